From an optimization exercise on the open Yosys and OpenROAD flow, aimed at small area; shortcuts taken in it are not production practice. RTL that was checked went through simulation tests only; none was proved equivalent to the original. Order is by start time. A run may have started before the one above it ended, and the first run may already hold edits. The series may have gaps, and a smaller design here may also do less where the tests do not look. Function not checked in run 3: the RTL went through the layout flow alone. The clock port is modelled as an ideal driver; clocking choices that lean on that would not hold on a real chip.

### design/flow/design.v
module uart_rx( 
   input                clk,
   input                rst_n,
   input  [2:0]         baud_set,
   input                din,  
   output  reg [7:0]    rx_dout,    
   output  reg          rx_vld     
);		
localparam  BPS_115200 = 434,
            BPS_57600  = 868,
            BPS_38400  = 1302,
            BPS_19200  = 2604,
            BPS_9600   = 5208;
reg   [12:0]      cnt_bps;
wire              add_cnt_bps;
wire              end_cnt_bps;
reg   [9:0]       cnt_bit;
wire              add_cnt_bit;
wire              end_cnt_bit;
reg  [12:0]       rx_bps;   
reg  [9:0]       rx_data_r;    
reg               din_r0;  
reg               din_r1;  
reg               din_r2;
wire              nedge;
reg              rx_flag;
always @(*)begin
   case(baud_set)
      0:rx_bps = BPS_115200;
      1:rx_bps = BPS_57600;
      2:rx_bps = BPS_38400;
      3:rx_bps = BPS_19200;
      4:rx_bps = BPS_9600;
      default : rx_bps = BPS_115200;
   endcase
end
always @(posedge clk or negedge rst_n)begin 
   if(!rst_n)begin
      cnt_bps <= 0;
   end 
   else if(add_cnt_bps)begin 
      if(end_cnt_bps)begin 
         cnt_bps <= 0;
      end
      else begin 
         cnt_bps <= cnt_bps + 1;
      end 
   end
end 
assign add_cnt_bps = rx_flag  ;
assign end_cnt_bps = add_cnt_bps && cnt_bps == rx_bps -1 ;
always @(posedge clk or negedge rst_n)begin
   if (!rst_n)begin
      din_r0 <= 1'b1;
      din_r1 <= 1'b1;
      din_r2 <= 1'b1;
   end
   else begin
      din_r0 <= din;
      din_r1 <= din_r0;    
      din_r2 <= din_r1;
   end
end
assign nedge = ~din_r1 & din_r2;
always @(posedge clk or negedge rst_n)begin 
      if(!rst_n)begin
          rx_flag <= 1'b0;
      end 
      else if(nedge && rx_flag == 1'b0 )begin 
         rx_flag <= 1'b1; 
      end 
      else if(end_cnt_bit && rx_flag == 1'b1)begin
         rx_flag <= 1'b0;
      end 
end
always @(posedge clk or negedge rst_n)begin 
   if(!rst_n)begin
       cnt_bit <= 0;
   end 
   else if(add_cnt_bit)begin 
      if(end_cnt_bit)begin 
         cnt_bit <= 0;
      end
      else begin 
         cnt_bit <= cnt_bit + 1;
      end 
   end
end 
assign add_cnt_bit = end_cnt_bps;
assign end_cnt_bit = add_cnt_bit && (cnt_bit == 10-1 || rx_data_r[0]);
always @(posedge clk or negedge rst_n)begin
    if(!rst_n) begin
      rx_data_r <= 0;
    end
    else if (rx_flag &&  cnt_bps == (rx_bps>>1 ))begin
       rx_data_r[cnt_bit] <= din_r1 ;
    end
end
always @(posedge clk or negedge rst_n) begin
   if(!rst_n) begin
      rx_dout <= 0;
   end
   else if (end_cnt_bit)begin
      rx_dout <= rx_data_r[8:1] ;
   end
end
   always @(posedge clk or negedge rst_n) begin
      if(!rst_n)begin
         rx_vld <= 1'b0;
      end
      else if (end_cnt_bit)begin
         rx_vld <= 1'b1;
      end
      else  begin
         rx_vld <= 1'b0;
      end
   end
endmodule
module fifo #(
    parameter DATA_WIDTH = 8,
    parameter ADDR_WIDTH = 8
) (
    input wire aclr,
    input wire clock,
    input wire [DATA_WIDTH-1:0] data,
    input wire rdreq,
    input wire wrreq,
    output wire empty,
    output wire full,
    output wire [DATA_WIDTH-1:0] q,
    output wire [ADDR_WIDTH-1:0] usedw
);
  localparam DEPTH = 1 << ADDR_WIDTH;
  reg [DATA_WIDTH-1:0] fifo_mem [0:DEPTH-1];
  reg [ADDR_WIDTH-1:0] rd_ptr;
  reg [ADDR_WIDTH-1:0] wr_ptr;
  reg [ADDR_WIDTH:0] usedw_reg;
  reg [DATA_WIDTH-1:0] q_reg;
  wire read_en = rdreq && (usedw_reg != 0);
  wire write_en = wrreq && (usedw_reg != DEPTH);
  assign empty = (usedw_reg == 0);
  assign full = (usedw_reg == DEPTH);
  assign usedw = usedw_reg[ADDR_WIDTH-1:0];
  assign q = q_reg;
  always @(posedge clock or posedge aclr) begin
    if (aclr) begin
      rd_ptr <= {ADDR_WIDTH{1'b0}};
      wr_ptr <= {ADDR_WIDTH{1'b0}};
      usedw_reg <= {(ADDR_WIDTH+1){1'b0}};
      q_reg <= {DATA_WIDTH{1'b0}};
    end else begin
      if (write_en) begin
        fifo_mem[wr_ptr] <= data;
        wr_ptr <= wr_ptr + 1'b1;
      end
      if (read_en) begin
        q_reg <= fifo_mem[rd_ptr];
        rd_ptr <= rd_ptr + 1'b1;
      end
      case ({write_en, read_en})
        2'b10: usedw_reg <= usedw_reg + 1'b1;
        2'b01: usedw_reg <= usedw_reg - 1'b1;
        default: usedw_reg <= usedw_reg;
      endcase
    end
  end
endmodule
module control
    (input clk,
     input rst_n,
     input [7 : 0] rx_din,
     input rx_vld,
     input busy,
     output reg [7 : 0] tx_din,
     output reg tx_vld   
    );
  parameter SEND_BYTE = 8;   
  reg rdreq_sig;   
  wire [7 : 0] data_sig;
  wire wrreq_sig;
  wire empty_sig;
  wire full_sig;
  wire [7 : 0] q_sig;
  wire [7 : 0] usedw_sig;
  reg rdreq_sig_flag;   
  always @(posedge clk or negedge rst_n) begin
    if (!rst_n) begin
      rdreq_sig_flag <= 1'b0;
    end else if (usedw_sig >= SEND_BYTE) begin
      rdreq_sig_flag <= 1'b1;
    end else if (empty_sig) begin
      rdreq_sig_flag <= 1'b0;
    end
  end
  always @(*) begin
    if (rdreq_sig_flag && empty_sig == 1'b0 && busy == 1'b0) begin
      rdreq_sig <= 1'b1;
    end else begin
      rdreq_sig <= 1'b0;
    end
  end
  always @(*) begin
    tx_din = q_sig;
  end
  always @(posedge clk or negedge rst_n) begin
    if (!rst_n) begin
      tx_vld <= 1'b0;
    end else if (rdreq_sig) begin
      tx_vld <= 1'b1;
    end else begin
      tx_vld <= 1'b0;
    end
  end
  assign wrreq_sig = rx_vld &&
                     full_sig == 1'b0;   
  assign data_sig = rx_din;
  fifo fifo_inst(.aclr(~rst_n),
                 .clock(clk),
                 .data(data_sig),
                 .rdreq(rdreq_sig),
                 .wrreq(wrreq_sig),
                 .empty(empty_sig),
                 .full(full_sig),
                 .q(q_sig),
                 .usedw(usedw_sig));
endmodule
module uart_tx(
    input         clk,
    input         rst_n,
    input  [2:0]  baud_set,
    input  [7:0]  tx_din,     
    input         tx_vld,     
    output  reg   tx_dout ,
    output   reg   busy    
);
    localparam  BPS_115200 = 434,
                BPS_57600  = 868,
                BPS_38400  = 1302,
                BPS_19200  = 2604,
                BPS_9600   = 5208;
    reg   [12:0]  cnt_bps;     
    wire          add_cnt_bps;
    wire          end_cnt_bps;
    reg   [3:0]   cnt_bit;     
    wire          add_cnt_bit;
    wire          end_cnt_bit;
    reg          tx_flag;
    reg    [12:0] tx_bps;
    reg    [9:0]  tx_data_r;   
    always @ (*)begin
        case(baud_set)
            0 : tx_bps = BPS_115200;
            1 : tx_bps = BPS_57600;
            2 : tx_bps = BPS_38400;
            3 : tx_bps = BPS_19200;
            4 : tx_bps = BPS_9600;
            default : tx_bps = BPS_115200;
        endcase
    end 
    always @ (posedge clk or negedge rst_n)begin
        if(!rst_n)begin
            cnt_bps <= 0;
        end
        else if (add_cnt_bps)begin
            if(end_cnt_bps)
                cnt_bps <= 0;
            else 
                cnt_bps <= cnt_bps + 1;    
        end
    end
    assign add_cnt_bps = tx_flag ;
    assign end_cnt_bps = add_cnt_bps && cnt_bps == tx_bps - 1;
    always @(posedge clk or negedge rst_n)begin 
            if(!rst_n)begin
                cnt_bit <= 0;
            end 
            else if(add_cnt_bit)begin 
                if(end_cnt_bit)
                    cnt_bit <= 0;
                else   
                    cnt_bit <= cnt_bit + 1;  
            end 
    end
    assign add_cnt_bit = end_cnt_bps;
    assign end_cnt_bit = add_cnt_bit && cnt_bit == 10-1;
    always @(posedge clk or negedge rst_n)begin
        if(!rst_n)begin
            tx_flag <= 1'b0;
        end
        else if(tx_vld)        
            tx_flag <= 1'b1;
        else if(end_cnt_bit)    
            tx_flag <= 1'b0;
    end
    always @(posedge clk or negedge rst_n)begin 
            if(!rst_n)begin
               tx_data_r <= 0;
            end 
            else if(tx_vld)begin 
                tx_data_r <= {1'b1,tx_din,1'b0};
            end 
    end
    always @(posedge clk or negedge rst_n)begin 
            if(!rst_n)begin
                tx_dout <= 1'b1;   
            end 
            else if(tx_flag && cnt_bps == 2-1 )begin   
                tx_dout <= tx_data_r[cnt_bit];
            end 
            else begin 
                tx_dout <= tx_dout;
            end 
    end
    always @(*)begin 
        if(tx_vld || tx_flag)begin 
            busy = 1'b1;
        end 
        else begin 
            busy = 0;
        end 
    end
endmodule
module de1_soc_uart_top (
    input  wire        CLOCK_50,
    input  wire        reset_n,
    input  wire        serial_rx,
    output wire        serial_tx,
    input  wire [2:0]  baud_select,
    output wire        tx_busy_led
);
  wire [7:0] rx_byte;
  wire       rx_byte_valid;
  wire [7:0] tx_byte;
  wire       tx_byte_valid;
  wire       tx_busy;
  uart_rx uart_rx_inst (
      .clk(CLOCK_50),
      .rst_n(reset_n),
      .baud_set(baud_select),
      .din(serial_rx),
      .rx_dout(rx_byte),
      .rx_vld(rx_byte_valid)
  );
  control control_inst (
      .clk(CLOCK_50),
      .rst_n(reset_n),
      .rx_din(rx_byte),
      .rx_vld(rx_byte_valid),
      .busy(tx_busy),
      .tx_din(tx_byte),
      .tx_vld(tx_byte_valid)
  );
  uart_tx uart_tx_inst (
      .clk(CLOCK_50),
      .rst_n(reset_n),
      .baud_set(baud_select),
      .tx_din(tx_byte),
      .tx_vld(tx_byte_valid),
      .tx_dout(serial_tx),
      .busy(tx_busy)
  );
  assign tx_busy_led = tx_busy;
endmodule
### design/flow/run.sh
#!/bin/bash
# synth_recipe.tcl (not shown) runs the flow's synth.tcl, then flattens the netlist and writes it again
# the make line also repeats each setting of config.mk as NAME=value (left out here)
make -C /OpenROAD-flow-scripts/flow DESIGN_CONFIG=/design/flow/config.mk WORK_HOME=/design/flow/orfs CLKGATE_MAP_FILE= SYNTH_SCRIPT=/design/flow/synth_recipe.tcl finish
### design/flow/config.mk
export PLATFORM = sky130hd
export DESIGN_NAME = de1_soc_uart_top
export DESIGN_NICKNAME = de1_soc_uart_top
export VERILOG_FILES = /design/flow/design.v
export SDC_FILE = /design/flow/constraint.sdc
export NUM_CORES = 4
export LEC_CHECK = 0
export CAP_MARGIN = 20
export CELL_PAD_IN_SITES_DETAIL_PLACEMENT = 1
export CELL_PAD_IN_SITES_GLOBAL_PLACEMENT = 2
export CORE_MARGIN = 2
export CORE_UTILIZATION = 30
export PLACE_DENSITY = 0.55
export SLEW_MARGIN = 20
### design/flow/constraint.sdc
create_clock -name core_clock -period 20.0 [get_ports {CLOCK_50}]
set_input_delay 4.0000 -clock core_clock [delete_from_list [all_inputs] [get_ports {CLOCK_50}]]
set_output_delay 4.0000 -clock core_clock [all_outputs]
set_load 0.01 [all_outputs]
==> flow_results.org, run 1 <==
** Layout
- The register with the most flip-flops in the layout has 2048 of them.
- In the final design database the tool counted 5852 nets.
- Most frequent cells in the layout :: 2048 x sky130_fd_sc_hd__edfxtp_1, 486 x sky130_fd_sc_hd__a22oi_1, 455 x sky130_fd_sc_hd__buf_4
- Most common library cell in the layout ignoring fill and taps :: sky130_fd_sc_hd__edfxtp_1
- Top reg by flops :: control_inst.fifo_inst.fifo_mem
- Registers with the most flip-flops :: control_inst.fifo_inst.fifo_mem x2048, uart_rx_inst.cnt_bps x13, uart_tx_inst.cnt_bps x13
- Compared with the post-synthesis result, the final layout area differs by 18.1%.
- In the final layout, the share of cells above drive strength 1 is 18.2%.

** Drt
- Antenna-violating nets left :: 0
- Detailed-route via count :: 67500
- 1st-iter DRT viols :: 14900
- Dividing the detail-routed wire length by the instance count gives 60.2 um.
- DRC violations left :: 0
- Initial DRT Pass Iterations :: 6
- Using the TritonRoute via totals, the vias-per-cell ratio works out to 6.89.
- Summed over all layers, the routed wires come to 590000 um.

** GRT
- The total overflow left after global routing is 0.
- GRT Util Overall :: 40.2%
- The via count of the first global-routing pass is 60100.
- The initial antenna violation count is 96.
- First-pass GRT wire length :: 728000 um
- Entering global routing, the biggest net connects 167 pins.

** Timing
- Slew margin rel. :: 8.79%
- Post-layout minimum cycle time :: 7.20 ns
- After layout, the worst path uses 36.0% of the clock period.
- Unrepaired setup endpoints after global routing :: no
- The number of max-slew violations in the final report came to 0.
- At the pin with the least slew margin, the transition time is 1.36 ns.
- The final hold violation count is 0.
- Setup violators final :: 0
- In the final timing run, aggregate negative setup slack is 0 ns.
- Static timing analysis puts the maximum clock frequency at 0.139 GHz.
- Worst clock skew :: 0.103 ns

** Clock network
- Clock tree from TritonCTS :: done
- Buffers inserted during clock tree synthesis total 240.
- Source-to-sink clock delay at the later pin of the worst-skew pair :: 0.99 ns
- Root buffer selected by CTS :: sky130_fd_sc_hd__clkbuf_16
- The tree built by TritonCTS fans out to 2156 sinks.
- Maximum number of buffers from clock root to sink :: 4
- The H-tree generated during clock tree synthesis spans 4 levels.
- Hold buffer count at CTS :: 0
- Setup fix buffers added after clock tree synthesis :: 0
- Clock-pin slew of the registers on the worst-case setup and hold paths :: 0.06 ns
- Post-cts resize count :: 0

** Floorplan
- Pin placement for this block handled 8 I/O pins.
- The floorplan step defined a die boundary enclosing 287000 sq um.
- Initial Util :: 30.1%
- The core region is 282000 sq um.
- The floorplan step set the die height to 536 um.
- The initialized floorplan defines 195 standard-cell rows.
- Measured along the x axis, the die boundary spans 536 um.

** Worst setup path
- Worst Setup Path Type :: flip-flop to flip-flop
- Worst Path Max Fanout :: 42
- Max stage delay cell, worst path :: sky130_fd_sc_hd__a2111oi_0
- Data required time at the worst endpoint :: 20.84 ns
- The worst setup path is captured at a flip-flop.
- Sequence of cells on the critical path :: buf_4, or4bb_2, buf_4, nor2_1, a2111oi_0, buf_4, nand4_1, nor4bb_1, nand3b_1, or2_1, nand4_1, o221a_2
- Sum of buffers and inverters on the critical path :: 3
- Data arrives at the worst endpoint at 8.04 ns.
- In this design, the stage delay of the slowest critical-path cell is 1.08 ns.
- In this design, the largest share of critical-path delay is due to simple AND/OR/NAND/NOR gates.
- Library cell appearing most often on the critical path :: sky130_fd_sc_hd__buf_4
- STA classifies the critical path startpoint as a flip-flop.

** Logic synthesis
- YS warnings :: 5
- Counting flops and latches in the post-synthesis netlist gives 2156.
- Async SR Flop Fraction :: 5.01%
- In this run, synthesis inferred 2048 flip-flops with an integrated enable.
- The number of different library cells used by synthesis comes to 101.
- After synthesis the cells add up to 84900 sq um.
- The cell count after synthesis came out at 5489.
- Post-Synthesis Net Count :: 5520
- Each instance of the synthesized netlist takes up on average 15.5 sq um.
- Portion of the post-synthesis area used by sequential elements :: 75.6%
- Among all flip-flop cells after synthesis, the most frequent one is sky130_fd_sc_hd__edfxtp_1.

** Flow run
- Across the run, the number of max-cap violations was 0.

** Placement
- The count of buffers added on input and output ports is 7.
- Routability-driven placement finished with a final weighted congestion of 1.11.
- The wire-length estimate of the detail-placed layout is 403000 um.

** Outcome
- Outcome :: complete, no violations

** Min path
- Worst hold path type :: flip-flop to flip-flop
[metal layers]
metal	GRT usage, %	wire, um	part of all wire [%]
met1	49.4	210000	36
met2	55.0	235000	40
met3	17.6	87500	15
met4	30.7	57200	9.7
met5	0	490	0.083
[worst register-to-register path, delay by kind of cell (launching register included)]
| family | cells | cell delay [ns] |
|---|---|---|
| compound gates | 2 | 1.37 |
| flops | 1 | 0.78 |
| buf+inv | 3 | 1.54 |
| simple gates | 7 | 3.43 |
[cells by family (layout without fill, tap and decap cells)]
logic type      Yosys count  count (layout)  synth area share, %
mux                      79              79                 1.01
xor+xnor                 59              59                0.608
buf+inv                 442             974                 2.38
simple gates           1353            1353                 8.00
compound gates         1374            1374                 12.0
other cells               0              39                    0
flops                  2156            2156                 75.6
fa+ha+maj                26              26                0.389
[through the flow]
step           utilization [%]  worst slack [ns]  hold slack (ns)  instances  cell area (sq um)
2_1_floorplan                -             13.74            0.345       5489              84900
3_3_place_gp              32.7             11.65            0.349       9296              92200
3_5_place_dp              32.8             11.77            0.348       9307              92400
4_1_cts                   35.5             12.68            0.360       9749             100000
5_1_grt                   35.5             12.51            0.363       9771             100000
6_report                  35.6             12.80            0.357       9803             100000
[cells in the mapped netlist (24+ instances only)]
cell | count | area [sq um]
sky130_fd_sc_hd__mux2i_1 | 33 | 330
sky130_fd_sc_hd__mux2_2 | 45 | 507
sky130_fd_sc_hd__a222oi_1 | 44 | 440
sky130_fd_sc_hd__nand3_1 | 244 | 1220
sky130_fd_sc_hd__a21oi_1 | 120 | 601
sky130_fd_sc_hd__inv_1 | 33 | 124
sky130_fd_sc_hd__clkbuf_1 | 189 | 709
sky130_fd_sc_hd__edfxtp_1 | 2048 | 61500
sky130_fd_sc_hd__a22o_1 | 72 | 631
sky130_fd_sc_hd__a31oi_1 | 25 | 156
sky130_fd_sc_hd__nand4_1 | 111 | 694
sky130_fd_sc_hd__o21ai_0 | 93 | 465
sky130_fd_sc_hd__o22ai_1 | 161 | 1010
sky130_fd_sc_hd__dfrtp_1 | 104 | 2600
sky130_fd_sc_hd__nor3_1 | 75 | 375
sky130_fd_sc_hd__a221oi_1 | 59 | 517
sky130_fd_sc_hd__a22oi_1 | 487 | 3660
sky130_fd_sc_hd__buf_2 | 125 | 626
sky130_fd_sc_hd__ha_1 | 24 | 300
sky130_fd_sc_hd__buf_1 | 62 | 233
sky130_fd_sc_hd__xor2_1 | 27 | 236
sky130_fd_sc_hd__nand2_1 | 158 | 593
sky130_fd_sc_hd__nor4_1 | 83 | 519
sky130_fd_sc_hd__a32oi_1 | 177 | 1550
sky130_fd_sc_hd__xnor2_1 | 32 | 280
sky130_fd_sc_hd__nor2_1 | 490 | 1840
[final cells by class]
class                   count  area, sq um
inverters                  34          128
well taps                3743         4680
fillers                 28700       182000
flip-flops and latches   2156        64300
clock inverters           151         1310
diodes                     39         97.6
multi-input cells        2891        19500
repair buffers            498         4100
clock buffers             291         6290
[path summary, 6_finish.rpt]
kind                                               endpoint  cells after the start                        startpoint  slack, ns
hold reg to reg                         uart_rx_inst.din_r1                      0               uart_rx_inst.din_r0       0.36
max in group asynchronous  control_inst.fifo_inst.rd_ptr[2]                      2                           reset_n      15.66
setup reg to reg            control_inst.fifo_inst.q_reg[3]                     12  control_inst.fifo_inst.rd_ptr[7]      12.80
setup / recovery            control_inst.fifo_inst.q_reg[3]                     12  control_inst.fifo_inst.rd_ptr[7]      12.80
hold / removal                          uart_rx_inst.din_r1                      0               uart_rx_inst.din_r0       0.36
min in group asynchronous           uart_rx_inst.cnt_bit[3]                      1                           reset_n       3.11
Power of run 1 is not shown: the default activity estimate is doubtful for this run.
==> run 2, diff against run 1 <==
==> design/flow/design.v (replaced) <==
module uart_rx (
    input            clk,
    input            rst_n,
    input      [2:0] baud_set,
    input            din,
    output     [7:0] rx_dout,
    output reg       rx_vld
);
  reg [12:0] rx_bps;
  reg [12:0] rx_half;
  always @(*) begin
    case (baud_set)
      3'd1: begin rx_bps = 13'd867;  rx_half = 13'd434;  end
      3'd2: begin rx_bps = 13'd1301; rx_half = 13'd651;  end
      3'd3: begin rx_bps = 13'd2603; rx_half = 13'd1302; end
      3'd4: begin rx_bps = 13'd5207; rx_half = 13'd2604; end
      default: begin rx_bps = 13'd433; rx_half = 13'd217; end
    endcase
  end
  reg [12:0] cnt_bps;
  reg [3:0]  cnt_bit;
  reg [8:0]  rx_data_r;
  reg        din_r0, din_r1, din_r2;
  reg        rx_flag;
  wire end_cnt_bps = rx_flag && cnt_bps == rx_bps;
  wire end_cnt_bit = end_cnt_bps && (cnt_bit == 4'd9 || rx_data_r[0]);
  wire nedge = ~din_r1 & din_r2;
  always @(posedge clk or negedge rst_n) begin
    if (!rst_n) begin
      cnt_bps <= 13'd0;
    end else if (rx_flag) begin
      if (end_cnt_bps) cnt_bps <= 13'd0;
      else cnt_bps <= cnt_bps + 13'd1;
    end
  end
  always @(posedge clk or negedge rst_n) begin
    if (!rst_n) begin
      din_r0 <= 1'b1;
      din_r1 <= 1'b1;
      din_r2 <= 1'b1;
    end else begin
      din_r0 <= din;
      din_r1 <= din_r0;
      din_r2 <= din_r1;
    end
  end
  always @(posedge clk or negedge rst_n) begin
    if (!rst_n) rx_flag <= 1'b0;
    else if (nedge && !rx_flag) rx_flag <= 1'b1;
    else if (end_cnt_bit) rx_flag <= 1'b0;
  end
  always @(posedge clk or negedge rst_n) begin
    if (!rst_n) cnt_bit <= 4'd0;
    else if (end_cnt_bps) begin
      if (end_cnt_bit) cnt_bit <= 4'd0;
      else cnt_bit <= cnt_bit + 4'd1;
    end
  end
  always @(posedge clk or negedge rst_n) begin
    if (!rst_n) rx_data_r <= 9'd0;
    else if (rx_flag && cnt_bps == rx_half && cnt_bit != 4'd9)
      rx_data_r[cnt_bit] <= din_r1;
  end
  assign rx_dout = rx_data_r[8:1];
  always @(posedge clk or negedge rst_n) begin
    if (!rst_n) rx_vld <= 1'b0;
    else rx_vld <= end_cnt_bit;
  end
endmodule
module fifo (
    input  wire       aclr_n,
    input  wire       clock,
    input  wire [7:0] data,
    input  wire       rdreq,
    input  wire       wrreq,
    output wire       empty,
    output wire       full,
    output wire [7:0] q,
    output wire       q_load,
    output wire [7:0] usedw
);
  reg [2047:0] ring;
  reg [7:0]    ph;
  reg [7:0]    rd_ptr;
  reg [7:0]    wr_ptr;
  reg [8:0]    usedw_reg;
  reg          wr_pend;
  reg          rd_pend;
  wire read_en  = rdreq && !empty;
  wire write_en = wrreq && !full;
  assign empty = (usedw_reg == 9'd0);
  assign full  = usedw_reg[8];
  assign usedw = usedw_reg[7:0];
  wire commit = wr_pend && (ph == wr_ptr);
  assign q_load = rd_pend && (ph == rd_ptr);
  assign q = ring[2047:2040];
  always @(posedge clock) begin
    ring <= {ring[7:0], commit ? data : ring[2047:2040], ring[2039:8]};
  end
  always @(posedge clock or negedge aclr_n) begin
    if (!aclr_n) begin
      ph        <= 8'd0;
      rd_ptr    <= 8'd0;
      wr_ptr    <= 8'd0;
      usedw_reg <= 9'd0;
      wr_pend   <= 1'b0;
      rd_pend   <= 1'b0;
    end else begin
      ph <= ph + 8'd1;
      if (write_en) begin
        wr_ptr  <= wr_ptr + 8'd1;
        wr_pend <= 1'b1;
      end else if (commit) begin
        wr_pend <= 1'b0;
      end
      if (read_en) begin
        rd_ptr  <= rd_ptr + 8'd1;
        rd_pend <= 1'b1;
      end else if (q_load) begin
        rd_pend <= 1'b0;
      end
      case ({write_en, read_en})
        2'b10: usedw_reg <= usedw_reg + 9'd1;
        2'b01: usedw_reg <= usedw_reg - 9'd1;
        default: ;
      endcase
    end
  end
endmodule
module control (
    input        clk,
    input        rst_n,
    input  [7:0] rx_din,
    input        rx_vld,
    input        busy,
    output [7:0] tx_din,
    output       tx_load,
    output reg   tx_vld
);
  wire       empty, full;
  wire [7:0] usedw;
  reg        rd_flag;
  wire       rdreq = rd_flag && !empty && !busy;
  always @(posedge clk or negedge rst_n) begin
    if (!rst_n) rd_flag <= 1'b0;
    else if (usedw >= 8'd8) rd_flag <= 1'b1;
    else if (empty) rd_flag <= 1'b0;
  end
  always @(posedge clk or negedge rst_n) begin
    if (!rst_n) tx_vld <= 1'b0;
    else tx_vld <= rdreq;
  end
  fifo fifo_inst (
      .aclr_n(rst_n),
      .clock(clk),
      .data(rx_din),
      .rdreq(rdreq),
      .wrreq(rx_vld && !full),
      .empty(empty),
      .full(full),
      .q(tx_din),
      .q_load(tx_load),
      .usedw(usedw)
  );
endmodule
module uart_tx (
    input            clk,
    input            rst_n,
    input      [2:0] baud_set,
    input      [7:0] tx_din,
    input            tx_load,
    input            tx_vld,
    output reg       tx_dout,
    output           busy
);
  reg [12:0] tx_bps;
  always @(*) begin
    case (baud_set)
      3'd1: tx_bps = 13'd867;
      3'd2: tx_bps = 13'd1301;
      3'd3: tx_bps = 13'd2603;
      3'd4: tx_bps = 13'd5207;
      default: tx_bps = 13'd433;
    endcase
  end
  reg [12:0] cnt_bps;
  reg [3:0]  cnt_bit;
  reg        tx_flag;
  reg [7:0]  tx_data_r;
  wire end_cnt_bps = tx_flag && cnt_bps == tx_bps;
  wire end_cnt_bit = end_cnt_bps && cnt_bit == 4'd9;
  always @(posedge clk or negedge rst_n) begin
    if (!rst_n) cnt_bps <= 13'd0;
    else if (tx_flag) begin
      if (end_cnt_bps) cnt_bps <= 13'd0;
      else cnt_bps <= cnt_bps + 13'd1;
    end
  end
  always @(posedge clk or negedge rst_n) begin
    if (!rst_n) cnt_bit <= 4'd0;
    else if (end_cnt_bps) begin
      if (end_cnt_bit) cnt_bit <= 4'd0;
      else cnt_bit <= cnt_bit + 4'd1;
    end
  end
  always @(posedge clk or negedge rst_n) begin
    if (!rst_n) tx_flag <= 1'b0;
    else if (tx_vld) tx_flag <= 1'b1;
    else if (end_cnt_bit) tx_flag <= 1'b0;
  end
  always @(posedge clk) begin
    if (tx_load) tx_data_r <= tx_din;
  end
  reg bit_val;
  always @(*) begin
    case (cnt_bit)
      4'd0: bit_val = 1'b0;
      4'd1: bit_val = tx_data_r[0];
      4'd2: bit_val = tx_data_r[1];
      4'd3: bit_val = tx_data_r[2];
      4'd4: bit_val = tx_data_r[3];
      4'd5: bit_val = tx_data_r[4];
      4'd6: bit_val = tx_data_r[5];
      4'd7: bit_val = tx_data_r[6];
      4'd8: bit_val = tx_data_r[7];
      default: bit_val = 1'b1;
    endcase
  end
  always @(posedge clk or negedge rst_n) begin
    if (!rst_n) tx_dout <= 1'b1;
    else if (tx_flag && cnt_bps == 13'd1) tx_dout <= bit_val;
  end
  assign busy = tx_vld | tx_flag;
endmodule
module de1_soc_uart_top (
    input  wire        CLOCK_50,
    input  wire        reset_n,
    input  wire        serial_rx,
    output wire        serial_tx,
    input  wire [2:0]  baud_select,
    output wire        tx_busy_led
);
  wire [7:0] rx_byte;
  wire       rx_byte_valid;
  wire [7:0] tx_byte;
  wire       tx_byte_load;
  wire       tx_byte_valid;
  wire       tx_busy;
  wire       tx_start_bit;
  uart_rx uart_rx_inst (
      .clk(CLOCK_50),
      .rst_n(reset_n),
      .baud_set(baud_select),
      .din(serial_rx),
      .rx_dout(rx_byte),
      .rx_vld(rx_byte_valid)
  );
  control control_inst (
      .clk(CLOCK_50),
      .rst_n(reset_n),
      .rx_din(rx_byte),
      .rx_vld(rx_byte_valid),
      .busy(tx_busy),
      .tx_din(tx_byte),
      .tx_load(tx_byte_load),
      .tx_vld(tx_byte_valid)
  );
  uart_tx uart_tx_inst (
      .clk(CLOCK_50),
      .rst_n(reset_n),
      .baud_set(baud_select),
      .tx_din(tx_byte),
      .tx_load(tx_byte_load),
      .tx_vld(tx_byte_valid),
      .tx_dout(serial_tx),
      .busy(tx_busy)
  );
  assign tx_busy_led = tx_busy;
endmodule
==> flow_results.org, run 2 <==
** Clock network
- Hold buffer count at CTS :: 0 (unchanged)
- Setup fix buffers added after clock tree synthesis :: 0 (unchanged)
- Number of levels in the clock H-tree :: 4 (unchanged)
- TritonCTS buffer count :: 202 (-16%)
- The clock net sink count came to 2143 (-0.60%).
- Maximum number of buffers from clock root to sink :: 3 (-1)
- Root buffer selected by CTS :: sky130_fd_sc_hd__clkbuf_16
- The clock latency of the later-clocked register in the worst-skew pair came to 0.79 ns (-0.20 ns).
- Post-cts resize count :: 0 (unchanged)
- Clock-pin slew of the registers on the worst-case setup and hold paths :: 0.06 ns (about the same)
- Clock tree from TritonCTS :: done

** Layout
- In the final layout, the registers with the most flip-flops are control_inst.fifo_inst.ring x2048, uart_rx_inst.cnt_bps x13, uart_tx_inst.cnt_bps x13.
- The share of layout cells above drive strength 1 is 11.8% (-6.4 points).
- Largest register FFs :: 2048 (unchanged)
- Most frequent cells in the layout :: 2048 x sky130_fd_sc_hd__dfxtp_1, 207 x sky130_fd_sc_hd__clkbuf_16, 83 x sky130_fd_sc_hd__dfrtp_1
- The number of antenna diodes was 0 (-100%).
- Most common library cell in the layout ignoring fill and taps :: sky130_fd_sc_hd__dfxtp_1
- Number of nets at the end of the flow :: 2856 (-51%)
- Count of placed standard cells in the final layout, fillers left out :: 5037 (-49%)
- From synthesis to final layout, the design area changed by 20.1%.
- Top reg by flops :: control_inst.fifo_inst.ring

** Drt
- The mean routed wirelength per cell came to 12.3 um (-80%).
- DRC violations left :: 0 (unchanged)
- Avg Vias per Cell :: 3.59 (-48%)
- The iteration-0 DRC count of the detailed router was 518 (-97%).
- The remaining antenna violation count came to 0 (unchanged).
- Total routed wirelength :: 62000 um (-90%)
- The first-pass iteration count of the detailed router was 4 (-2).
- Detailed-route via count :: 18100 (-73%)

** Timing
- The number of setup violations in the final report is 0 (unchanged).
- Highest clock rate :: 0.146 GHz (+5.4%)
- Unrepaired setup endpoints after global routing :: no
- The shortest period the worst path allows came to 6.83 ns (-0.369 ns).
- The post-route setup TNS is 0 ns (unchanged).
- The number of max-slew violations in the final report is 0 (unchanged).
- Worst clock skew :: 0.0380 ns (-0.0652 ns)
- The final period utilization was 34.2% (-1.8 points).
- Transition at the pin with the smallest max-transition slack :: 1.01 ns (-0.343 ns)
- Slew margin rel. :: 32.2% (+23 points)
- Number of endpoints with negative hold slack in the final report :: 0 (unchanged)

** Logic synthesis
- Post-Synthesis Net Count :: 2677 (-52%)
- Library cell with the highest instance count after synthesis :: sky130_fd_sc_hd__dfxtp_1
- The area share of and/or/nand/nor cells after synthesis is 2.45% (-5.5 points).
- Adder-Cell Fraction of Synth Area :: 0.686% (+0.30 points)
- After synthesis, the largest family of logic cells by area is simple AND/OR/NAND/NOR gates.
- The share of synthesized area spent on multiplexers came to 0.474% (-0.54 points).
- Portion of the post-synthesis area used by sequential elements :: 92.9% (+17 points)
- By count the netlist is led by 2048 x sky130_fd_sc_hd__dfxtp_1, 83 x sky130_fd_sc_hd__dfrtp_1, 58 x sky130_fd_sc_hd__nor2_1.
- The number of storage elements in the synthesis netlist was 2143 (-0.60%).
- YS warnings :: 4 (-1)
- Xor-xnor portion of the synthesized cell area :: 1.42% (+0.82 points)
- The instance count of the mapped netlist is 2646 (-52%).
- Of all cell types, the one taking the most synthesized area is sky130_fd_sc_hd__dfxtp_1.
- Number of distinct library cells after synthesis :: 67 (-34%)
- Among all flip-flop cells after synthesis, the most frequent one is sky130_fd_sc_hd__dfxtp_1.
- Async SR Flop Fraction :: 4.06% (-0.95 points)
- Fraction of post-synthesis cell area in the top cell type by area :: 87.7% (+15 points)
- The average footprint of a synthesized cell is 17.7 sq um (+14%).
- The number of synthesized flops with an enable pin is 8 (-99.6%).
- Complex-gate fraction of the synthesized area :: 1.50% (-11 points)
- Top cells by area in the synthesized netlist :: sky130_fd_sc_hd__dfxtp_1 88%, sky130_fd_sc_hd__dfrtp_1 4.4%, sky130_fd_sc_hd__xor2_1 0.88%, sky130_fd_sc_hd__ha_1 0.64%, sky130_fd_sc_hd__xnor2_1 0.54%
- The summed instance area of the synthesized netlist was 46700 sq um (-45%).

** GRT
- The initial antenna violation count was 0 (-100%).
- Largest net degree at the start of global routing :: 52 (-69%)
- The overall track demand over capacity in global routing is 8.17% (-32 points).
- The wire length of the first global-routing pass is 106000 um (-86%).
- The met1 layer usage reported by global route was 10.8% (-39 points).
- The met2 layer usage reported by global route is 12.0% (-43 points).
- Met3 Resource Use GR :: 2.82% (-15 points)
- met2 is the most crowded layer.
- GR Overflow Total :: 0 (unchanged)
- The via count of the first global-routing pass is 19900 (-67%).

** Floorplan
- Core area :: 154000 sq um (-45%)
- The row count came to 144 (-26%).
- Initial Util :: 30.3% (+0.14 points)
- Ports :: 8 (unchanged)
- Die footprint :: 159000 sq um (-45%)
- The die span in y is 399 um (-26%).
- The die width was 399 um (-26%).

** Worst setup path
- The maximum single-stage delay on the critical path came to 1.03 ns (-0.05 ns).
- Arrival time at the worst endpoint :: 7.49 ns (-0.55 ns)
- Data required time at the worst endpoint :: 20.66 ns (-0.18 ns)
- The signal on the critical path passes through clkdlybuf4s50_1, nor2b_1, nor2_1, nor4b_1, o21ba_2, and3b_1, mux2_2.
- Worst setup SP type :: input pin
- The total buffers and inverters traversed by the critical path is 1 (-2).
- Worst Setup Path Type :: input pin to flip-flop
- Endpoint class of the critical path :: flip-flop
- The peak fanout along the critical path came to 24 (-43%).
- Among all stages on the critical path, the largest delay is contributed by sky130_fd_sc_hd__clkdlybuf4s50_1.
- Kind of cell with the highest combined delay on the critical path :: simple AND/OR/NAND/NOR gates

** Placement
- Placed Instances :: 4664 (-50%)
- Placed wire-length estimate after detailed placement :: 31000 um (-92%)
- Last weighted congestion value of the routability-driven placer :: 0.697 (-37%)
- The count of buffers inserted at the top-level ports was 7 (unchanged).

** Flow run
- Max capacitance violation total :: 0 (unchanged)

** Outcome
- The flow ran to the end and the layout has no timing, DRC or antenna violations.

** Min path
- Worst hold path type :: flip-flop to flip-flop
run 2: changes by cell type in the layout (fill, tap and decap cells not counted), moves of 100 or more:
| cell | change |
|---|---|
| sky130_fd_sc_hd__nand2_1 | -109 |
| sky130_fd_sc_hd__nor2_1 | -337 |
| sky130_fd_sc_hd__a22oi_1 | -483 |
| sky130_fd_sc_hd__edfxtp_1 | -2040 |
| sky130_fd_sc_hd__buf_4 | -452 |
| sky130_fd_sc_hd__dfxtp_1 | +2048 |
| sky130_fd_sc_hd__a21oi_1 | -100 |
| sky130_fd_sc_hd__o22ai_1 | -153 |
| sky130_fd_sc_hd__nand3_1 | -211 |
| sky130_fd_sc_hd__a32oi_1 | -177 |
run 2: kinds of logic (layout without fill, tap and decap cells):
kind of cell,count (synthesis),count (layout)
compound gates,105,105
xor+xnor,76,76
fa+ha+maj,25,25
flops,2143,2143
buf+inv,55,402
simple gates,222,222
mux,20,20
run 2: layer usage:
layer  vias up  routed length (um)
li1       8835                   -
met1      8800               30300
met2       268               26300
met3       189                3180
met4         0                2170
met5         -                   0
run 2: final cells by class:
| cell class | count | area [sq um] |
|---|---|---|
| Inverter | 21 | 78.8 |
| Tap cell | 2044 | 2560 |
| Clock inverter | 85 | 1170 |
| Fill cell | 15200 | 98300 |
| Timing Repair Buffer | 9 | 77.6 |
| Clock buffer | 287 | 5750 |
| Sequential cell | 2143 | 43400 |
| Multi-Input combinational cell | 448 | 3060 |
run 2: worst paths after layout:
check / start / to / slack (ns) / cells past startpoint
min in group asynchronous: reset_n / control_inst.rd_flag / 3.17 / 1
max in group asynchronous: reset_n / uart_rx_inst.cnt_bit[2] / 15.65 / 2
max: baud_select[0] / uart_rx_inst.cnt_bit[0] / 13.17 / 7
min: control_inst.fifo_inst.ring[149] / control_inst.fifo_inst.ring[141] / 0.30 / 0
min reg2reg: control_inst.fifo_inst.ring[149] / control_inst.fifo_inst.ring[141] / 0.30 / 0
max reg2reg: control_inst.fifo_inst.usedw_reg[7] / control_inst.fifo_inst.usedw_reg[8] / 16.04 / 11
run 2: metrics by stage:
step / util [%] / hold slack (ns) / instance area (sq um) / worst slack [ns]
global placement: 31.9 / 0.311 / 49200 / 12.25
floorplan: - / 0.310 / 46700 / 14.26
finish: 36.3 / 0.298 / 56100 / 13.17
detailed placement: 31.9 / 0.313 / 49200 / 12.20
global route: 36.3 / 0.307 / 56100 / 12.94
CTS: 36.3 / 0.289 / 56100 / 13.11
Power of run 2 is not shown: the default activity estimate is doubtful for this run.
==> run 3, diff against run 2 <==
--- a/design/flow/design.v
+++ b/design/flow/design.v
@@ -3,34 +3,43 @@
     input            rst_n,
     input      [2:0] baud_set,
     input            din,
-    output     [7:0] rx_dout,
+    output reg [7:0] rx_dout,
     output reg       rx_vld
 );
-  reg [12:0] rx_bps;
-  reg [12:0] rx_half;
+  reg [3:0] seg_end;
+  reg [3:0] seg_mid;
+  reg       odd;
   always @(*) begin
     case (baud_set)
-      3'd1: begin rx_bps = 13'd867;  rx_half = 13'd434;  end
-      3'd2: begin rx_bps = 13'd1301; rx_half = 13'd651;  end
-      3'd3: begin rx_bps = 13'd2603; rx_half = 13'd1302; end
-      3'd4: begin rx_bps = 13'd5207; rx_half = 13'd2604; end
-      default: begin rx_bps = 13'd433; rx_half = 13'd217; end
+      3'd1: begin seg_end = 4'd1;  seg_mid = 4'd1; odd = 1'b0; end
+      3'd2: begin seg_end = 4'd2;  seg_mid = 4'd1; odd = 1'b1; end
+      3'd3: begin seg_end = 4'd5;  seg_mid = 4'd3; odd = 1'b0; end
+      3'd4: begin seg_end = 4'd11; seg_mid = 4'd6; odd = 1'b0; end
+      default: begin seg_end = 4'd0; seg_mid = 4'd0; odd = 1'b1; end
     endcase
   end
-  reg [12:0] cnt_bps;
-  reg [3:0]  cnt_bit;
-  reg [8:0]  rx_data_r;
-  reg        din_r0, din_r1, din_r2;
-  reg        rx_flag;
-  wire end_cnt_bps = rx_flag && cnt_bps == rx_bps;
-  wire end_cnt_bit = end_cnt_bps && (cnt_bit == 4'd9 || rx_data_r[0]);
+  reg [8:0] sub;
+  reg [3:0] seg;
+  reg [3:0] cnt_bit;
+  reg       bit0;
+  reg       din_r0, din_r1, din_r2;
+  reg       rx_flag;
+  wire sub_end = sub == 9'd433;
+  wire end_cnt_bps = rx_flag && sub_end && seg == seg_end;
+  wire end_cnt_bit = end_cnt_bps && (cnt_bit == 4'd9 || bit0);
+  wire mid = rx_flag && seg == seg_mid && sub == (odd ? 9'd217 : 9'd0);
   wire nedge = ~din_r1 & din_r2;
   always @(posedge clk or negedge rst_n) begin
     if (!rst_n) begin
-      cnt_bps <= 13'd0;
+      sub <= 9'd0;
+      seg <= 4'd0;
     end else if (rx_flag) begin
-      if (end_cnt_bps) cnt_bps <= 13'd0;
-      else cnt_bps <= cnt_bps + 13'd1;
+      if (sub_end) begin
+        sub <= 9'd0;
+        seg <= end_cnt_bps ? 4'd0 : seg + 4'd1;
+      end else begin
+        sub <= sub + 9'd1;
+      end
     end
   end
   always @(posedge clk or negedge rst_n) begin
@@ -56,12 +65,14 @@
       else cnt_bit <= cnt_bit + 4'd1;
     end
   end
-  always @(posedge clk or negedge rst_n) begin
-    if (!rst_n) rx_data_r <= 9'd0;
-    else if (rx_flag && cnt_bps == rx_half && cnt_bit != 4'd9)
-      rx_data_r[cnt_bit] <= din_r1;
-  end
-  assign rx_dout = rx_data_r[8:1];
+  always @(posedge clk) begin
+    if (mid && cnt_bit == 4'd0) bit0 <= din_r1;
+  end
+  always @(posedge clk or negedge rst_n) begin
+    if (!rst_n) rx_dout <= 8'd0;
+    else if (mid && cnt_bit != 4'd0 && cnt_bit != 4'd9)
+      rx_dout <= {din_r1, rx_dout[7:1]};
+  end
   always @(posedge clk or negedge rst_n) begin
     if (!rst_n) rx_vld <= 1'b0;
     else rx_vld <= end_cnt_bit;
@@ -83,14 +94,14 @@
   reg [7:0]    ph;
   reg [7:0]    rd_ptr;
   reg [7:0]    wr_ptr;
-  reg [8:0]    usedw_reg;
+  reg          full_r;
   reg          wr_pend;
   reg          rd_pend;
+  assign usedw = wr_ptr - rd_ptr;
+  assign full  = full_r;
+  assign empty = (wr_ptr == rd_ptr) && !full_r;
   wire read_en  = rdreq && !empty;
-  wire write_en = wrreq && !full;
-  assign empty = (usedw_reg == 9'd0);
-  assign full  = usedw_reg[8];
-  assign usedw = usedw_reg[7:0];
+  wire write_en = wrreq && !full_r;
   wire commit = wr_pend && (ph == wr_ptr);
   assign q_load = rd_pend && (ph == rd_ptr);
   assign q = ring[2047:2040];
@@ -99,12 +110,12 @@
   end
   always @(posedge clock or negedge aclr_n) begin
     if (!aclr_n) begin
-      ph        <= 8'd0;
-      rd_ptr    <= 8'd0;
-      wr_ptr    <= 8'd0;
-      usedw_reg <= 9'd0;
-      wr_pend   <= 1'b0;
-      rd_pend   <= 1'b0;
+      ph      <= 8'd0;
+      rd_ptr  <= 8'd0;
+      wr_ptr  <= 8'd0;
+      full_r  <= 1'b0;
+      wr_pend <= 1'b0;
+      rd_pend <= 1'b0;
     end else begin
       ph <= ph + 8'd1;
       if (write_en) begin
@@ -119,11 +130,8 @@
       end else if (q_load) begin
         rd_pend <= 1'b0;
       end
-      case ({write_en, read_en})
-        2'b10: usedw_reg <= usedw_reg + 9'd1;
-        2'b01: usedw_reg <= usedw_reg - 9'd1;
-        default: ;
-      endcase
+      if (read_en) full_r <= 1'b0;
+      else if (write_en && usedw == 8'd255) full_r <= 1'b1;
     end
   end
 endmodule
@@ -173,27 +181,35 @@
     output reg       tx_dout,
     output           busy
 );
-  reg [12:0] tx_bps;
+  reg [3:0] seg_end;
   always @(*) begin
     case (baud_set)
-      3'd1: tx_bps = 13'd867;
-      3'd2: tx_bps = 13'd1301;
-      3'd3: tx_bps = 13'd2603;
-      3'd4: tx_bps = 13'd5207;
-      default: tx_bps = 13'd433;
+      3'd1: seg_end = 4'd1;
+      3'd2: seg_end = 4'd2;
+      3'd3: seg_end = 4'd5;
+      3'd4: seg_end = 4'd11;
+      default: seg_end = 4'd0;
     endcase
   end
-  reg [12:0] cnt_bps;
-  reg [3:0]  cnt_bit;
-  reg        tx_flag;
-  reg [7:0]  tx_data_r;
-  wire end_cnt_bps = tx_flag && cnt_bps == tx_bps;
+  reg [8:0] sub;
+  reg [3:0] seg;
+  reg [3:0] cnt_bit;
+  reg       tx_flag;
+  reg [7:0] tx_data_r;
+  wire sub_end = sub == 9'd433;
+  wire end_cnt_bps = tx_flag && sub_end && seg == seg_end;
   wire end_cnt_bit = end_cnt_bps && cnt_bit == 4'd9;
   always @(posedge clk or negedge rst_n) begin
-    if (!rst_n) cnt_bps <= 13'd0;
-    else if (tx_flag) begin
-      if (end_cnt_bps) cnt_bps <= 13'd0;
-      else cnt_bps <= cnt_bps + 13'd1;
+    if (!rst_n) begin
+      sub <= 9'd0;
+      seg <= 4'd0;
+    end else if (tx_flag) begin
+      if (sub_end) begin
+        sub <= 9'd0;
+        seg <= end_cnt_bps ? 4'd0 : seg + 4'd1;
+      end else begin
+        sub <= sub + 9'd1;
+      end
     end
   end
   always @(posedge clk or negedge rst_n) begin
@@ -228,7 +244,7 @@
   end
   always @(posedge clk or negedge rst_n) begin
     if (!rst_n) tx_dout <= 1'b1;
-    else if (tx_flag && cnt_bps == 13'd1) tx_dout <= bit_val;
+    else if (tx_flag && seg == 4'd0 && sub == 9'd1) tx_dout <= bit_val;
   end
   assign busy = tx_vld | tx_flag;
 endmodule
==> design/flow/flow/run.sh (new file) <==
#!/bin/bash
# Standard layout, with clock tree synthesis using small leaf clusters of
# clkbuf_8 and no dummy loads.
set -euo pipefail
export CTS_ARGS="-sink_clustering_enable -repair_clock_nets -dont_use_dummy_load -buf_list sky130_fd_sc_hd__clkbuf_8 -sink_clustering_size 16 -sink_clustering_max_diameter 40"
bash standard.sh > standard.log 2>&1
==> design/flow/standard.sh (new file) <==
#!/bin/bash
# synth_recipe.tcl (not shown) runs the flow's synth.tcl, then flattens the netlist and writes it again
# the make line also repeats each setting of config.mk as NAME=value (left out here)
make -C /OpenROAD-flow-scripts/flow DESIGN_CONFIG=/design/flow/config.mk WORK_HOME=/design/flow/orfs CLKGATE_MAP_FILE= SYNTH_SCRIPT=/design/flow/synth_recipe.tcl "${@:-finish}"
==> design/flow/config.mk (replaced) <==
export PLATFORM = sky130hd
export DESIGN_NAME = de1_soc_uart_top
export DESIGN_NICKNAME = de1_soc_uart_top
export VERILOG_FILES = /design/flow/design.v
export SDC_FILE = /design/flow/constraint.sdc
export NUM_CORES = 4
export LEC_CHECK = 0
export CAP_MARGIN = 20
export CELL_PAD_IN_SITES_DETAIL_PLACEMENT = 0
export CELL_PAD_IN_SITES_GLOBAL_PLACEMENT = 1
export CORE_MARGIN = 2
export CORE_UTILIZATION = 65
export PLACE_DENSITY = 0.75
export SLEW_MARGIN = 20
removed: design/flow/run.sh
==> flow_results.org, run 3 <==
** Drt
- Antenna-violating nets left :: 0 (unchanged)
- Total routed wirelength :: 46900 um (-24%)
- DRC violations left :: 0 (unchanged)
- 1st-iter DRT viols :: 572 (+10%)
- The mean routed wirelength per cell is 13.0 um (+5.4%).
- Initial DRT Pass Iterations :: 4 (unchanged)
- Detailed-route via count :: 15800 (-13%)
- The post-detailed-route via-to-cell ratio came to 4.37 (+22%).

** Clock network
- The clock latency of the later-clocked register in the worst-skew pair came to 0.77 ns (-0.02 ns).
- Post-cts resize count :: 0 (unchanged)
- The maximum count of clock buffers along a single path came to 3 (unchanged).
- Hold buffer count at CTS :: 0 (unchanged)
- The number of buffers created by CTS is 163 (-19%).
- # clock sinks :: 2135 (-0.37%)
- Clock tree from TritonCTS :: done
- Root buffer selected by CTS :: sky130_fd_sc_hd__clkbuf_8
- The CTS H-tree depth is 4 (unchanged).
- The clock transition at the register clock pins on the worst setup and hold paths after CTS is 0.09 ns (+0.03 ns).
- Setup fix buffers added after clock tree synthesis :: 0 (unchanged)

** Min path
- The worst hold path belongs to the class flip-flop to flip-flop.

** GRT
- GR Util met1 :: 20.7% (+9.9 points)
- GR Overflow Total :: 0 (unchanged)
- The via count of the first global-routing pass came to 16500 (-17%).
- Met3 Resource Use GR :: 4.05% (+1.2 points)
- The wire length of the first global-routing pass came to 81100 um (-23%).
- Initial antenna violation count :: 1 (+1)
- GRT Max-Usage Layer :: met1
- The overall track demand over capacity in global routing is 13.6% (+5.4 points).
- The met2 layer usage reported by global route is 17.9% (+6.0 points).
- Largest net degree at the start of global routing :: 79 (+52%)

** Floorplan
- The initial core utilization was 65.6% (+35 points).
- The row count was 97 (-33%).
- The placeable core region is 69900 sq um (-55%).
- Ports :: 8 (unchanged)
- The die span in y was 270 um (-32%).
- The die width was 270 um (-32%).
- Die footprint :: 72700 sq um (-54%)

** Worst setup path
- Data required time at the worst endpoint :: 20.58 ns (-0.08 ns)
- The worst setup path is launched from an input pin.
- Max stage delay cell, worst path :: sky130_fd_sc_hd__clkdlybuf4s50_1
- The maximum single-stage delay on the critical path came to 0.66 ns (-0.37 ns).
- Arrival time at the worst endpoint :: 6.82 ns (-0.67 ns)
- Sequence of cells on the critical path :: clkdlybuf4s50_1, nor3b_2, or2_2, a31oi_1, a2111oi_0, nor2b_1, mux2_2
- The peak fanout along the critical path was 11 (-54%).
- Endpoint class of the critical path :: flip-flop
- The critical path is of the input pin to flip-flop type.

** Logic synthesis
- Cell taking the most area after synthesis :: sky130_fd_sc_hd__dfxtp_1
- Synth Area per Inst :: 18.2 sq um (+3.0%)
- The number of distinct library cells after synthesis is 61 (-9.0%).
- The number of nets in the synthesized netlist was 2555 (-4.6%).
- For this run, the leading register cell type out of synthesis is sky130_fd_sc_hd__dfxtp_1.
- Post-synth top cells :: 2048 x sky130_fd_sc_hd__dfxtp_1, 74 x sky130_fd_sc_hd__dfrtp_1, 42 x sky130_fd_sc_hd__nor2_1
- Top cells by area in the synthesized netlist :: sky130_fd_sc_hd__dfxtp_1 89%, sky130_fd_sc_hd__dfrtp_1 4.0%, sky130_fd_sc_hd__ha_1 0.68%, sky130_fd_sc_hd__xnor2_1 0.59%, sky130_fd_sc_hd__edfxtp_1 0.59%
- The proportion of synthesized chip area in sequential cells is 94.2% (+1.3 points).
- sky130_fd_sc_hd__dfxtp_1 is the most common cell in the netlist.
- The number of synthesized flops with an enable pin came to 9 (+1).
- The area share of the leading cell type in the synthesized netlist is 89.4% (+1.6 points).
- Post-synthesis instance area :: 45900 sq um (-1.8%)
- The number of storage elements in the synthesis netlist was 2135 (-0.37%).
- Async SR Flop Fraction :: 3.65% (-0.41 points)
- The number of synthesis warnings was 4 (unchanged).
- Syn Inst Count :: 2523 (-4.6%)

** Layout
- Number of nets at the end of the flow :: 2712 (-5.0%)
- The count of placed standard cells in the final layout, fillers left out came to 3619 (-28%).
- The flip-flop count of the largest register after layout is 2048 (unchanged).
- Layout cell share with drive strength beyond 1 :: 7.51% (-4.3 points)
- Most common library cell in the layout ignoring fill and taps :: sky130_fd_sc_hd__dfxtp_1
- Top reg by flops :: control_inst.fifo_inst.ring
- The area growth from synthesis to layout is 7.46%.
- Most frequent cells in the layout :: 2048 x sky130_fd_sc_hd__dfxtp_1, 163 x sky130_fd_sc_hd__clkbuf_8, 74 x sky130_fd_sc_hd__dfrtp_1
- The largest registers in the layout are control_inst.fifo_inst.ring x2048, uart_rx_inst.sub x9, uart_tx_inst.sub x9.

** Flow run
- The count of max-cap constraint violations is 0 (unchanged).

** Timing
- Post-Route Hold Slack :: 0.260 ns (-0.0379 ns)
- The relative slew slack was 51.1% (+19 points).
- Setup repair after global routing left no endpoint under its margin.
- The final period utilization is 31.2% (-3.0 points).
- Final Worst Setup Slack :: 13.77 ns (+0.597 ns)
- The transition at the pin with the smallest max-transition slack came to 0.730 ns (-0.284 ns).
- Highest clock rate :: 0.160 GHz (+9.6%)
- The post-route setup TNS is 0 ns (unchanged).
- Setup violators final :: 0 (unchanged)
- The number of max-slew violations in the final report was 0 (unchanged).
- Post-layout minimum cycle time :: 6.23 ns (-0.597 ns)
- The clock skew came to 0.0870 ns (+0.0489 ns).
- The final hold violation count is 0 (unchanged).

** Outcome
- The run finished with no timing, DRC or antenna violations.

** Placement
- The count of buffers inserted at the top-level ports is 7 (unchanged).
- Placed wire-length estimate after detailed placement :: 23100 um (-26%)
- Pre-CTS setup slack :: 12.96 ns (+0.761 ns)
- Placed Instances :: 3455 (-26%)
- Last weighted congestion value of the routability-driven placer :: 0.779 (+12%)
==> run 3: cell count changes in the layout (fill, tap and decap cells not counted), sizes merged, moves of 10 or more <==
cell	delta
nand3	-12
clkbuf	-124
nor2	-17
o21ai	-10
xor2	-17
bufinv	-21
clkinv	-41
==> run 3: routing by layer <==
metal	wire length, um	up-vias
met3	2000	123
met4	1380	0
met2	17800	193
met1	25700	7341
met5	0	-
li1	-	8142
==> run 3: logic make-up after synthesis <==
group                      share of synthesized area [%]
adders and majority gates                          0.726
AOI/OAI and AO/OA                                   1.05
buffers and inverters                              0.398
and+or+nand+nor                                     1.91
xor gates and xnor gates                            1.16
DFF                                                 94.2
muxes                                              0.513
==> run 3: cell type report <==
type	instances	area, sq um
clock buffer	163	2240
tap	940	1180
inverter	26	97.6
multi-input combinational	345	2460
sequential	2135	43200
antenna	1	2.50
timing repair buffer	9	83.8
fill	4467	20600
==> run 3: through the flow <==
step | util [%] | area (sq um)
after global routing | 70.5 | 49300
after CTS | 70.5 | 49300
after floorplan | - | 45900
after detailed placement | 67.3 | 47000
final | 70.5 | 49300
after global placement | 67.3 | 47000
==> run 3: worst paths after layout <==
| check | cells past startpoint | from | slack [ns] | end |
|---|---|---|---|---|
| hold reg to reg | 0 | control_inst.fifo_inst.ring[1995] | 0.26 | control_inst.fifo_inst.ring[1987] |
| setup reg to reg | 6 | uart_rx_inst.sub[0] | 17.33 | uart_rx_inst.rx_dout[5] |
| setup / recovery | 7 | baud_select[2] | 13.77 | uart_rx_inst.rx_dout[5] |
| max in group asynchronous | 2 | reset_n | 16.04 | uart_rx_inst.sub[5] |
| min in group asynchronous | 2 | reset_n | 3.40 | control_inst.fifo_inst.ph[1] |
| hold / removal | 0 | control_inst.fifo_inst.ring[1995] | 0.26 | control_inst.fifo_inst.ring[1987] |
==> run 3: worst max-delay path: cells and delay by family <==
family | cells | cell delay (ns)
and+or+nand+nor | 3 | 1.15
buffers and inverters | 1 | 0.66
AOI/OAI and AO/OA | 2 | 0.61
muxes | 1 | 0.40
Power of run 3 is not shown: the default activity estimate is doubtful for this run.
==> run 4, diff against run 3 <==
--- a/design/flow/design.v
+++ b/design/flow/design.v
@@ -29,18 +29,13 @@
   wire end_cnt_bit = end_cnt_bps && (cnt_bit == 4'd9 || bit0);
   wire mid = rx_flag && seg == seg_mid && sub == (odd ? 9'd217 : 9'd0);
   wire nedge = ~din_r1 & din_r2;
-  always @(posedge clk or negedge rst_n) begin
-    if (!rst_n) begin
-      sub <= 9'd0;
-      seg <= 4'd0;
-    end else if (rx_flag) begin
-      if (sub_end) begin
-        sub <= 9'd0;
-        seg <= end_cnt_bps ? 4'd0 : seg + 4'd1;
-      end else begin
-        sub <= sub + 9'd1;
-      end
-    end
+  always @(posedge clk) begin
+    if (!rx_flag || sub_end) sub <= 9'd0;
+    else sub <= sub + 9'd1;
+  end
+  always @(posedge clk) begin
+    if (!rx_flag || end_cnt_bps) seg <= 4'd0;
+    else if (sub_end) seg <= seg + 4'd1;
   end
   always @(posedge clk or negedge rst_n) begin
     if (!rst_n) begin
@@ -58,12 +53,9 @@
     else if (nedge && !rx_flag) rx_flag <= 1'b1;
     else if (end_cnt_bit) rx_flag <= 1'b0;
   end
-  always @(posedge clk or negedge rst_n) begin
-    if (!rst_n) cnt_bit <= 4'd0;
-    else if (end_cnt_bps) begin
-      if (end_cnt_bit) cnt_bit <= 4'd0;
-      else cnt_bit <= cnt_bit + 4'd1;
-    end
+  always @(posedge clk) begin
+    if (!rx_flag || end_cnt_bit) cnt_bit <= 4'd0;
+    else if (end_cnt_bps) cnt_bit <= cnt_bit + 4'd1;
   end
   always @(posedge clk) begin
     if (mid && cnt_bit == 4'd0) bit0 <= din_r1;
@@ -91,44 +83,39 @@
     output wire [7:0] usedw
 );
   reg [2047:0] ring;
-  reg [7:0]    ph;
-  reg [7:0]    rd_ptr;
-  reg [7:0]    wr_ptr;
+  reg [7:0]    rd_rel;
+  reg [7:0]    wr_rel;
   reg          full_r;
   reg          wr_pend;
   reg          rd_pend;
-  assign usedw = wr_ptr - rd_ptr;
+  assign usedw = wr_rel - rd_rel;
   assign full  = full_r;
-  assign empty = (wr_ptr == rd_ptr) && !full_r;
+  assign empty = (usedw == 8'd0) && !full_r;
   wire read_en  = rdreq && !empty;
   wire write_en = wrreq && !full_r;
-  wire commit = wr_pend && (ph == wr_ptr);
-  assign q_load = rd_pend && (ph == rd_ptr);
+  wire commit = wr_pend && (wr_rel == 8'd0);
+  assign q_load = rd_pend && (rd_rel == 8'd0);
   assign q = ring[2047:2040];
   always @(posedge clock) begin
     ring <= {ring[7:0], commit ? data : ring[2047:2040], ring[2039:8]};
   end
   always @(posedge clock or negedge aclr_n) begin
     if (!aclr_n) begin
-      ph      <= 8'd0;
-      rd_ptr  <= 8'd0;
-      wr_ptr  <= 8'd0;
+      rd_rel  <= 8'd0;
+      wr_rel  <= 8'd0;
       full_r  <= 1'b0;
       wr_pend <= 1'b0;
       rd_pend <= 1'b0;
     end else begin
-      ph <= ph + 8'd1;
-      if (write_en) begin
-        wr_ptr  <= wr_ptr + 8'd1;
-        wr_pend <= 1'b1;
-      end else if (commit) begin
-        wr_pend <= 1'b0;
+      if (write_en) wr_pend <= 1'b1;
+      else begin
+        wr_rel <= wr_rel - 8'd1;
+        if (commit) wr_pend <= 1'b0;
       end
-      if (read_en) begin
-        rd_ptr  <= rd_ptr + 8'd1;
-        rd_pend <= 1'b1;
-      end else if (q_load) begin
-        rd_pend <= 1'b0;
+      if (read_en) rd_pend <= 1'b1;
+      else begin
+        rd_rel <= rd_rel - 8'd1;
+        if (q_load) rd_pend <= 1'b0;
       end
       if (read_en) full_r <= 1'b0;
       else if (write_en && usedw == 8'd255) full_r <= 1'b1;
@@ -199,25 +186,17 @@
   wire sub_end = sub == 9'd433;
   wire end_cnt_bps = tx_flag && sub_end && seg == seg_end;
   wire end_cnt_bit = end_cnt_bps && cnt_bit == 4'd9;
-  always @(posedge clk or negedge rst_n) begin
-    if (!rst_n) begin
-      sub <= 9'd0;
-      seg <= 4'd0;
-    end else if (tx_flag) begin
-      if (sub_end) begin
-        sub <= 9'd0;
-        seg <= end_cnt_bps ? 4'd0 : seg + 4'd1;
-      end else begin
-        sub <= sub + 9'd1;
-      end
-    end
-  end
-  always @(posedge clk or negedge rst_n) begin
-    if (!rst_n) cnt_bit <= 4'd0;
-    else if (end_cnt_bps) begin
-      if (end_cnt_bit) cnt_bit <= 4'd0;
-      else cnt_bit <= cnt_bit + 4'd1;
-    end
+  always @(posedge clk) begin
+    if (!tx_flag || sub_end) sub <= 9'd0;
+    else sub <= sub + 9'd1;
+  end
+  always @(posedge clk) begin
+    if (!tx_flag || end_cnt_bps) seg <= 4'd0;
+    else if (sub_end) seg <= seg + 4'd1;
+  end
+  always @(posedge clk) begin
+    if (!tx_flag || end_cnt_bit) cnt_bit <= 4'd0;
+    else if (end_cnt_bps) cnt_bit <= cnt_bit + 4'd1;
   end
   always @(posedge clk or negedge rst_n) begin
     if (!rst_n) tx_flag <= 1'b0;
==> design/flow/flow/run.sh (replaced) <==
#!/bin/bash
# The standard layout (standard.sh), with clock tree synthesis told to
# build leaf clusters of at most 18 sinks driven by clkbuf_8 and to insert
# no dummy loads: the ~2100 flip-flops otherwise get a clkbuf_16 per ~12
# sinks plus dummy loads. The full output goes to standard.log; ORFS's own
# per-step logs are under orfs/logs.
set -euo pipefail
export CTS_ARGS="-sink_clustering_enable -repair_clock_nets -dont_use_dummy_load -buf_list sky130_fd_sc_hd__clkbuf_8 -sink_clustering_size 18 -sink_clustering_max_diameter 50"
bash standard.sh > standard.log 2>&1
==> flow_results.org, run 4 <==
** Worst setup path
- Sum of buffers and inverters on the critical path :: 1 (unchanged)
- The signal on the critical path passes through clkdlybuf4s50_1, nor3b_1, a31oi_1, nor4_4, mux2_2.
- Endpoint class of the critical path :: flip-flop
- The endpoint identified for the worst register-to-register timing path is control_inst.fifo_inst.rd_rel[6].
- Worst Setup Path Type :: input pin to flip-flop
- Destination of the critical timing path :: uart_rx_inst.rx_dout[4]
- Max incr delay on CP :: 0.69 ns (+0.03 ns)
- The worst setup path is launched from an input pin.
- The critical path data arrival time came to 6.58 ns (-0.24 ns).
- The internal reg-to-reg setup slack is 16.75 ns (-0.58 ns).
- The peak fanout along the critical path was 10 (-1).
- The worst register-to-register path begins at control_inst.fifo_inst.wr_rel[0].
- The total number of cells along the worst setup path is 5 (-2).
- Kind of cell with the highest combined delay on the critical path :: simple AND/OR/NAND/NOR gates
- Worst reg2reg path depth :: 11 (+5)
- Origin of the worst setup path :: baud_select[2]
- The critical path data required time was 20.59 ns (about the same).
- The slowest stage of the critical path belongs to the cell sky130_fd_sc_hd__clkdlybuf4s50_1.

** Min path
- In this run the worst hold path is classified as flip-flop to flip-flop.

** Logic synthesis
- Of all cell types, the one taking the most synthesized area is sky130_fd_sc_hd__dfxtp_1.
- The share of flip-flops with an asynchronous set or reset came to 1.69% (-2.0 points).
- Number of enable flip-flop cells after synthesis :: 9 (unchanged)
- Post-synthesis instance area :: 45100 sq um (-1.6%)
- Most used flip-flop cell after synthesis :: sky130_fd_sc_hd__dfxtp_1
- The number of distinct library cells after synthesis is 55 (-9.8%).
- Portion of the post-synthesis area used by sequential elements :: 94.9% (+0.70 points)
- By area the synthesized netlist is led by sky130_fd_sc_hd__dfxtp_1 92%, sky130_fd_sc_hd__dfrtp_1 1.8%, sky130_fd_sc_hd__ha_1 0.67%, sky130_fd_sc_hd__edfxtp_1 0.60%, sky130_fd_sc_hd__xnor2_1 0.54%.
- Syn Inst Count :: 2459 (-2.5%)
- The area share of the leading cell type in the synthesized netlist is 92.3% (+3.0 points).
- The number of storage elements in the synthesis netlist was 2127 (-0.37%).
- Synth Area per Inst :: 18.4 sq um (+0.97%)
- Library cell with the highest instance count after synthesis :: sky130_fd_sc_hd__dfxtp_1
- Post-Synthesis Net Count :: 2490 (-2.5%)
- YS warnings :: 4 (unchanged)
- The commonest cells after synthesis are 2082 x sky130_fd_sc_hd__dfxtp_1, 55 x sky130_fd_sc_hd__nor2_1, 32 x sky130_fd_sc_hd__dfrtp_1.

** Layout
- Leaving out fill and tap cells, the most frequent cell in the layout is sky130_fd_sc_hd__dfxtp_1.
- The largest registers in the layout are control_inst.fifo_inst.ring x2048, uart_rx_inst.sub x9, uart_tx_inst.sub x9.
- The final non-filler cell area is 48300 sq um (-2.0%).
- Layout cell share with drive strength beyond 1 :: 6.58% (-0.93 points)
- Largest register FFs :: 2048 (unchanged)
- Number of nets at the end of the flow :: 2633 (-2.9%)
- The filler cell count in the final layout is 4397 (-1.6%).
- In the layout the commonest cells are 2082 x sky130_fd_sc_hd__dfxtp_1, 140 x sky130_fd_sc_hd__clkbuf_8, 55 x sky130_fd_sc_hd__nor2_1.
- Area Overhead vs Synth :: 6.97%
- The register with the most flip-flops in the final layout is control_inst.fifo_inst.ring.

** Timing
- The achievable clock frequency came to 0.167 GHz (+4.0%).
- Setup violators final :: 0 (unchanged)
- Slew margin rel. :: 54.2% (+3.1 points)
- Setup repair after global routing left no endpoint under its margin.
- The final hold violation count is 0 (unchanged).
- The shortest period the worst path allows came to 5.99 ns (-0.242 ns).
- Setup TNS :: 0 ns (unchanged)
- Worst clock skew :: 0.0807 ns (-0.00626 ns)
- Period Utilization, post-route :: 30.0% (-1.2 points)
- The number of max-slew violations in the final report was 0 (unchanged).
- The transition at the pin with the smallest max-transition slack was 0.685 ns (-0.0455 ns).

** Clock network
- The clock latency of the later-clocked register in the worst-skew pair was 0.78 ns (about the same).
- Hold buffer count at CTS :: 0 (unchanged)
- Clock tree synthesis selected as its root buffer the cell sky130_fd_sc_hd__clkbuf_8.
- Number of levels in the clock H-tree :: 4 (unchanged)
- Clock-pin slew of the registers on the worst-case setup and hold paths :: 0.10 ns (about the same)
- The number of gates resized after cts came to 0 (unchanged).
- The clock net sink count came to 2127 (-0.37%).
- TritonCTS buffer count :: 140 (-14%)
- The maximum count of clock buffers along a single path is 3 (unchanged).
- Setup fix buffers added after clock tree synthesis :: 0 (unchanged)
- Clock tree from TritonCTS :: done

** Floorplan
- Core area :: 68700 sq um (-1.7%)
- Floorplan die width :: 268 um (-0.79%)
- The die span in y came to 268 um (-0.79%).
- Ports :: 8 (unchanged)
- The row count is 96 (-1.0%).
- The area of the die is 71600 sq um (-1.6%).
- The initial core utilization came to 65.7% (+0.084 points).

** GRT
- The overflow left after global routing came to 0 (unchanged).
- The initial antenna violation count is 1 (unchanged).
- The pin count of the biggest net entering global routing is 37 (-53%).
- The wire length of the first global-routing pass came to 77500 um (-4.4%).
- The via count of the first global-routing pass came to 15700 (-4.7%).
- The overall track demand over capacity in global routing is 13.4% (-0.17 points).

** Drt
- Antenna-violating nets left :: 0 (unchanged)
- Total routed wirelength :: 45600 um (-2.9%)
- DRC violations left :: 0 (unchanged)
- The mean routed wirelength per cell was 12.9 um (-0.54%).
- The iteration-0 DRC count of the detailed router is 610 (+6.6%).
- The post-detailed-route via-to-cell ratio is 4.34 (-0.66%).
- Detailed-route via count :: 15300 (-3.1%)
- Initial DRT Pass Iterations :: 4 (unchanged)

** Placement
- # port buffers :: 7 (unchanged)
- The post-detailed-placement half-perimeter wirelength came to 22400 um (-2.9%).
- Last weighted congestion value of the routability-driven placer :: 0.726 (-6.7%)
- Cell area reported after detailed placement :: 46400 sq um (-1.5%)

** Flow run
- Max capacitance violation total :: 0 (unchanged)

** Outcome
- Outcome :: complete, no violations
-- run 4: cell families after synthesis --
logic type | after synthesis | synth area share, %
buf+inv | 36 | 0.316
flops | 2127 | 94.9
mux | 25 | 0.632
compound gates | 43 | 0.646
simple gates | 149 | 1.71
fa+ha+maj | 25 | 0.710
xor+xnor | 54 | 1.05
-- run 4: worst min path at each step --
stage,start,to,cells past startpoint
after floorplan,control_inst.fifo_inst.ring[8],control_inst.fifo_inst.ring[0],0
after global placement,control_inst.fifo_inst.ring[0],control_inst.fifo_inst.ring[2040],0
after detailed placement,control_inst.fifo_inst.ring[1178],control_inst.fifo_inst.ring[1170],0
after CTS,control_inst.fifo_inst.ring[1913],control_inst.fifo_inst.ring[1905],0
after global routing,control_inst.fifo_inst.ring[1913],control_inst.fifo_inst.ring[1905],0
final,control_inst.fifo_inst.ring[1913],control_inst.fifo_inst.ring[1905],0
-- run 4: final cells by class --
cell class / count / area, sq um / area share (%)
Clock buffer: 140 / 1930 / 3.99
Antenna cell: 1 / 2.50 / 0.00518
Multi-Input combinational cell: 296 / 2140 / 4.44
Timing Repair Buffer: 10 / 92.6 / 0.192
Inverter: 27 / 101 / 0.210
Tap cell: 931 / 1160 / 2.41
Sequential cell: 2127 / 42900 / 88.8
-- run 4: routing by layer --
layer	global-route usage (%)	wire length, um
met5	0	0
met4	5.83	1210
met3	3.71	1860
met2	17.9	17500
met1	20.4	25000
-- run 4: per-stage QoR --
stage | hold slack [ns] | instances | setup slack [ns] | util [%]
floorplan | 0.310 | 2459 | 14.04 | -
detailed placement | 0.312 | 3391 | 13.32 | 67.5
global route | 0.263 | 3532 | 13.94 | 70.3
CTS | 0.272 | 3531 | 13.96 | 70.3
finish | 0.270 | 3532 | 14.01 | 70.3
global placement | 0.310 | 3391 | 13.39 | 67.5
Power of run 4 is not shown: the default activity estimate is doubtful for this run.
==> run 5, diff against run 4 <==
--- a/design/flow/config.mk
+++ b/design/flow/config.mk
@@ -5,6 +5,7 @@
 export SDC_FILE = /design/flow/constraint.sdc
 export NUM_CORES = 4
 export LEC_CHECK = 0
+export ABC_AREA = 1
 export CAP_MARGIN = 20
 export CELL_PAD_IN_SITES_DETAIL_PLACEMENT = 0
 export CELL_PAD_IN_SITES_GLOBAL_PLACEMENT = 1
==> flow_results.org, run 5 <==
** Worst setup path
- The critical path data arrival time was 2.48 ns (-4.10 ns).
- Worst reg2reg startpoint :: control_inst.fifo_inst.wr_rel[0]
- Endpoint class of the critical path :: primary output
- Destination of the critical timing path :: tx_busy_led
- Worst reg2reg path depth :: 14 (+3)
- The critical path data required time is 16.00 ns (-4.59 ns).
- Reg2Reg Capture Point :: control_inst.fifo_inst.rd_pend
- Tracing the worst setup path back leads to its startpoint at uart_tx_inst.tx_flag.
- Worst setup SP type :: flip-flop
- The internal reg-to-reg setup slack came to 17.53 ns (+0.78 ns).
- The peak fanout along the critical path is 10 (unchanged).
- The critical path is of the flip-flop to primary output type.

** Layout
- The area of the multi-input gates came to 2380 sq um (+11%).
- The share of layout cells above drive strength 1 came to 6.80% (+0.22 points).
- The largest registers in the layout are control_inst.fifo_inst.ring x2048, uart_rx_inst.sub x9, uart_tx_inst.sub x9.
- The flip-flop count of the largest register after layout was 2048 (unchanged).
- The final net count came to 2814 (+6.9%).
- The layout-stage area growth over the synthesis result was 7.01% (about the same).
- Combined flip-flop and latch cell area :: 42900 sq um (unchanged)
- Number of inserted filler cells in the final layout :: 4379 (-0.41%)
- The library cell used most frequently in the layout, excluding fill and tap cells, is sky130_fd_sc_hd__dfxtp_1.
- Ranked by flip-flop count, first place goes to control_inst.fifo_inst.ring.
- In the layout the commonest cells are 2082 x sky130_fd_sc_hd__dfxtp_1, 154 x sky130_fd_sc_hd__nand2_1, 142 x sky130_fd_sc_hd__clkbuf_8.

** GRT
- Initial antenna violation count :: 3 (+2)
- The overall track demand over capacity in global routing came to 14.2% (+0.77 points).
- Largest net degree at the start of global routing :: 37 (unchanged)
- The wire length of the first global-routing pass is 81500 um (+5.2%).
- Number of global-route vias before repair :: 16400 (+4.4%)
- The overflow left after global routing came to 0 (unchanged).

** Logic synthesis
- Cell taking the most area after synthesis :: sky130_fd_sc_hd__dfxtp_1
- Fraction of post-synthesis cell area in the top cell type by area :: 91.4% (-0.90 points)
- Number of distinct library cells after synthesis :: 46 (-16%)
- The number of synthesized flops with an enable pin was 9 (unchanged).
- In the synthesized netlist, the cells that appear most often are 2082 x sky130_fd_sc_hd__dfxtp_1, 154 x sky130_fd_sc_hd__nand2_1, 74 x sky130_fd_sc_hd__inv_1.
- The share of flip-flops with an asynchronous set or reset is 1.69% (unchanged).
- Post-Synthesis Net Count :: 2665 (+7.0%)
- Syn Inst Count :: 2634 (+7.1%)
- Post-synthesis instance area :: 45600 sq um (+0.98%)
- Portion of the post-synthesis area used by sequential elements :: 94.0% (-0.92 points)
- YS warnings :: 4 (unchanged)
- The average footprint of a synthesized cell is 17.3 sq um (-5.7%).
- For this run, the leading register cell type out of synthesis is sky130_fd_sc_hd__dfxtp_1.
- Library cell with the highest instance count after synthesis :: sky130_fd_sc_hd__dfxtp_1
- The number of storage elements in the synthesis netlist was 2127 (unchanged).
- Top cells by area in the synthesized netlist :: sky130_fd_sc_hd__dfxtp_1 91%, sky130_fd_sc_hd__dfrtp_1 1.8%, sky130_fd_sc_hd__nand2_1 1.3%, sky130_fd_sc_hd__ha_1 0.66%, sky130_fd_sc_hd__inv_1 0.61%

** Floorplan
- Die footprint :: 72300 sq um (+0.97%)
- The placeable core region is 69800 sq um (+1.6%).
- The number of top-level pins is 8 (unchanged).
- Floorplan die width :: 269 um (+0.48%)
- Initial Util :: 65.3% (-0.38 points)
- Die height :: 269 um (+0.48%)
- Std cell rows :: 97 (+1.0%)

** Drt
- The overall routed net length was 48500 um (+6.5%).
- The iteration-0 DRC count of the detailed router is 638 (+4.6%).
- Mean routed wirelength per cell :: 13.0 um (+1.0%)
- Antenna-violating nets left :: 0 (unchanged)
- Initial DRT Pass Iterations :: 6 (+2)
- Avg Vias per Cell :: 4.33 (about the same)
- DRC violations left :: 0 (unchanged)
- Detailed-route via count :: 16100 (+5.3%)

** Timing
- Number of endpoints with negative hold slack in the final report :: 0 (unchanged)
- Setup violators final :: 0 (unchanged)
- Final Slew Violations :: 0 (unchanged)
- The final period utilization is 32.4% (+2.4 points).
- Highest clock rate :: 0.154 GHz (-7.6%)
- The transition at the pin with the smallest max-transition slack came to 0.836 ns (+0.151 ns).
- The relative slew slack was 44.0% (-10 points).
- Worst clock skew :: 0.0729 ns (-0.00777 ns)
- Post-layout minimum cycle time :: 6.48 ns (+0.490 ns)
- Setup TNS :: 0 ns (unchanged)
- Setup repair after global routing left no endpoint under its margin.

** Clock network
- The clock net sink count is 2127 (unchanged).
- The clock latency of the later-clocked register in the worst-skew pair was 0.74 ns (-0.04 ns).
- The cell sitting at the root of the clock tree is a sky130_fd_sc_hd__clkbuf_8.
- The CTS H-tree depth was 4 (unchanged).
- TritonCTS built the clock tree.
- The maximum count of clock buffers along a single path was 3 (unchanged).
- Setup fix buffers added after clock tree synthesis :: 0 (unchanged)
- Hold buffer count at CTS :: 0 (unchanged)
- The clock transition at the register clock pins on the worst setup and hold paths after CTS was 0.10 ns (about the same).
- TritonCTS buffer count :: 142 (+1.4%)
- The number of gates resized after cts was 0 (unchanged).

** Placement
- Placed wire-length estimate after detailed placement :: 25000 um (+12%)
- The count of buffers inserted at the top-level ports was 7 (unchanged).
- Last weighted congestion value of the routability-driven placer :: 0.747 (+2.8%)

** Flow run
- Max capacitance violation total :: 0 (unchanged)

** Min path
- The path class of the tightest hold or removal check is flip-flop to flip-flop.

** Outcome
- The run finished with no timing, DRC or antenna violations.
## run 5: area by class of cell
cell class	count	area share, %
tap	940	2.41
antenna	1	0.00513
timing repair buffer	9	0.174
sequential	2127	87.9
inverter	86	0.662
clock buffer	142	4.01
multi-input combinational	417	4.88
## run 5: logic make-up after synthesis
kind of cell | after synthesis | share of synthesized area, %
xor+xnor | 28 | 0.554
buf+inv | 90 | 0.760
simple gates | 320 | 3.42
flops | 2127 | 94.0
fa+ha+maj | 25 | 0.703
compound gates | 44 | 0.546
## run 5: how the worst min path moves through the flow
stage                                      start                                 to  slack [ns]  cells past startpoint
2_1_floorplan     control_inst.fifo_inst.ring[8]     control_inst.fifo_inst.ring[0]        0.31                      0
3_3_place_gp    control_inst.fifo_inst.ring[541]   control_inst.fifo_inst.ring[533]        0.31                      0
3_5_place_dp   control_inst.fifo_inst.ring[1138]  control_inst.fifo_inst.ring[1130]        0.31                      0
4_1_cts        control_inst.fifo_inst.ring[1684]  control_inst.fifo_inst.ring[1676]        0.29                      0
5_1_grt        control_inst.fifo_inst.ring[1684]  control_inst.fifo_inst.ring[1676]        0.30                      0
6_report       control_inst.fifo_inst.ring[1867]  control_inst.fifo_inst.ring[1859]        0.29                      0
## run 5: metal layers
layer  global-route usage (%)  up-vias  wire length, um
met3                     3.33      128             1730
li1                         -     8366                -
met2                     19.1      186            18700
met1                     21.6     7448            26600
met5                        0        -                0
met4                     6.62        0             1480
## run 5: worst max-delay path, cell delays in order (launching register included)
cell and delay (ns):
sky130_fd_sc_hd__dfrtp_1 0.47, sky130_fd_sc_hd__nor2_1 0.69, sky130_fd_sc_hd__inv_1 0.12, sky130_fd_sc_hd__clkdlybuf4s50_1 0.51
## run 5: stage by stage
step                      utilization (%)  setup slack (ns)  hold slack, ns  cells  cell area, sq um
after floorplan                         -             14.77           0.310   2634             45600
after global placement               67.1             14.10           0.310   3579             46800
after detailed placement             67.1             14.06           0.312   3579             46800
after CTS                            69.9             13.35           0.291   3721             48800
after global routing                 69.9             13.28           0.296   3722             48800
final                                69.9             13.52           0.293   3722             48800
Power of run 5 is not shown: the default activity estimate is doubtful for this run.
==> run 6, diff against run 5 <==
==> design/flow/flow/run.sh (replaced) <==
#!/bin/bash
# The standard layout (standard.sh), with clock tree synthesis told to
# build leaf clusters of at most 18 sinks driven by clkbuf_8 and to insert
# no dummy loads: the ~2100 flip-flops otherwise get a clkbuf_16 per ~12
# sinks plus dummy loads. The full output goes to standard.log; ORFS's own
# per-step logs are under orfs/logs.
set -euo pipefail
export CTS_ARGS="-sink_clustering_enable -repair_clock_nets -dont_use_dummy_load -buf_list sky130_fd_sc_hd__clkbuf_8 -sink_clustering_size 22 -sink_clustering_max_diameter 40"
bash standard.sh > standard.log 2>&1
--- a/design/flow/config.mk
+++ b/design/flow/config.mk
@@ -5,7 +5,6 @@
 export SDC_FILE = /design/flow/constraint.sdc
 export NUM_CORES = 4
 export LEC_CHECK = 0
-export ABC_AREA = 1
 export CAP_MARGIN = 20
 export CELL_PAD_IN_SITES_DETAIL_PLACEMENT = 0
 export CELL_PAD_IN_SITES_GLOBAL_PLACEMENT = 1
==> flow_results.org, run 6 <==
** Outcome
- The flow ran to the end and the layout has no timing, DRC or antenna violations.

** Worst setup path
- The critical path in this run is classified as flip-flop to primary output.
- Minimum setup slack among reg-to-reg paths :: 16.68 ns (-0.85 ns)
- Max incr delay on CP :: 0.48 ns (-0.21 ns)
- Worst Path Max Fanout :: 6 (-4)
- Reg2Reg Capture Point :: control_inst.fifo_inst.rd_rel[6]
- The cell depth of the worst flop-to-flop path came to 11 (-3).
- Origin of the worst setup path :: uart_tx_inst.tx_flag
- The critical path data required time was 16.00 ns (about the same).
- Worst setup SP type :: flip-flop
- Destination of the critical timing path :: tx_busy_led
- Max stage delay cell, worst path :: sky130_fd_sc_hd__clkdlybuf4s50_1
- Endpoint class of the critical path :: primary output
- Walking the worst path, the cells encountered are or2_2, clkdlybuf4s50_1.
- Arrival time at the worst endpoint :: 1.96 ns (-0.52 ns)
- In this run the critical register-to-register path is launched from control_inst.fifo_inst.wr_rel[0].

** Timing
- The number of max-slew violations in the final report came to 0 (unchanged).
- The shortest period the worst path allows was 5.96 ns (-0.521 ns).
- Unrepaired setup endpoints after global routing :: no
- Setup TNS :: 0 ns (unchanged)
- The transition at the pin with the smallest max-transition slack was 0.662 ns (-0.175 ns).
- Number of endpoints with negative hold slack in the final report :: 0 (unchanged)
- The clock skew is 0.0694 ns (-0.00356 ns).
- Setup violators final :: 0 (unchanged)
- Slew margin rel. :: 55.3% (+11 points)
- Final Worst Setup Slack :: 14.04 ns (+0.521 ns)
- The final period utilization is 29.8% (-2.6 points).
- The achievable clock frequency is 0.168 GHz (+8.7%).

** Clock network
- Clock tree from TritonCTS :: done
- Root buffer selected by CTS :: sky130_fd_sc_hd__clkbuf_8
- TritonCTS buffer count :: 146 (+2.8%)
- # clock sinks :: 2127 (unchanged)
- The clock transition at the register clock pins on the worst setup and hold paths after CTS is 0.11 ns (about the same).
- The maximum count of clock buffers along a single path was 3 (unchanged).
- The clock latency of the later-clocked register in the worst-skew pair was 0.75 ns (about the same).
- The CTS H-tree depth came to 4 (unchanged).
- The number of hold buffers added after cts is 0 (unchanged).
- The number of gates resized after cts came to 0 (unchanged).
- Setup fix buffers added after clock tree synthesis :: 0 (unchanged)

** Floorplan
- Die footprint :: 71600 sq um (-0.96%)
- The placeable core region was 68700 sq um (-1.5%).
- Std cell rows :: 96 (-1.0%)
- The die width came to 268 um (-0.48%).
- The initial core utilization is 65.7% (+0.38 points).
- Ports :: 8 (unchanged)
- Die height :: 268 um (-0.48%)

** GRT
- The initial antenna violation count was 2 (-1).
- First-pass GRT wire length :: 77200 um (-5.3%)
- The overall track demand over capacity in global routing was 13.4% (-0.78 points).
- Number of global-route vias before repair :: 15600 (-5.1%)
- GR Overflow Total :: 0 (unchanged)
- Largest net degree at the start of global routing :: 37 (unchanged)

** Layout
- Area Overhead vs Synth :: 7.16%
- In the layout the commonest cells are 2082 x sky130_fd_sc_hd__dfxtp_1, 146 x sky130_fd_sc_hd__clkbuf_8, 55 x sky130_fd_sc_hd__nor2_1.
- The library cell used most frequently in the layout, excluding fill and tap cells, is sky130_fd_sc_hd__dfxtp_1.
- The flip-flop count of the largest register after layout was 2048 (unchanged).
- The largest registers in the layout are control_inst.fifo_inst.ring x2048, uart_rx_inst.sub x9, uart_tx_inst.sub x9.
- Counting flops per register, the top entry is control_inst.fifo_inst.ring.
- The final net count was 2639 (-6.2%).
- Number of inserted filler cells in the final layout :: 4402 (+0.53%)
- The share of layout cells above drive strength 1 was 6.79% (about the same).

** Drt
- 1st-iter DRT viols :: 615 (-3.6%)
- The detailed-route DRC error count came to 0 (unchanged).
- The overall routed net length came to 45500 um (-6.3%).
- Mean routed wirelength per cell :: 12.8 um (-1.4%)
- The first-pass iteration count of the detailed router was 6 (unchanged).
- The detailed-route via count came to 15300 (-4.9%).
- Antenna-violating nets left :: 0 (unchanged)
- Avg Vias per Cell :: 4.34 (about the same)

** Placement
- Placed wire-length estimate after detailed placement :: 22400 um (-10%)
- Pre-CTS setup slack :: 13.32 ns (-0.745 ns)
- The count of buffers inserted at the top-level ports was 7 (unchanged).
- The routability congestion estimate came to 0.726 (-2.8%).

** Logic synthesis
- Fraction of post-synthesis cell area in the top cell type by area :: 92.3% (+0.90 points)
- The average footprint of a synthesized cell came to 18.4 sq um (+6.1%).
- For this run, the leading register cell type out of synthesis is sky130_fd_sc_hd__dfxtp_1.
- Number of distinct library cells after synthesis :: 55 (+20%)
- Portion of the post-synthesis area used by sequential elements :: 94.9% (+0.92 points)
- Library cell with the highest instance count after synthesis :: sky130_fd_sc_hd__dfxtp_1
- The number of synthesis warnings was 4 (unchanged).
- Cell taking the most area after synthesis :: sky130_fd_sc_hd__dfxtp_1
- Syn Inst Count :: 2459 (-6.6%)
- The summed instance area of the synthesized netlist is 45100 sq um (-0.97%).
- Yosys reg bits :: 2127 (unchanged)
- In the synthesized netlist, the cells that appear most often are 2082 x sky130_fd_sc_hd__dfxtp_1, 55 x sky130_fd_sc_hd__nor2_1, 32 x sky130_fd_sc_hd__dfrtp_1.
- Number of enable flip-flop cells after synthesis :: 9 (unchanged)
- The number of nets in the synthesized netlist was 2490 (-6.6%).
- The share of flip-flops with an asynchronous set or reset came to 1.69% (unchanged).
- Ranked by total cell area, the synthesized netlist is headed by sky130_fd_sc_hd__dfxtp_1 92%, sky130_fd_sc_hd__dfrtp_1 1.8%, sky130_fd_sc_hd__ha_1 0.67%, sky130_fd_sc_hd__edfxtp_1 0.60%, sky130_fd_sc_hd__xnor2_1 0.54%.

** Flow run
- The count of max-cap constraint violations came to 0 (unchanged).

** Min path
- The tightest min-delay check is of the flip-flop to flip-flop type.
- Cell count of the worst hold path :: 0 (unchanged)
-- run 6: cell count changes in the layout (fill, tap and decap cells not counted), moves of 10 or more --
cell                      delta
sky130_fd_sc_hd__nand2_1   -131
sky130_fd_sc_hd__inv_2      -11
sky130_fd_sc_hd__xnor2_1    +22
sky130_fd_sc_hd__mux2_2     +18
sky130_fd_sc_hd__nand4_1    -23
sky130_fd_sc_hd__inv_1      -47
sky130_fd_sc_hd__a21oi_1    -10
sky130_fd_sc_hd__nor3_1     -11
sky130_fd_sc_hd__nand3_1    -21
sky130_fd_sc_hd__nor2_1     +11
-- run 6: worst min-delay path by stage --
stage / endpoint / start / slack (ns)
after CTS: control_inst.fifo_inst.ring[1905] / control_inst.fifo_inst.ring[1913] / 0.26
after detailed placement: control_inst.fifo_inst.ring[1170] / control_inst.fifo_inst.ring[1178] / 0.31
after global placement: control_inst.fifo_inst.ring[2040] / control_inst.fifo_inst.ring[0] / 0.31
final: control_inst.fifo_inst.ring[1905] / control_inst.fifo_inst.ring[1913] / 0.26
after global routing: control_inst.fifo_inst.ring[1905] / control_inst.fifo_inst.ring[1913] / 0.25
after floorplan: control_inst.fifo_inst.ring[0] / control_inst.fifo_inst.ring[8] / 0.31
-- run 6: layout make-up --
| type | instances | area [sq um] | share of cell area, % |
|---|---|---|---|
| Timing Repair Buffer | 10 | 92.6 | 0.191 |
| Multi-Input combinational cell | 296 | 2140 | 4.43 |
| Sequential cell | 2127 | 42900 | 88.6 |
| Inverter | 27 | 101 | 0.210 |
| Tap cell | 931 | 1160 | 2.41 |
| Clock buffer | 146 | 2010 | 4.15 |
| Antenna cell | 2 | 5.00 | 0.0103 |
-- run 6: layer usage --
metal,GRT usage [%],share of wire [%],routed length (um),vias up
li1,-,-,-,7880
met1,20.4,55,24800,7151
met2,17.7,38,17400,195
met3,3.73,4.2,1920,119
met4,6.21,3.0,1360,0
met5,0,0,0,-
-- run 6: cells by family (layout without fill, tap and decap cells) --
logic type / Yosys count / in the layout / share of synthesized area [%]
DFF: 2127 / 2127 / 94.9
and+or+nand+nor: 149 / 149 / 1.71
xor gates and xnor gates: 54 / 54 / 1.05
AOI/OAI and AO/OA: 43 / 43 / 0.646
buffers and inverters: 36 / 183 / 0.316
adders and majority gates: 25 / 25 / 0.710
muxes: 25 / 25 / 0.632
other: 0 / 2 / 0
-- run 6: critical path: cells and delay by family, from the launching register on --
kind | cells | cell delay [ns]
buffers and inverters | 1 | 0.48
DFF | 1 | 0.43
and+or+nand+nor | 1 | 0.33
-- run 6: stage by stage --
step           util [%]  instance area, sq um  instances  hold WS [ns]
3_3_place_gp       67.5                 46400       3391         0.310
2_1_floorplan         -                 45100       2459         0.310
6_report           70.4                 48400       3539         0.259
3_5_place_dp       67.5                 46400       3391         0.312
4_1_cts            70.4                 48400       3537         0.259
5_1_grt            70.4                 48400       3539         0.254
Power of run 6 is not shown: the default activity estimate is doubtful for this run.
==> run 7, diff against run 6 <==
==> design/flow/flow/run.sh (replaced) <==
#!/bin/bash
# The standard layout (standard.sh), with clock tree synthesis told to
# build leaf clusters of at most 18 sinks driven by clkbuf_8 and to insert
# no dummy loads: the ~2100 flip-flops otherwise get a clkbuf_16 per ~12
# sinks plus dummy loads. The full output goes to standard.log; ORFS's own
# per-step logs are under orfs/logs.
set -euo pipefail
export CTS_ARGS="-sink_clustering_enable -repair_clock_nets -dont_use_dummy_load -buf_list sky130_fd_sc_hd__clkbuf_8 -sink_clustering_size 20 -sink_clustering_max_diameter 45"
bash standard.sh > standard.log 2>&1
==> flow_results.org, run 7 <==
** Min path
- Worst hold path type :: flip-flop to flip-flop

** Clock network
- Source-to-sink clock delay at the later pin of the worst-skew pair :: 0.77 ns (+0.02 ns)
- Clock-pin slew of the registers on the worst-case setup and hold paths :: 0.10 ns (about the same)
- The number of buffers created by CTS is 138 (-5.5%).
- The number of hold buffers added after cts is 0 (unchanged).
- The maximum count of clock buffers along a single path was 3 (unchanged).
- The CTS H-tree depth was 4 (unchanged).
- Root buffer selected by CTS :: sky130_fd_sc_hd__clkbuf_8
- The number of gates resized after cts was 0 (unchanged).
- Clock tree from TritonCTS :: done
- The total setup buffers inserted after CTS was 0 (unchanged).
- # clock sinks :: 2127 (unchanged)

** Logic synthesis
- Summed over all instances, the cell type with the most area after synthesis is sky130_fd_sc_hd__dfxtp_1.
- Number of distinct library cells after synthesis :: 55 (unchanged)
- The instance count of the mapped netlist was 2459 (unchanged).
- YS warnings :: 4 (unchanged)
- By instance count, the leading cell after synthesis is sky130_fd_sc_hd__dfxtp_1.
- Fraction of post-synthesis cell area in the top cell type by area :: 92.3% (unchanged)
- For this run, the leading register cell type out of synthesis is sky130_fd_sc_hd__dfxtp_1.
- Yosys reg bits :: 2127 (unchanged)
- The share of flip-flops with an asynchronous set or reset is 1.69% (unchanged).
- Number of enable flip-flop cells after synthesis :: 9 (unchanged)
- Post-Synthesis Net Count :: 2490 (unchanged)
- After synthesis, the most frequently instantiated cells are 2082 x sky130_fd_sc_hd__dfxtp_1, 55 x sky130_fd_sc_hd__nor2_1, 32 x sky130_fd_sc_hd__dfrtp_1.
- The proportion of synthesized chip area in sequential cells came to 94.9% (unchanged).
- By area the synthesized netlist is led by sky130_fd_sc_hd__dfxtp_1 92%, sky130_fd_sc_hd__dfrtp_1 1.8%, sky130_fd_sc_hd__ha_1 0.67%, sky130_fd_sc_hd__edfxtp_1 0.60%, sky130_fd_sc_hd__xnor2_1 0.54%.
- The summed instance area of the synthesized netlist was 45100 sq um (unchanged).
- The average footprint of a synthesized cell is 18.4 sq um (unchanged).

** Floorplan
- Die footprint :: 71600 sq um (unchanged)
- Die height :: 268 um (unchanged)
- The placeable core region was 68700 sq um (unchanged).
- Initial Util :: 65.7% (unchanged)
- The number of top-level pins was 8 (unchanged).
- The row count was 96 (unchanged).
- The die width came to 268 um (unchanged).

** Drt
- The remaining antenna violation count came to 0 (unchanged).
- Initial DRT Pass Iterations :: 4 (-2)
- The detailed-route DRC error count is 0 (unchanged).
- The iteration-0 DRC count of the detailed router came to 663 (+7.8%).
- The post-detailed-route via-to-cell ratio was 4.33 (about the same).
- The detailed-route via count was 15300 (-0.29%).
- The mean routed wirelength per cell is 12.9 um (+0.39%).
- Total routed wirelength :: 45500 um (+0.14%)

** Timing
- The clock skew was 0.0710 ns (+0.00159 ns).
- The post-route setup TNS is 0 ns (unchanged).
- The relative slew slack came to 53.8% (-1.5 points).
- Number of endpoints with negative hold slack in the final report :: 0 (unchanged)
- Transition at the pin with the smallest max-transition slack :: 0.692 ns (+0.0300 ns)
- The final period utilization was 30.0% (+0.16 points).
- Final Slew Violations :: 0 (unchanged)
- Unrepaired setup endpoints after global routing :: no
- The achievable clock frequency was 0.167 GHz (-0.53%).
- Setup violators final :: 0 (unchanged)
- Post-Route Hold Slack :: 0.253 ns (-0.00567 ns)
- Post-layout minimum cycle time :: 5.99 ns (+0.0319 ns)

** Placement
- # port buffers :: 7 (unchanged)
- The total cell area at the placement stage came to 46400 sq um (unchanged).
- Last weighted congestion value of the routability-driven placer :: 0.726 (unchanged)
- Placed Instances :: 3391 (unchanged)
- Placed wire-length estimate after detailed placement :: 22400 um (unchanged)

** GRT
- The initial antenna violation count was 1 (-1).
- Largest net degree at the start of global routing :: 37 (unchanged)
- The layer flagged by global routing as most heavily used is met1.
- The overflow left after global routing came to 0 (unchanged).
- The wire length of the first global-routing pass was 77500 um (+0.47%).
- The met3 layer usage reported by global route was 3.65% (-0.083 points).
- Number of global-route vias before repair :: 15600 (+0.21%)
- GR Util met1 :: 20.5% (+0.14 points)
- GRT Util Overall :: 13.4% (+0.070 points)
- Met2 Use GR :: 17.9% (+0.13 points)

** Worst setup path
- Worst reg2reg path depth :: 11 (unchanged)
- Worst reg2reg startpoint :: control_inst.fifo_inst.wr_rel[0]
- Worst setup SP type :: input pin
- The critical path data arrival time is 6.58 ns (+4.62 ns).
- In this run the worst setup path terminates at uart_rx_inst.rx_dout[4].
- Reg2Reg Capture Point :: control_inst.fifo_inst.rd_rel[6]
- Minimum setup slack among reg-to-reg paths :: 16.68 ns (about the same)
- The critical path starts at baud_select[2].
- STA classifies the critical path endpoint as a flip-flop.
- The critical path data required time came to 20.59 ns (+4.59 ns).
- By startpoint and endpoint, the worst setup path is classified as input pin to flip-flop.
- Worst Path Max Fanout :: 10 (+4)

** Outcome
- The flow ran to the end and the layout has no timing, DRC or antenna violations.

** Layout
- Layout cell share with drive strength beyond 1 :: 6.51% (-0.29 points)
- Number of inserted filler cells in the final layout :: 4421 (+0.43%)
- Ranked by flip-flop count, first place goes to control_inst.fifo_inst.ring.
- Most frequent cells in the layout :: 2082 x sky130_fd_sc_hd__dfxtp_1, 138 x sky130_fd_sc_hd__clkbuf_8, 55 x sky130_fd_sc_hd__nor2_1
- Design Area, Final :: 48300 sq um (-0.23%)
- Most common library cell in the layout ignoring fill and taps :: sky130_fd_sc_hd__dfxtp_1
- Largest register FFs :: 2048 (unchanged)
- Area Overhead vs Synth :: 6.91%
- Count of placed standard cells in the final layout, fillers left out :: 3530 (-0.25%)
- The largest registers in the layout are control_inst.fifo_inst.ring x2048, uart_rx_inst.sub x9, uart_tx_inst.sub x9.
- Number of nets at the end of the flow :: 2631 (-0.30%)

** Flow run
- Max capacitance violation total :: 0 (unchanged)
-- run 7: critical path: stages --
cell	delay, ns
sky130_fd_sc_hd__clkdlybuf4s50_1	0.69
sky130_fd_sc_hd__nor3b_1	0.63
sky130_fd_sc_hd__a31oi_1	0.29
sky130_fd_sc_hd__nor4_4	0.56
sky130_fd_sc_hd__mux2_2	0.41
-- run 7: through the flow --
stage	util, %	setup WS (ns)
final	70.2	14.01
after global routing	70.2	13.90
after global placement	67.5	13.39
after CTS	70.2	13.92
after floorplan	-	14.04
after detailed placement	67.5	13.32
-- run 7: cell type report --
| type | instances | area, sq um | share of cell area (%) |
|---|---|---|---|
| flip-flops and latches | 2127 | 42900 | 88.8 |
| multi-input cells | 296 | 2140 | 4.44 |
| clock buffers | 138 | 1900 | 3.94 |
| well taps | 931 | 1160 | 2.41 |
| inverters | 27 | 101 | 0.210 |
| repair buffers | 10 | 92.6 | 0.192 |
| diodes | 1 | 2.50 | 0.00519 |
-- run 7: worst min-delay path by stage --
stage / startpoint / end / cells past startpoint
global route: control_inst.fifo_inst.ring[1913] / control_inst.fifo_inst.ring[1905] / 0
floorplan: control_inst.fifo_inst.ring[8] / control_inst.fifo_inst.ring[0] / 0
global placement: control_inst.fifo_inst.ring[0] / control_inst.fifo_inst.ring[2040] / 0
finish: control_inst.fifo_inst.ring[1913] / control_inst.fifo_inst.ring[1905] / 0
CTS: control_inst.fifo_inst.ring[1913] / control_inst.fifo_inst.ring[1905] / 0
detailed placement: control_inst.fifo_inst.ring[1178] / control_inst.fifo_inst.ring[1170] / 0
-- run 7: cells by family after synthesis --
family	Yosys count	synth area share (%)
AND/OR/NAND/NOR	149	1.71
flip-flops	2127	94.9
AO/OA/AOI/OAI	43	0.646
adder cells (fa/ha/maj)	25	0.710
XOR/XNOR	54	1.05
multiplexers	25	0.632
buffers and inverters	36	0.316
-- run 7: per-layer routing --
| layer | vias up | share of wire, % |
|---|---|---|
| met5 | - | 0 |
| met4 | 0 | 2.9 |
| met3 | 117 | 4.1 |
| met2 | 184 | 39 |
| met1 | 7140 | 54 |
| li1 | 7860 | - |
Power of run 7 is not shown: the default activity estimate is doubtful for this run.
==> run 8, diff against run 7 <==
--- a/design/flow/design.v
+++ b/design/flow/design.v
@@ -12,9 +12,9 @@
   always @(*) begin
     case (baud_set)
       3'd1: begin seg_end = 4'd1;  seg_mid = 4'd1; odd = 1'b0; end
-      3'd2: begin seg_end = 4'd2;  seg_mid = 4'd1; odd = 1'b1; end
-      3'd3: begin seg_end = 4'd5;  seg_mid = 4'd3; odd = 1'b0; end
-      3'd4: begin seg_end = 4'd11; seg_mid = 4'd6; odd = 1'b0; end
+      3'd2: begin seg_end = 4'd3;  seg_mid = 4'd1; odd = 1'b1; end
+      3'd3: begin seg_end = 4'd13; seg_mid = 4'd7; odd = 1'b0; end
+      3'd4: begin seg_end = 4'd5;  seg_mid = 4'd11; odd = 1'b0; end
       default: begin seg_end = 4'd0; seg_mid = 4'd0; odd = 1'b1; end
     endcase
   end
@@ -24,18 +24,18 @@
   reg       bit0;
   reg       din_r0, din_r1, din_r2;
   reg       rx_flag;
-  wire sub_end = sub == 9'd433;
+  wire sub_end = sub == 9'd182;
   wire end_cnt_bps = rx_flag && sub_end && seg == seg_end;
   wire end_cnt_bit = end_cnt_bps && (cnt_bit == 4'd9 || bit0);
-  wire mid = rx_flag && seg == seg_mid && sub == (odd ? 9'd217 : 9'd0);
+  wire mid = rx_flag && seg == seg_mid && sub == (odd ? 9'd77 : 9'd0);
   wire nedge = ~din_r1 & din_r2;
   always @(posedge clk) begin
     if (!rx_flag || sub_end) sub <= 9'd0;
-    else sub <= sub + 9'd1;
+    else sub <= {sub[7:0], ~(sub[8] ^ sub[4])};
   end
   always @(posedge clk) begin
     if (!rx_flag || end_cnt_bps) seg <= 4'd0;
-    else if (sub_end) seg <= seg + 4'd1;
+    else if (sub_end) seg <= {seg[2:0], ~(seg[3] ^ seg[2])};
   end
   always @(posedge clk or negedge rst_n) begin
     if (!rst_n) begin
@@ -55,7 +55,7 @@
   end
   always @(posedge clk) begin
     if (!rx_flag || end_cnt_bit) cnt_bit <= 4'd0;
-    else if (end_cnt_bps) cnt_bit <= cnt_bit + 4'd1;
+    else if (end_cnt_bps) cnt_bit <= {cnt_bit[2:0], ~(cnt_bit[3] ^ cnt_bit[2])};
   end
   always @(posedge clk) begin
     if (mid && cnt_bit == 4'd0) bit0 <= din_r1;
@@ -172,9 +172,9 @@
   always @(*) begin
     case (baud_set)
       3'd1: seg_end = 4'd1;
-      3'd2: seg_end = 4'd2;
-      3'd3: seg_end = 4'd5;
-      3'd4: seg_end = 4'd11;
+      3'd2: seg_end = 4'd3;
+      3'd3: seg_end = 4'd13;
+      3'd4: seg_end = 4'd5;
       default: seg_end = 4'd0;
     endcase
   end
@@ -183,20 +183,20 @@
   reg [3:0] cnt_bit;
   reg       tx_flag;
   reg [7:0] tx_data_r;
-  wire sub_end = sub == 9'd433;
+  wire sub_end = sub == 9'd182;
   wire end_cnt_bps = tx_flag && sub_end && seg == seg_end;
   wire end_cnt_bit = end_cnt_bps && cnt_bit == 4'd9;
   always @(posedge clk) begin
     if (!tx_flag || sub_end) sub <= 9'd0;
-    else sub <= sub + 9'd1;
+    else sub <= {sub[7:0], ~(sub[8] ^ sub[4])};
   end
   always @(posedge clk) begin
     if (!tx_flag || end_cnt_bps) seg <= 4'd0;
-    else if (sub_end) seg <= seg + 4'd1;
+    else if (sub_end) seg <= {seg[2:0], ~(seg[3] ^ seg[2])};
   end
   always @(posedge clk) begin
     if (!tx_flag || end_cnt_bit) cnt_bit <= 4'd0;
-    else if (end_cnt_bps) cnt_bit <= cnt_bit + 4'd1;
+    else if (end_cnt_bps) cnt_bit <= {cnt_bit[2:0], ~(cnt_bit[3] ^ cnt_bit[2])};
   end
   always @(posedge clk or negedge rst_n) begin
     if (!rst_n) tx_flag <= 1'b0;
@@ -211,13 +211,13 @@
     case (cnt_bit)
       4'd0: bit_val = 1'b0;
       4'd1: bit_val = tx_data_r[0];
-      4'd2: bit_val = tx_data_r[1];
-      4'd3: bit_val = tx_data_r[2];
-      4'd4: bit_val = tx_data_r[3];
-      4'd5: bit_val = tx_data_r[4];
-      4'd6: bit_val = tx_data_r[5];
-      4'd7: bit_val = tx_data_r[6];
-      4'd8: bit_val = tx_data_r[7];
+      4'd3: bit_val = tx_data_r[1];
+      4'd7: bit_val = tx_data_r[2];
+      4'd14: bit_val = tx_data_r[3];
+      4'd13: bit_val = tx_data_r[4];
+      4'd11: bit_val = tx_data_r[5];
+      4'd6: bit_val = tx_data_r[6];
+      4'd12: bit_val = tx_data_r[7];
       default: bit_val = 1'b1;
     endcase
   end
==> design/flow/flow/run.sh (replaced) <==
#!/bin/bash
# The standard layout (standard.sh), with clock tree synthesis told to
# build leaf clusters of at most 18 sinks driven by clkbuf_8 and to insert
# no dummy loads: the ~2100 flip-flops otherwise get a clkbuf_16 per ~12
# sinks plus dummy loads. Port buffers are buf_1 rather than the
# clkdlybuf4s50_1 that buffer_ports picks by default. The full output goes
# to standard.log; ORFS's own per-step logs are under orfs/logs.
set -euo pipefail
export CTS_ARGS="-sink_clustering_enable -repair_clock_nets -dont_use_dummy_load -buf_list sky130_fd_sc_hd__clkbuf_8 -sink_clustering_size 18 -sink_clustering_max_diameter 50"
export BUFFER_PORTS_ARGS="-buffer_cell sky130_fd_sc_hd__buf_1"
bash standard.sh > standard.log 2>&1
==> flow_results.org, run 8 <==
** Placement
- The post-detailed-placement half-perimeter wirelength was 23200 um (+3.4%).
- The routability congestion estimate came to 0.697 (-4.1%).
- The count of buffers inserted at the top-level ports was 7 (unchanged).

** Logic synthesis
- For this run, the leading register cell type out of synthesis is sky130_fd_sc_hd__dfxtp_1.
- Post-Synthesis Net Count :: 2452 (-1.5%)
- The summed instance area of the synthesized netlist was 44900 sq um (-0.53%).
- In the post-synthesis netlist, the biggest area contributors are sky130_fd_sc_hd__dfxtp_1 93%, sky130_fd_sc_hd__dfrtp_1 1.8%, sky130_fd_sc_hd__edfxtp_1 0.60%, sky130_fd_sc_hd__ha_1 0.47%, sky130_fd_sc_hd__mux2_1 0.40%.
- The area share of the leading cell type in the synthesized netlist came to 92.8% (+0.49 points).
- Post-synth top cells :: 2082 x sky130_fd_sc_hd__dfxtp_1, 32 x sky130_fd_sc_hd__dfrtp_1, 30 x sky130_fd_sc_hd__nand2_1
- The number of distinct library cells after synthesis was 58 (+5.5%).
- The largest total area in the synthesized netlist belongs to sky130_fd_sc_hd__dfxtp_1.
- Yosys reg bits :: 2127 (unchanged)
- The average footprint of a synthesized cell came to 18.5 sq um (+0.74%).
- Syn Inst Count :: 2428 (-1.3%)
- The proportion of synthesized chip area in sequential cells was 95.4% (+0.51 points).
- YS warnings :: 4 (unchanged)
- Number of enable flip-flop cells after synthesis :: 9 (unchanged)
- The share of flip-flops with an asynchronous set or reset is 1.69% (unchanged).
- Yosys instantiated no cell more often than sky130_fd_sc_hd__dfxtp_1.

** Worst setup path
- The critical path goes through or2_2, buf_1.
- Worst setup SP type :: flip-flop
- The peak fanout along the critical path is 12 (+2).
- Arrival time at the worst endpoint :: 1.73 ns (-4.85 ns)
- Worst Setup Path Type :: flip-flop to primary output
- Endpoint class of the critical path :: primary output
- Max stage delay cell, worst path :: sky130_fd_sc_hd__dfrtp_1
- The critical path data required time came to 16.00 ns (-4.59 ns).
- The maximum single-stage delay on the critical path was 0.51 ns (-0.18 ns).

** Clock network
- The clock transition at the register clock pins on the worst setup and hold paths after CTS was 0.10 ns (about the same).
- Hold buffer count at CTS :: 0 (unchanged)
- TritonCTS built the clock tree.
- Post-cts resize count :: 0 (unchanged)
- The clock net sink count came to 2127 (unchanged).
- Number of levels in the clock H-tree :: 4 (unchanged)
- Source-to-sink clock delay at the later pin of the worst-skew pair :: 0.74 ns (-0.03 ns)
- The maximum count of clock buffers along a single path was 3 (unchanged).
- Setup fix buffers added after clock tree synthesis :: 0 (unchanged)
- TritonCTS buffer count :: 145 (+5.1%)
- Root buffer selected by CTS :: sky130_fd_sc_hd__clkbuf_8

** Floorplan
- The die width is 267 um (-0.26%).
- Initial Util :: 65.6% (-0.12 points)
- The die span in y is 267 um (-0.26%).
- Std cell rows :: 96 (unchanged)
- The area of the die is 71200 sq um (-0.52%).
- The placeable core region was 68500 sq um (-0.35%).
- Ports :: 8 (unchanged)

** Layout
- The largest registers in the layout are control_inst.fifo_inst.ring x2048, uart_rx_inst.sub x9, uart_tx_inst.sub x9.
- Most frequent cells in the layout :: 2082 x sky130_fd_sc_hd__dfxtp_1, 145 x sky130_fd_sc_hd__clkbuf_8, 32 x sky130_fd_sc_hd__dfrtp_1
- The layout-stage area growth over the synthesis result came to 6.88% (about the same).
- The share of layout cells above drive strength 1 came to 6.26% (-0.25 points).
- Top reg by flops :: control_inst.fifo_inst.ring
- The library cell used most frequently in the layout, excluding fill and tap cells, is sky130_fd_sc_hd__dfxtp_1.
- The flip-flop count of the largest register after layout is 2048 (unchanged).
- Number of nets at the end of the flow :: 2598 (-1.3%)

** GRT
- The overall track demand over capacity in global routing is 13.8% (+0.32 points).
- Largest net degree at the start of global routing :: 37 (unchanged)
- The via count of the first global-routing pass came to 15600 (+0.19%).
- The initial antenna violation count came to 1 (unchanged).
- The wire length of the first global-routing pass is 78700 um (+1.5%).
- GR Overflow Total :: 0 (unchanged)

** Timing
- Setup violators final :: 0 (unchanged)
- Transition at the pin with the smallest max-transition slack :: 0.881 ns (+0.189 ns)
- The final hold violation count came to 0 (unchanged).
- The number of max-slew violations in the final report was 0 (unchanged).
- The shortest period the worst path allows came to 5.73 ns (-0.261 ns).
- Period Utilization, post-route :: 28.7% (-1.3 points)
- Unrepaired setup endpoints after global routing :: no
- The clock skew was 0.0940 ns (+0.0230 ns).
- The relative slew slack is 41.3% (-12 points).
- The post-route setup TNS came to 0 ns (unchanged).
- Highest clock rate :: 0.174 GHz (+4.5%)

** Drt
- Initial DRT Pass Iterations :: 4 (unchanged)
- Avg Vias per Cell :: 4.36 (+0.47%)
- Total routed wirelength :: 46000 um (+1.1%)
- Mean routed wirelength per cell :: 13.3 um (+3.3%)
- The detailed-route DRC error count was 0 (unchanged).
- Antenna-violating nets left :: 0 (unchanged)
- The iteration-0 DRC count of the detailed router is 724 (+9.2%).
- Detailed-route via count :: 15000 (-1.7%)

** Min path
- Worst hold path type :: flip-flop to flip-flop

** Outcome
- The run finished with no timing, DRC or antenna violations.

** Flow run
- The count of max-cap constraint violations is 0 (unchanged).
==> run 8: cell types whose count changed after synthesis, sizes merged, moves of 7 or more <==
cell   change
a21oi      +7
nand2      +7
o21ai      +7
xnor2      -8
and2      +10
nor2b      +7
xor2      -18
nand3     -10
ha         -7
mux2i     +10
nor2      -28
==> run 8: final timing paths <==
path / from / endpoint / slack [ns] / depth (start not counted)
hold / removal: control_inst.fifo_inst.ring[35] / control_inst.fifo_inst.ring[27] / 0.25 / 0
max in group asynchronous: reset_n / uart_rx_inst.rx_dout[4] / 15.98 / 1
min in group asynchronous: reset_n / uart_rx_inst.rx_dout[1] / 3.37 / 1
hold reg to reg: control_inst.fifo_inst.ring[35] / control_inst.fifo_inst.ring[27] / 0.25 / 0
setup / recovery: uart_tx_inst.tx_flag / tx_busy_led / 14.27 / 2
setup reg to reg: control_inst.fifo_inst.wr_rel[0] / control_inst.fifo_inst.rd_rel[1] / 16.83 / 11
==> run 8: critical path, delay by kind of cell (launching register included) <==
| kind | cells | cell delay [ns] |
|---|---|---|
| flip-flops | 1 | 0.51 |
| buffers and inverters | 1 | 0.14 |
| AND/OR/NAND/NOR | 1 | 0.39 |
==> run 8: cell families (layout without fill, tap and decap cells) <==
kind of cell               Yosys count  after routing  share of synthesized area, %
muxes                               32             32                         0.758
xor gates and xnor gates            28             28                         0.546
buffers and inverters               35            179                         0.312
and+or+nand+nor                    128            128                          1.60
other                                0              1                             0
AOI/OAI and AO/OA                   60             60                         0.819
DFF                               2127           2127                          95.4
adders and majority gates           18             18                         0.518
==> run 8: layout make-up <==
| class | count | area, sq um |
|---|---|---|
| antenna | 1 | 2.50 |
| timing repair buffer | 7 | 27.5 |
| inverter | 27 | 101 |
| tap | 882 | 1100 |
| fill | 4204 | 20500 |
| multi-input combinational | 266 | 1910 |
| sequential | 2127 | 42900 |
| clock buffer | 145 | 2000 |
==> run 8: per-layer routing <==
metal  global-route usage [%]  wire, um
met5                        0         0
met4                     6.18      1250
met3                     3.66      1710
met2                     18.5     17900
met1                     21.0     25200
==> run 8: per-stage QoR <==
step / util (%) / hold WS [ns] / worst slack [ns] / instances / instance area, sq um
after floorplan: - / 0.310 / 14.25 / 2428 / 44900
after CTS: 70.1 / 0.249 / 14.16 / 3454 / 48000
after global placement: 67.2 / 0.310 / 13.91 / 3309 / 46000
final: 70.1 / 0.249 / 14.27 / 3455 / 48000
after detailed placement: 67.2 / 0.312 / 13.76 / 3309 / 46000
after global routing: 70.1 / 0.251 / 14.14 / 3455 / 48000
Power of run 8 is not shown: the default activity estimate is doubtful for this run.
==> run 9, diff against run 8 <==
--- a/design/flow/flow/run.sh
+++ b/design/flow/flow/run.sh
@@ -8,4 +8,5 @@
 set -euo pipefail
 export CTS_ARGS="-sink_clustering_enable -repair_clock_nets -dont_use_dummy_load -buf_list sky130_fd_sc_hd__clkbuf_8 -sink_clustering_size 18 -sink_clustering_max_diameter 50"
 export BUFFER_PORTS_ARGS="-buffer_cell sky130_fd_sc_hd__buf_1"
+export POST_CTS_TCL="$PWD/flow/post_cts.tcl"
 bash standard.sh > standard.log 2>&1
==> design/flow/flow/post_cts.tcl (new file) <==
# Downsize lightly loaded clock buffers: a clkbuf_8 whose net drives at most
# 10 pins becomes a clkbuf_4.
set n 0
foreach inst [get_cells -filter "ref_name == sky130_fd_sc_hd__clkbuf_8"] {
  set out [get_pins -of_objects $inst -filter "direction == output"]
  set net [get_nets -of_objects $out]
  set loads [llength [get_pins -of_objects $net -filter "direction == input"]]
  if {$loads <= 10} {
    replace_cell $inst sky130_fd_sc_hd__clkbuf_4
    incr n
  }
}
puts "post_cts: downsized $n clock buffers to clkbuf_4"
==> flow_results.org, run 9 <==
** Timing
- The clock skew is 0.129 ns (+0.0347 ns).
- Number of endpoints with negative hold slack in the final report :: 0 (unchanged)
- Setup repair after global routing left no endpoint under its margin.
- Final Worst Setup Slack :: 14.24 ns (-0.0285 ns)
- The number of max-slew violations in the final report is 0 (unchanged).
- The post-route setup TNS is 0 ns (unchanged).
- Post-layout minimum cycle time :: 5.76 ns (+0.0285 ns)
- The number of setup violations in the final report came to 0 (unchanged).
- The achievable clock frequency was 0.174 GHz (-0.49%).
- The relative slew slack is 41.3% (about the same).
- The transition at the pin with the smallest max-transition slack came to 0.881 ns (+0.000214 ns).
- Period Utilization, post-route :: 28.8% (+0.14 points)

** Layout
- The final design utilization is 69.8% (-0.25 points).
- From synthesis to final layout, the design area changed by 6.50%.
- Leaving out fill and tap cells, the most frequent cell in the layout is sky130_fd_sc_hd__dfxtp_1.
- Top reg by flops :: control_inst.fifo_inst.ring
- Layout cell share with drive strength beyond 1 :: 6.26% (unchanged)
- Most frequent cells in the layout :: 2082 x sky130_fd_sc_hd__dfxtp_1, 117 x sky130_fd_sc_hd__clkbuf_8, 32 x sky130_fd_sc_hd__dfrtp_1
- The flip-flop count of the largest register after layout was 2048 (unchanged).
- Number of inserted filler cells in the final layout :: 4225 (+0.50%)
- The largest registers in the layout are control_inst.fifo_inst.ring x2048, uart_rx_inst.sub x9, uart_tx_inst.sub x9.
- The final net count came to 2598 (unchanged).

** Logic synthesis
- YS warnings :: 4 (unchanged)
- The area share of the leading cell type in the synthesized netlist is 92.8% (unchanged).
- The number of distinct library cells after synthesis was 58 (unchanged).
- Library cell with the highest instance count after synthesis :: sky130_fd_sc_hd__dfxtp_1
- Syn Inst Count :: 2428 (unchanged)
- The share of flip-flops with an asynchronous set or reset came to 1.69% (unchanged).
- Synth Area per Inst :: 18.5 sq um (unchanged)
- The proportion of synthesized chip area in sequential cells came to 95.4% (unchanged).
- Yosys reg bits :: 2127 (unchanged)
- Post-Synthesis Net Count :: 2452 (unchanged)
- Cell taking the most area after synthesis :: sky130_fd_sc_hd__dfxtp_1
- By count the netlist is led by 2082 x sky130_fd_sc_hd__dfxtp_1, 32 x sky130_fd_sc_hd__dfrtp_1, 30 x sky130_fd_sc_hd__nand2_1.
- Post-synthesis instance area :: 44900 sq um (unchanged)
- The number of synthesized flops with an enable pin was 9 (unchanged).
- By area the synthesized netlist is led by sky130_fd_sc_hd__dfxtp_1 93%, sky130_fd_sc_hd__dfrtp_1 1.8%, sky130_fd_sc_hd__edfxtp_1 0.60%, sky130_fd_sc_hd__ha_1 0.47%, sky130_fd_sc_hd__mux2_1 0.40%.
- Among all flip-flop cells after synthesis, the most frequent one is sky130_fd_sc_hd__dfxtp_1.

** Drt
- The detailed-route via count is 15100 (+0.040%).
- The iteration-0 DRC count of the detailed router is 674 (-6.9%).
- Antenna-violating nets left :: 0 (unchanged)
- Avg Vias per Cell :: 4.36 (about the same)
- Initial DRT Pass Iterations :: 6 (+2)
- Total routed wirelength :: 46000 um (-0.14%)
- The detailed-route DRC error count is 0 (unchanged).
- Mean routed wirelength per cell :: 13.3 um (-0.17%)

** Worst setup path
- Data required time at the worst endpoint :: 16.00 ns (about the same)
- Worst Path Max Fanout :: 12 (unchanged)
- Among cell families on the critical path, the largest total delay comes from flip-flops.
- The total buffers and inverters traversed by the critical path came to 1 (unchanged).
- The worst setup path is captured at a primary output.
- Max incr delay on CP :: 0.52 ns (about the same)
- Worst setup SP type :: flip-flop
- Worst Setup Path Type :: flip-flop to primary output
- Sequence of cells on the critical path :: or2_2, buf_1
- Max stage delay cell, worst path :: sky130_fd_sc_hd__dfrtp_1
- The critical path data arrival time came to 1.76 ns (+0.03 ns).

** GRT
- The overall track demand over capacity in global routing was 13.8% (about the same).
- GR Overflow Total :: 0 (unchanged)
- The initial antenna violation count was 2 (+1).
- Largest net degree at the start of global routing :: 37 (unchanged)
- Number of global-route vias before repair :: 15600 (-0.032%)
- First-pass GRT wire length :: 78700 um (about the same)

** Flow run
- Max capacitance violation total :: 0 (unchanged)

** Min path
- The min-delay analysis places its worst path in the category flip-flop to flip-flop.

** Floorplan
- Core area :: 68500 sq um (unchanged)
- Ports :: 8 (unchanged)
- The area of the die is 71200 sq um (unchanged).
- Std cell rows :: 96 (unchanged)
- Floorplan die width :: 267 um (unchanged)
- The initial core utilization was 65.6% (unchanged).
- Die height :: 267 um (unchanged)

** Clock network
- The clock net sink count was 2127 (unchanged).
- The clock latency of the later-clocked register in the worst-skew pair came to 0.77 ns (+0.03 ns).
- TritonCTS built the clock tree.
- The clock transition at the register clock pins on the worst setup and hold paths after CTS came to 0.10 ns (about the same).

** Outcome
- The flow ran to the end and the layout has no timing, DRC or antenna violations.

** Placement
- # port buffers :: 7 (unchanged)
- The placement-stage worst setup slack was 13.76 ns (unchanged).
- Last weighted congestion value of the routability-driven placer :: 0.697 (unchanged)
- The post-detailed-placement half-perimeter wirelength was 23200 um (unchanged).
-- run 9: per-layer routing --
layer  vias to the layer above  wire, um  track usage [%]
met5                         -         0                0
met4                         0      1220             6.19
met3                       102      1680             3.64
met2                       163     17900             18.5
met1                      7011     25200             21.0
li1                       7777         -                -
-- run 9: final timing paths --
path                                                  start                               end  slack, ns  cells past startpoint
max                                    uart_tx_inst.tx_flag                       tx_busy_led      14.24                      2
min                         control_inst.fifo_inst.ring[35]   control_inst.fifo_inst.ring[27]       0.23                      0
max reg2reg                control_inst.fifo_inst.wr_rel[0]  control_inst.fifo_inst.rd_rel[1]      16.76                     11
min reg2reg                 control_inst.fifo_inst.ring[35]   control_inst.fifo_inst.ring[27]       0.23                      0
max in group asynchronous                           reset_n           uart_rx_inst.rx_dout[4]      15.98                      1
min in group asynchronous                           reset_n           uart_rx_inst.rx_dout[1]       3.35                      1
-- run 9: cells by family after synthesis --
kind of cell | count (synthesis) | synth area share [%]
buffers and inverters | 35 | 0.312
adders and majority gates | 18 | 0.518
and+or+nand+nor | 128 | 1.60
xor gates and xnor gates | 28 | 0.546
DFF | 2127 | 95.4
AOI/OAI and AO/OA | 60 | 0.819
muxes | 32 | 0.758
-- run 9: area by class of cell --
type	count	area, sq um	area share [%]
Timing Repair Buffer	7	27.5	0.0576
Tap cell	882	1100	2.31
Clock buffer	145	1820	3.81
Sequential cell	2127	42900	89.6
Antenna cell	2	5.00	0.0105
Multi-Input combinational cell	266	1910	3.98
Inverter	27	101	0.212
-- run 9: through the flow --
stage	instance area [sq um]	hold WS [ns]	std cells
2_1_floorplan	44900	0.310	2428
3_3_place_gp	46000	0.310	3309
3_5_place_dp	46000	0.312	3309
5_1_grt	47800	0.237	3456
6_report	47800	0.233	3456
Power of run 9 is not shown: the default activity estimate is doubtful for this run.
==> run 10, diff against run 9 <==
--- a/design/flow/flow/run.sh
+++ b/design/flow/flow/run.sh
@@ -5,6 +5,8 @@
 # sinks plus dummy loads. Port buffers are buf_1 rather than the
 # clkdlybuf4s50_1 that buffer_ports picks by default. The full output goes
 # to standard.log; ORFS's own per-step logs are under orfs/logs.
+# flow/post_cts.tcl, run by ORFS right after clock tree synthesis, turns
+# clkbuf_8s that drive at most 10 pins into clkbuf_4s.
 set -euo pipefail
 export CTS_ARGS="-sink_clustering_enable -repair_clock_nets -dont_use_dummy_load -buf_list sky130_fd_sc_hd__clkbuf_8 -sink_clustering_size 18 -sink_clustering_max_diameter 50"
 export BUFFER_PORTS_ARGS="-buffer_cell sky130_fd_sc_hd__buf_1"
==> flow_results.org, run 10 <==
** Logic synthesis
- Counting instances in the post-synthesis netlist gives the leading cell types as 2082 x sky130_fd_sc_hd__dfxtp_1, 32 x sky130_fd_sc_hd__dfrtp_1, 30 x sky130_fd_sc_hd__nand2_1.
- Most used flip-flop cell after synthesis :: sky130_fd_sc_hd__dfxtp_1
- In the post-synthesis netlist, the cell with the most instances is sky130_fd_sc_hd__dfxtp_1.
- The summed instance area of the synthesized netlist came to 44900 sq um (unchanged).
- The xor/xnor cell area share of the yosys netlist is 0.546% (unchanged).
- Number of distinct library cells after synthesis :: 58 (unchanged)
- Number of enable flip-flop cells after synthesis :: 9 (unchanged)
- The instance count of the mapped netlist is 2428 (unchanged).
- The adder-cell share of the synthesized area is 0.518% (unchanged).
- The area share of the leading cell type in the synthesized netlist was 92.8% (unchanged).
- Yosys reg bits :: 2127 (unchanged)
- The share of synthesized area spent on multiplexers was 0.758% (unchanged).
- The area share of and/or/nand/nor cells after synthesis is 1.60% (unchanged).
- The number of synthesis warnings was 4 (unchanged).
- Post-Synthesis Net Count :: 2452 (unchanged)
- The compound-cell area share of the yosys netlist was 0.819% (unchanged).
- The synthesized design spends more area on one cell type than any other, namely sky130_fd_sc_hd__dfxtp_1.
- Synth Area per Inst :: 18.5 sq um (unchanged)
- The proportion of synthesized chip area in sequential cells is 95.4% (unchanged).
- By area the synthesized netlist is led by sky130_fd_sc_hd__dfxtp_1 93%, sky130_fd_sc_hd__dfrtp_1 1.8%, sky130_fd_sc_hd__edfxtp_1 0.60%, sky130_fd_sc_hd__ha_1 0.47%, sky130_fd_sc_hd__mux2_1 0.40%.
- Async SR Flop Fraction :: 1.69% (unchanged)
- Main combinational cell family by area after synthesis :: simple AND/OR/NAND/NOR gates

** Drt
- The remaining antenna violation count came to 0 (unchanged).
- The first-pass iteration count of the detailed router was 6 (unchanged).
- Total routed wirelength :: 46000 um (unchanged)
- The post-detailed-route via-to-cell ratio was 4.36 (unchanged).
- 1st-iter DRT viols :: 674 (unchanged)
- The detailed-route DRC error count is 0 (unchanged).
- The detailed-route via count came to 15100 (unchanged).
- The mean routed wirelength per cell was 13.3 um (unchanged).

** Floorplan
- The row count is 96 (unchanged).
- The number of top-level pins is 8 (unchanged).
- Die height :: 267 um (unchanged)
- The placeable core region is 68500 sq um (unchanged).
- The area of the die is 71200 sq um (unchanged).
- The initial core utilization came to 65.6% (unchanged).
- The die width is 267 um (unchanged).

** Timing
- Unrepaired setup endpoints after global routing :: no
- The number of max-slew violations in the final report came to 0 (unchanged).
- Final Worst Setup Slack :: 14.24 ns (unchanged)
- The transition at the pin with the smallest max-transition slack was 0.881 ns (unchanged).
- Period Utilization, post-route :: 28.8% (unchanged)
- Worst clock skew :: 0.129 ns (unchanged)
- Setup violators final :: 0 (unchanged)
- Setup TNS :: 0 ns (unchanged)
- Slew margin rel. :: 41.3% (unchanged)
- The final hold violation count was 0 (unchanged).
- Highest clock rate :: 0.174 GHz (unchanged)
- The shortest period the worst path allows came to 5.76 ns (unchanged).

** GRT
- The initial antenna violation count was 2 (unchanged).
- The met1 layer usage reported by global route was 21.0% (unchanged).
- Number of global-route vias before repair :: 15600 (unchanged)
- The met2 layer usage reported by global route was 18.5% (unchanged).
- Met3 Resource Use GR :: 3.64% (unchanged)
- The wire length of the first global-routing pass came to 78700 um (unchanged).
- The overflow left after global routing was 0 (unchanged).
- Largest net degree at the start of global routing :: 37 (unchanged)
- The overall track demand over capacity in global routing came to 13.8% (unchanged).
- The layer flagged by global routing as most heavily used is met1.

** Layout
- The layout-stage area growth over the synthesis result was 6.50% (unchanged).
- The filler cell count in the final layout came to 4225 (unchanged).
- Count of placed standard cells in the final layout, fillers left out :: 3456 (unchanged)
- Largest register FFs :: 2048 (unchanged)
- Layout cell share with drive strength beyond 1 :: 6.26% (unchanged)
- Registers with the most flip-flops :: control_inst.fifo_inst.ring x2048, uart_rx_inst.sub x9, uart_tx_inst.sub x9
- The top cell types in the final layout, fill and taps aside, are 2082 x sky130_fd_sc_hd__dfxtp_1, 117 x sky130_fd_sc_hd__clkbuf_8, 32 x sky130_fd_sc_hd__dfrtp_1.
- The register with the most flip-flops in the final layout is control_inst.fifo_inst.ring.
- The final design utilization is 69.8% (unchanged).
- The library cell used most frequently in the layout, excluding fill and tap cells, is sky130_fd_sc_hd__dfxtp_1.
- Number of nets at the end of the flow :: 2598 (unchanged)

** Clock network
- Clock-pin slew of the registers on the worst-case setup and hold paths :: 0.10 ns (about the same)
- Source-to-sink clock delay at the later pin of the worst-skew pair :: 0.77 ns (about the same)
- # clock sinks :: 2127 (unchanged)
- Clock tree from TritonCTS :: done

** Flow run
- Max capacitance violation total :: 0 (unchanged)

** Min path
- Cell count of the worst hold path :: 0 (unchanged)
- The path class of the tightest hold or removal check is flip-flop to flip-flop.

** Placement
- The number of instances in the placed design was 3309 (unchanged).
- Pre-CTS setup slack :: 13.76 ns (unchanged)
- The post-detailed-placement half-perimeter wirelength came to 23200 um (unchanged).
- The count of buffers inserted at the top-level ports was 7 (unchanged).
- The routability congestion estimate is 0.697 (unchanged).

** Worst setup path
- Worst setup SP type :: flip-flop
- The cell depth of the worst flop-to-flop path came to 11 (unchanged).
- The critical path data required time is 16.00 ns (about the same).
- The signal on the critical path passes through or2_2, buf_1.
- The critical path is of the flip-flop to primary output type.
- Arrival time at the worst endpoint :: 1.76 ns (about the same)
- Max incr delay on CP :: 0.52 ns (about the same)
- On the critical path, the stage with the largest delay is an instance of sky130_fd_sc_hd__dfrtp_1.
- The worst setup path is captured at a primary output.
- The peak fanout along the critical path was 12 (unchanged).

** Outcome
- The flow ran to the end and the layout has no timing, DRC or antenna violations.
==> run 10: cell counts after synthesis <==
No cell type changed its count.
==> run 10: per-layer routing <==
metal / up-vias / share of wire (%)
li1: 7777 / -
met1: 7011 / 55
met2: 163 / 39
met3: 102 / 3.7
met4: 0 / 2.7
met5: - / 0
==> run 10: critical path: cells and delay by family (launching register included) <==
kind | cells | cell delay, ns
and+or+nand+nor | 1 | 0.39
buffers and inverters | 1 | 0.14
DFF | 1 | 0.52
==> run 10: layout make-up <==
type | count | area (sq um) | area share (%)
Sequential cell | 2127 | 42900 | 89.6
Antenna cell | 2 | 5.00 | 0.0105
Timing Repair Buffer | 7 | 27.5 | 0.0576
Clock buffer | 145 | 1820 | 3.81
Multi-Input combinational cell | 266 | 1910 | 3.98
Inverter | 27 | 101 | 0.212
Tap cell | 882 | 1100 | 2.31
==> run 10: per-stage QoR <==
stage / hold slack (ns) / cell area [sq um]
final: 0.233 / 47800
after global routing: 0.237 / 47800
after global placement: 0.310 / 46000
after detailed placement: 0.312 / 46000
after floorplan: 0.310 / 44900
==> run 10: logic make-up after synthesis <==
family                   count (synthesis)
multiplexers                            32
AND/OR/NAND/NOR                        128
AO/OA/AOI/OAI                           60
adder cells (fa/ha/maj)                 18
flip-flops                            2127
XOR/XNOR                                28
buffers and inverters                   35
==> run 10: path summary, 6_finish.rpt <==
path | startpoint | end | slack [ns]
worst max-delay path | uart_tx_inst.tx_flag | tx_busy_led | 14.24
worst max register to register | control_inst.fifo_inst.wr_rel[0] | control_inst.fifo_inst.rd_rel[1] | 16.76
max in group asynchronous | reset_n | uart_rx_inst.rx_dout[4] | 15.98
min in group asynchronous | reset_n | uart_rx_inst.rx_dout[1] | 3.35
worst min register to register | control_inst.fifo_inst.ring[35] | control_inst.fifo_inst.ring[27] | 0.23
worst min-delay path | control_inst.fifo_inst.ring[35] | control_inst.fifo_inst.ring[27] | 0.23
Power of run 10 is not shown: the default activity estimate is doubtful for this run.
==> run 11, diff against run 10 <==
--- a/design/flow/design.v
+++ b/design/flow/design.v
@@ -21,12 +21,11 @@
   reg [8:0] sub;
   reg [3:0] seg;
   reg [3:0] cnt_bit;
-  reg       bit0;
   reg       din_r0, din_r1, din_r2;
   reg       rx_flag;
   wire sub_end = sub == 9'd182;
   wire end_cnt_bps = rx_flag && sub_end && seg == seg_end;
-  wire end_cnt_bit = end_cnt_bps && (cnt_bit == 4'd9 || bit0);
+  wire end_cnt_bit = end_cnt_bps && cnt_bit == 4'd9;
   wire mid = rx_flag && seg == seg_mid && sub == (odd ? 9'd77 : 9'd0);
   wire nedge = ~din_r1 & din_r2;
   always @(posedge clk) begin
@@ -55,10 +54,8 @@
   end
   always @(posedge clk) begin
     if (!rx_flag || end_cnt_bit) cnt_bit <= 4'd0;
+    else if (mid && cnt_bit == 4'd0 && din_r1) cnt_bit <= 4'd9;
     else if (end_cnt_bps) cnt_bit <= {cnt_bit[2:0], ~(cnt_bit[3] ^ cnt_bit[2])};
-  end
-  always @(posedge clk) begin
-    if (mid && cnt_bit == 4'd0) bit0 <= din_r1;
   end
   always @(posedge clk or negedge rst_n) begin
     if (!rst_n) rx_dout <= 8'd0;
==> flow_results.org, run 11 <==
** Outcome
- The flow ran to the end and the layout has no timing, DRC or antenna violations.

** Clock network
- Clock tree from TritonCTS :: done
- The clock transition at the register clock pins on the worst setup and hold paths after CTS came to 0.10 ns (about the same).
- The clock net sink count came to 2126 (-0.047%).
- Source-to-sink clock delay at the later pin of the worst-skew pair :: 0.82 ns (+0.05 ns)

** GRT
- GRT Util Overall :: 13.6% (-0.15 points)
- First-pass GRT wire length :: 77900 um (-0.93%)
- Largest net degree at the start of global routing :: 37 (unchanged)
- The overflow left after global routing came to 0 (unchanged).
- The via count of the first global-routing pass was 15700 (+0.44%).
- The initial antenna violation count came to 2 (unchanged).

** Worst setup path
- Traced cell by cell, the critical path runs through or2_2, buf_1.
- The worst setup path is launched from a flip-flop.
- Data required time at the worst endpoint :: 16.00 ns (about the same)
- Minimum setup slack among reg-to-reg paths :: 17.06 ns (+0.30 ns)
- Among all stages on the critical path, the largest delay is contributed by sky130_fd_sc_hd__dfrtp_1.
- The peak fanout along the critical path is 17 (+5).
- The critical path is of the flip-flop to primary output type.
- Max incr delay on CP :: 0.55 ns (+0.03 ns)
- The critical path data arrival time is 1.76 ns (about the same).
- The worst setup path is captured at a primary output.

** Timing
- The transition at the pin with the smallest max-transition slack was 0.947 ns (+0.0659 ns).
- The relative slew slack came to 36.9% (-4.4 points).
- Setup violators final :: 0 (unchanged)
- Number of endpoints with negative hold slack in the final report :: 0 (unchanged)
- Post-layout minimum cycle time :: 5.76 ns (-0.000400 ns)
- Final Slew Violations :: 0 (unchanged)
- Worst clock skew :: 0.0930 ns (-0.0357 ns)
- Setup repair after global routing left no endpoint under its margin.
- The achievable clock frequency came to 0.174 GHz (about the same).
- The post-route setup TNS is 0 ns (unchanged).
- Period Utilization, post-route :: 28.8% (about the same)

** Floorplan
- The number of top-level pins is 8 (unchanged).
- Die footprint :: 71100 sq um (about the same)
- The die span in y came to 267 um (about the same).
- The die width is 267 um (about the same).
- Initial Util :: 65.5% (about the same)
- Std cell rows :: 96 (unchanged)
- Core area :: 68500 sq um (unchanged)

** Logic synthesis
- Most used flip-flop cell after synthesis :: sky130_fd_sc_hd__dfxtp_1
- sky130_fd_sc_hd__dfxtp_1 is the most common cell in the netlist.
- The xor/xnor cell area share of the yosys netlist came to 0.468% (-0.078 points).
- Complex-gate fraction of the synthesized area :: 0.901% (+0.081 points)
- The share of flip-flops with an asynchronous set or reset is 1.69% (about the same).
- The number of nets in the synthesized netlist came to 2450 (-0.082%).
- The commonest cells after synthesis are 2082 x sky130_fd_sc_hd__dfxtp_1, 32 x sky130_fd_sc_hd__dfrtp_1, 27 x sky130_fd_sc_hd__nor2_1.
- The area share of the leading cell type in the synthesized netlist is 92.9% (about the same).
- The number of synthesized flops with an enable pin is 8 (-1).
- Main combinational cell family by area after synthesis :: simple AND/OR/NAND/NOR gates
- By area the synthesized netlist is led by sky130_fd_sc_hd__dfxtp_1 93%, sky130_fd_sc_hd__dfrtp_1 1.8%, sky130_fd_sc_hd__edfxtp_1 0.54%, sky130_fd_sc_hd__ha_1 0.50%, sky130_fd_sc_hd__mux2_2 0.40%.
- Area fraction in and, or, nand and nor cells after synthesis :: 1.67% (+0.071 points)
- The summed instance area of the synthesized netlist was 44900 sq um (about the same).
- Cell taking the most area after synthesis :: sky130_fd_sc_hd__dfxtp_1
- The number of distinct library cells after synthesis is 60 (+3.4%).
- Yosys reg bits :: 2126 (-0.047%)
- The number of synthesis warnings is 4 (unchanged).
- Syn Inst Count :: 2425 (-0.12%)
- Adder-Cell Fraction of Synth Area :: 0.547% (+0.028 points)
- The average footprint of a synthesized cell is 18.5 sq um (about the same).
- The share of synthesized area spent on multiplexers is 0.692% (-0.066 points).
- The proportion of synthesized chip area in sequential cells was 95.4% (about the same).

** Drt
- The remaining antenna violation count was 0 (unchanged).
- The detailed-route DRC error count is 0 (unchanged).
- The first-pass iteration count of the detailed router is 4 (-2).
- The detailed-route via count came to 15100 (+0.51%).
- 1st-iter DRT viols :: 663 (-1.6%)
- Total routed wirelength :: 45700 um (-0.55%)
- The mean routed wirelength per cell is 13.2 um (-0.40%).
- Avg Vias per Cell :: 4.38 (+0.66%)

** Layout
- Most common library cell in the layout ignoring fill and taps :: sky130_fd_sc_hd__dfxtp_1
- The filler cell count in the final layout was 4395 (+4.0%).
- The flip-flop count of the largest register after layout is 2048 (unchanged).
- Number of nets at the end of the flow :: 2591 (-0.27%)
- Area Overhead vs Synth :: 6.48% (about the same)
- Registers with the most flip-flops :: control_inst.fifo_inst.ring x2048, uart_rx_inst.sub x9, uart_tx_inst.sub x9
- Layout cell share with drive strength beyond 1 :: 6.79% (+0.53 points)
- The top cell types in the final layout, fill and taps aside, are 2082 x sky130_fd_sc_hd__dfxtp_1, 119 x sky130_fd_sc_hd__clkbuf_8, 32 x sky130_fd_sc_hd__dfrtp_1.
- Ranked by flip-flop count, first place goes to control_inst.fifo_inst.ring.

** Placement
- The routability congestion estimate came to 0.775 (+11%).
- The post-detailed-placement half-perimeter wirelength was 22800 um (-1.5%).
- The count of buffers inserted at the top-level ports is 7 (unchanged).

** Min path
- Worst hold path type :: flip-flop to flip-flop

** Flow run
- Max capacitance violation total :: 0 (unchanged)
## run 11: cell count changes after synthesis, moves of 6 or more
cell | previous run | this run
sky130_fd_sc_hd__and2_1 | 12 | 6
sky130_fd_sc_hd__mux2_1 | 16 | 0
sky130_fd_sc_hd__mux2_2 | 0 | 16
sky130_fd_sc_hd__nand3_1 | 2 | 8
sky130_fd_sc_hd__nor3_1 | 5 | 13
sky130_fd_sc_hd__o21ai_1 | 6 | 0
## run 11: layout make-up
class / instances / area, sq um / share of cell area [%]
flip-flops and latches: 2126 / 42800 / 89.6
multi-input cells: 267 / 1920 / 4.02
clock buffers: 139 / 1790 / 3.74
well taps: 882 / 1100 / 2.31
inverters: 24 / 90.1 / 0.189
repair buffers: 8 / 35.0 / 0.0733
diodes: 5 / 12.5 / 0.0262
## run 11: routing by layer
metal,part of all wire [%],track usage (%),vias to the layer above,wire length (um)
met3,4.1,3.59,126,1880
li1,-,-,7775,-
met4,3.0,6.60,0,1390
met5,0,0,-,0
met1,55,20.6,7048,25000
met2,38,18.2,181,17400
## run 11: critical path, delay by kind of cell (launching register included)
kind,cells,cell delay (ns)
flops,1,0.55
simple gates,1,0.37
buf+inv,1,0.13
## run 11: path summary, 6_finish.rpt
kind,from,end,cells after the start
worst min register to register,control_inst.fifo_inst.ring[394],control_inst.fifo_inst.ring[386],0
worst min-delay path,control_inst.fifo_inst.ring[394],control_inst.fifo_inst.ring[386],0
min in group asynchronous,reset_n,control_inst.fifo_inst.wr_rel[1],1
max in group asynchronous,reset_n,control_inst.fifo_inst.wr_pend,1
worst max register to register,control_inst.fifo_inst.wr_rel[0],control_inst.fifo_inst.rd_rel[3],11
worst max-delay path,uart_tx_inst.tx_flag,tx_busy_led,2
## run 11: logic make-up (layout without fill, tap and decap cells)
kind of cell,after synthesis,in the layout
compound gates,61,61
mux,29,29
other cells,0,5
simple gates,134,134
flops,2126,2126
xor+xnor,24,24
fa+ha+maj,19,19
buf+inv,32,171
## run 11: per-stage QoR
| stage | utilization, % | cell area [sq um] | setup slack, ns | cells | hold slack, ns |
|---|---|---|---|---|---|
| after floorplan | - | 44900 | 14.38 | 2425 | 0.310 |
| after global placement | 67.2 | 46000 | 13.96 | 3307 | 0.310 |
| after detailed placement | 67.2 | 46000 | 13.81 | 3307 | 0.312 |
| after global routing | 69.8 | 47800 | 14.09 | 3451 | 0.242 |
| final | 69.8 | 47800 | 14.24 | 3451 | 0.248 |
Power of run 11 is not shown: the default activity estimate is doubtful for this run.

==> re-timing with driven ports <==
How much do the figures lean on ideal ports? The routed layouts below were timed once more, with nothing changed but the port constraints.
Step 1 assumes that a clkbuf_16 drives the clock port and a buf_2 every other input.
Step 2, shift: input delay + t, output delay - t, t = (earliest + latest rising clock arrival at the registers) / 2. This alone moves slack from input paths to output paths.
a / b / c = no drivers / after step 1 / after step 2; a / b = the first two.
run | t (ns) | setup WS [ns] | worst setup path at the end
run 1 | 1.039 | 12.800 / 12.800 / 11.845 | input to register
run 2 | 0.839 | 13.169 / 13.201 / 12.362 | input to register
run 3 | 0.794 | 13.765 / 13.795 / 13.001 | input to register
run 4 | 0.793 | 14.008 / 13.996 / 13.244 | input to register
run 5 | 0.782 | 13.518 / 13.458 / 14.035 | input to register
run 6 | 0.793 | 14.039 / 13.984 / 13.279 | input to register
run 7 | 0.793 | 14.007 / 13.958 / 13.242 | input to register
run 8 | 0.763 | 14.268 / 14.213 / 13.748 | input to register
run 9 | 0.779 | 14.240 / 14.185 / 13.724 | input to register
run 10 | 0.779 | 14.240 / 14.185 / 13.724 | input to register
run 11 | 0.834 | 14.240 / 14.177 / 13.764 | input to register
After both steps every run listed still meets setup and hold. For run 1, which loses most, drivers alone change the setup slack by 0.000 ns; drivers and shift together by -0.955 ns.
